This design comes from an exercise in tuning for small area on the open sky130 flow, not from production work.
In this exercise RTL edits were held to simulation tests only and were not proved equivalent to the original.
The runs stand in the order in which they began. Some may have run side by side, so a run need not build on the results above it, and the first need not be the original design.
Not every run is shown, and edits may drop behaviour that the tests do not exercise.
In runs 6 to 10 the design's own scripts or RTL, not TritonCTS, make the clock network.
No driver is modelled on the clock port, so clock power and skew are understated where the tree is cut down; a real chip needs a root buffer or a tree.
Power is estimated from default activity; no workload was simulated.

==> design.v <==
module uart_rx#(
	parameter CLK_FRE 	= 50,
	parameter UART_RATE = 115200
	) (
	input 				clk,    
	input 				rst_n,
	output 	 			recv_en,	
	output reg 	[ 7:0] 	recv_data,	
	input 				rx_pin 
);
parameter  RATE_CNT = (CLK_FRE * 1000_000 / UART_RATE) - 1;
reg [10:0] clk_cnt;
localparam WAIT = 2'd0, START = 2'd1, RECV = 2'd2, STOP = 2'd3;
reg [1:0] state;
assign recv_en = clk_cnt == RATE_CNT * 3 / 2;
reg [ 7:0] recv_data_r;
reg [ 2:0] recv_cnt;
always@(posedge clk)
	if(!rst_n)begin
		state 		<= WAIT;
		clk_cnt 	<= 0;
		recv_data 	<= 0;
	end
	else
	case(state)
		WAIT:
			if(!rx_pin)begin 
				recv_cnt <= 'd0;
				state <= START;
			end
		START:begin 
			if(clk_cnt == RATE_CNT / 2)begin 
				clk_cnt <= 0;
				state <= RECV;
			end
			else
				clk_cnt <= clk_cnt + 1;
		end
		RECV:begin 
			if(clk_cnt == RATE_CNT)begin 
				clk_cnt <= 0;
				recv_data_r[recv_cnt] <= rx_pin;
				recv_cnt <= recv_cnt + 1;
				state <= (recv_cnt == 7 )?STOP : RECV ;
			end
			else
				clk_cnt <= clk_cnt + 1;
		end
		STOP:begin 
			recv_data <= recv_data_r;
			if(clk_cnt == RATE_CNT * 3 / 2)begin 
				clk_cnt <= 0;
				state <= WAIT;
			end
			else 
				clk_cnt <= clk_cnt + 1;
		end
	endcase
endmodule
module uart_tx#(
	parameter CLK_FRE 	= 50,
	parameter UART_RATE = 115200
	) (
	input 				clk,    
	input 				rst_n,
	input 				send_en ,	
	output 	 			send_busy ,	
	input 		[ 7:0] 	send_data ,	
	output reg 			tx_pin
);
parameter  RATE_CNT = (CLK_FRE * 1000_000 / UART_RATE) - 1;
reg [10:0] clk_cnt;
localparam WAIT = 2'd0, START = 2'd1, SEND = 2'd2, STOP = 2'd3;
reg [1:0] state;
assign send_busy = state != WAIT;
reg [ 7:0] send_data_r;
reg [ 2:0] send_cnt;
always@(posedge clk)
	if(!rst_n)begin
		state 	<= WAIT;
		clk_cnt <= 0;
		tx_pin 	<= 1;
	end
	else
	case(state)
		WAIT:
			if(send_en)begin 
				send_data_r <= send_data;
				send_cnt <= 'd0;
				state <= START;
			end
		START:begin 
			tx_pin <= 0;
			if(clk_cnt == RATE_CNT)begin 
				clk_cnt <= 0;
				state <= SEND;
			end
			else
				clk_cnt <= clk_cnt + 1;
		end
		SEND:begin 
			tx_pin <= send_data_r[send_cnt];
			if(clk_cnt == RATE_CNT)begin 
				clk_cnt <= 0;
				send_cnt <= send_cnt + 1;
				state <= (send_cnt == 7 )?STOP : SEND ;
			end
			else
				clk_cnt <= clk_cnt + 1;
		end
		STOP:begin 
			tx_pin <= 1;
			if(clk_cnt == RATE_CNT)begin 
				clk_cnt <= 0;
				state <= WAIT;
			end
			else
				clk_cnt <= clk_cnt + 1;
		end
	endcase
endmodule
module uart_top (
	input 		clk,    
	input 		rst_n,
	input 		uart_rx,
	output		uart_tx
);
parameter CLK_FRE 		= 50;
parameter UART_RATE 	= 115200;
localparam SEND = 2'd0, WAIT = 2'd1;
reg [1:0] state;
reg  [31:0] wait_cnt;
reg  [ 7:0] send_cnt;
reg  [ 7:0] send_data;
reg  	    send_en;
wire [ 7:0] recv_data;
wire 		recv_en;
wire 		send_busy;
parameter 	ENG_NUM  = 9; 
parameter 	CHE_NUM  = 2; 
parameter 	DATA_NUM = CHE_NUM * 3 + ENG_NUM;  
wire [ DATA_NUM * 8 - 1:0] char_data = {8'hE4,8'hBD,8'hA0,8'hE5,8'hA5,8'hBD,"  World","\r\n"};
wire [ 7:0] char_byte = (send_cnt < DATA_NUM) ? char_data[ (DATA_NUM - 1 - send_cnt) * 8 +: 8] : 8'h00;
always@(posedge clk)
	if(!rst_n)begin
		state 		<= SEND;
		wait_cnt 	<= 0;
		send_cnt 	<= 0;
		send_en 	<= 'b0;
	end
	else
	case(state)
		SEND:begin  
			if(send_cnt == DATA_NUM + 1)begin 
				send_en 	<= 'b0;
				send_cnt 	<=  0;
				state 		<= WAIT;
			end
			else if(!send_busy)begin
				send_en 	<= 'b1;
				send_data 	<= char_byte;
				send_cnt 	<= send_cnt + 1;
			end
		end
		WAIT: 
			if(wait_cnt == CLK_FRE * 1000_000)begin 
				wait_cnt <= 0;
				state <= SEND;
			end
			else begin
				send_en <= recv_en;
				send_data <= recv_data;
				wait_cnt <= wait_cnt + 1;
			end
	endcase
uart_tx #(
	.CLK_FRE 	(CLK_FRE 	),
	.UART_RATE 	(UART_RATE 	)
	)uart_tx_m0(
	.clk 		(clk 		),
	.rst_n 		(rst_n 		),
	.send_en 	(send_en 	),
	.send_busy 	(send_busy 	),
	.send_data 	(send_data 	),
	.tx_pin 	(uart_tx 	)
	);
uart_rx #(
	.CLK_FRE 	(CLK_FRE 	),
	.UART_RATE 	(UART_RATE 	)
	)uart_rx_m0(
	.clk 		(clk 		),
	.rst_n 		(rst_n 		),
	.recv_en 	(recv_en 	),
	.recv_data 	(recv_data 	),
	.rx_pin 	(uart_rx 	)
	);
endmodule
==> run.sh <==
#!/bin/bash
# synth_recipe.tcl (not shown) runs the flow's synth.tcl, then flattens the netlist and writes it again
# the make line also repeats each setting of config.mk as NAME=value (left out here)
make -C /OpenROAD-flow-scripts/flow DESIGN_CONFIG=/design/flow/config.mk WORK_HOME=/design/flow/orfs CLKGATE_MAP_FILE= SYNTH_SCRIPT=/design/flow/synth_recipe.tcl finish
==> config.mk <==
export PLATFORM = sky130hd
export DESIGN_NAME = uart_top
export DESIGN_NICKNAME = uart_top
export VERILOG_FILES = /design/flow/design.v
export SDC_FILE = /design/flow/constraint.sdc
export NUM_CORES = 4
export LEC_CHECK = 0
export CAP_MARGIN = 20
export CORE_MARGIN = 2
export CORE_UTILIZATION = 40
export SLEW_MARGIN = 20
==> constraint.sdc <==
create_clock -name core_clock -period 20.0 [get_ports {clk}]
set_input_delay 4.0000 -clock core_clock [delete_from_list [all_inputs] [get_ports {clk}]]
set_output_delay 4.0000 -clock core_clock [all_outputs]
set_load 0.01 [all_outputs]
==> results of run 1 <==
[worst register-to-register path: stages, from the launching register on]
cell and delay [ns]:
dfxtp_1 0.33, inv_1 0.08, ha_1 0.15, nor4b_1 0.29, nand4_1 0.25, o31ai_1 0.67
a21oi_1 0.39
[sequential cells by signal, summed over array words and instances, names as in the netlist]
register                flops
wait_cnt                   32
uart_rx_m0.clk_cnt         11
uart_tx_m0.clk_cnt         11
send_cnt                    8
send_data                   8
uart_rx_m0.recv_data        8
uart_rx_m0.recv_data_r      8
uart_tx_m0.send_data_r      8
uart_rx_m0.recv_cnt         3
uart_tx_m0.send_cnt         3
uart_rx_m0.state            2
uart_tx_m0.state            2
send_en                     1
state                       1
uart_tx_m0.tx_pin           1
[area by class of cell]
type / count / area share [%]
clock inverter: 7 / 1.01
timing repair buffer: 4 / 0.648
sequential: 107 / 42.1
tap: 176 / 3.80
multi-input combinational: 395 / 46.9
inverter: 25 / 1.62
clock buffer: 9 / 3.89
[Yosys cell counts, types with 2 or more instances]
cell,instances,share of area [%]
nor4_2,2,0.47
clkbuf_1,10,0.70
or3_2,2,0.28
buf_2,5,0.47
o21ai_1,2,0.19
ha_1,27,6.3
o32ai_1,2,0.33
mux2i_1,11,2.1
a32o_1,3,0.56
nor4b_1,5,0.82
o41ai_1,2,0.33
nor2b_1,5,0.59
nor2_1,85,6.0
nand4b_1,2,0.33
nor2_2,2,0.23
xnor2_1,30,4.9
nand4_1,13,1.5
inv_1,25,1.8
o31ai_1,3,0.42
nand3b_1,5,0.70
a21oi_1,12,1.1
and2_1,4,0.47
a211oi_1,3,0.42
and4_1,3,0.49
nor3_1,14,1.3
a22o_1,3,0.49
nor4_1,8,0.94
mux2_2,6,1.3
and3_1,6,0.70
maj3_1,2,0.37
nand2_1,38,2.7
or3_1,2,0.23
o21ai_0,12,1.1
nand2b_1,3,0.35
mux4_2,2,0.84
dfxtp_1,77,29
nand3_1,23,2.2
nor4_4,2,0.80
xor2_1,25,4.1
o311a_1,2,0.37
edfxtp_1,30,17
[worst max path at each step]
stage                              end
after floorplan           send_data[0]
after global placement    send_data[0]
after detailed placement  send_data[4]
after CTS                 send_data[2]
after global routing      send_data[3]
final                     send_data[1]
[power groups by stage]
| stage | clock network [W] | logic, W | registers [W] |
|---|---|---|---|
| 2_1_floorplan | 0 | 0.000129 | 0.000279 |
| 3_3_place_gp | 0 | 0.000152 | 0.000286 |
| 4_1_cts | 0.000174 | 0.000156 | 0.000282 |
| 6_report | 0.000168 | 0.000155 | 0.000282 |
| 3_5_place_dp | 0 | 0.000155 | 0.000287 |
| 5_1_grt | 0.000183 | 0.000177 | 0.000286 |
[cell usage in the layout (no fill, tap or decap), types with 12 or more instances in the layout]
cell type | synthesis | final
xor2_1 | 25 | 25
nor2_1 | 85 | 85
ha_1 | 27 | 27
a21oi_1 | 12 | 12
nand2_1 | 38 | 38
xnor2_1 | 30 | 30
nor3_1 | 14 | 14
dfxtp_1 | 77 | 77
nand3_1 | 23 | 23
edfxtp_1 | 30 | 30
nand4_1 | 13 | 13
inv_1 | 25 | 25
[per-stage QoR]
| stage | utilization, % | total power [W] |
|---|---|---|
| floorplan | - | 0.000408 |
| global placement | 42.0 | 0.000438 |
| detailed placement | 42.0 | 0.000442 |
| CTS | 44.1 | 0.000612 |
| global route | 44.1 | 0.000646 |
| finish | 44.1 | 0.000604 |
[metal layers]
metal	GRT usage [%]	share of wire [%]	vias up
met3	4.18	2.7	9
met1	17.7	50	1734
met4	3.90	1.1	0
met5	0	0	-
met2	22.8	46	22
li1	-	-	1907
[cells by family (layout without fill, tap and decap cells)]
family / after synthesis / count (layout)
AOI/OAI and AO/OA: 54 / 54
DFF: 107 / 107
xor gates and xnor gates: 55 / 55
adders and majority gates: 29 / 29
muxes: 19 / 19
and+or+nand+nor: 238 / 238
buffers and inverters: 43 / 45
==> impl_metrics.yaml, run 1 <==
status:
  outcome: "complete, no violations"
critical_path:
  cp_slowest_cell: "clkdlybuf4s50_1"
  reg2reg_from: "wait_cnt[1]"
  worst_setup_path_start_kind: "primary input"
  crit_family: "compound AO/OA/AOI/OAI gates"
  crit_start: "rst_n"
  max_stage_delay_ns: 0.90
  required_ns: 19.99
  end_kind: "register"
  worstSetupPathType: "primary input to register"
  reg2reg_to: "send_data[1]"
  worst-path-stages: 3
  path_buf_inv: 1
  critPathArrivalTime_ns: 5.93
  critical_path.cell_chain: "clkdlybuf4s50_1 > o21ai_0 > a21oi_1"
  reg2reg_setup_slack_ns: 17.51
  cp_max_fo: 16
  r2r_cells: 6
clock_tree:
  cts_buffers: 9
  clock-sinks: 107
  clk_pin_slew_ns: 0.07
  clock_path_buffers: 2
  htree_levels: 3
  cts_tree: "done"
  cts_root_buf: "clkbuf_16"
  cts_hold_buf: 0
  post_cts_buffers: 0
  cts_resized: 0
  clk_latency_ns: 0.35
hold_path:
  hold_path_depth: 0
  hp-class: "register to register"
  min_to: "uart_tx_m0.send_data_r[1]"
  min_from: "send_data[1]"
floorplanning:
  core_area_mm2: 0.0131
  start_util_pct: 40.7
  dieArea_mm2: 0.0143
  io_pins: 4
  chipWidth_um: 120
  die_h_um: 120
  rows: 42
logic_synthesis:
  synth_compound_area_share_pct: 7.28
  synth_warnings: 3
  synth_seq_cells: 107
  async_flop_share_pct: 0
  synth_top_family_by_area: "simple AND/OR/NAND/NOR gates"
  syn-num-nets: 575
  syn_avg_cell_area_um2: 9.81
  synth_cells: 545
  synth_xor_area_share_pct: 9.01
  synth_simple_gate_area_share_pct: 23.5
  synth_fa_ha_area_share_pct: 6.69
  muxShareOfSynthArea_pct: 4.17
  synth_ff_type: "dfxtp_1"
  seq_area_frac_synth_pct: 45.7
  ys_types: 68
  synth_edf_count: 30
  synthesis.area_mm2: 0.00535
final_layout:
  nNetsFinal: 572
  antenna_cells: 0
  area_growth_pct: 8.42
  seq_area_mm2: 0.00244
  layout-drive-gt1-share_pct: 7.68
  fillers: 1277
  final_design_area_no_fill_mm2: 0.00580
  multi_input_area_mm2: 0.00272
  fin_cells: 723
detailed_routing:
  drt-initial-drc-count: 175
  viasPerCell: 5.08
  drt-total-wl_mm: 9.23
  wl_per_cell_um: 12.8
  vias: 3672
  antenna_left: 0
  drc: 0
  first_pass_iters: 4
place:
  placed_cell_area_mm2: 0.00551
  dp.cells: 707
  place_ws_ns: 13.69
  hpwl_mm: 6.64
  gp_congestion: 0.796
  io_buffers: 3
timing:
  tightest_slew_ns: 0.754
  period_share_pct: 29.7
  rsz0062_at_grt: "no"
  fmax_ghz: 0.168
  relSlewSlack_pct: 49.4
  fin_setup_tns_ns: 0
  fin_worst_skew_ns: 0.00782
  setup_viol: 0
  setup_ws_ns: 14.06
  hold_slack_ns: 0.422
  slew_violations: 0
  period_needed_ns: 5.94
  hold_viol: 0
global_route:
  grt_pass1_wl_mm: 16.2
  grt_pass1_vias: 3500
  grt_max_degree: 32
  antenna_found_initial: 0
  grt.overflow.total: 0
  grtUsageTotal_pct: 13.8
job:
  drv_cap: 0
power_and_ir_drop:
  p_leak_nw: 2.01
  p_sw_share_pct: 31.1
  switchingPower_w: 0.000188
  peakVddDrop_uv: 68.3
  p_int_w: 0.000416
  pwr-share-clk_pct: 27.8
  pwr_density_cell_mw_per_mm2: 104
  pwr-share-seq_pct: 46.6
  p_comb_share_pct: 25.6
==> inputs of run 2 (changes only) <==
==> design.v (replaced) <==
module uart_rx (
	input 				clk,
	input 				rst_n,
	input 				hold,
	output 	 			recv_en,
	output reg 	[ 7:0] 	data_r,
	input 				rx_pin
);
localparam [8:0] T = 9'hb6, XS = 9'h4d, XP2 = 9'h9b;
localparam [3:0] PW = 4'd2, PS = 4'd7, PP1 = 4'd0, PP2 = 4'd1;
reg [8:0] rt;
reg [3:0] rp;
wire is_w = rp == PW;
wire hit  = rt == T;
assign recv_en = hit && rp == PP2;
always @(posedge clk) begin
	if (is_w)
		rt <= XS;
	else if (hit)
		rt <= (rp == PP1) ? XP2 : 9'd0;
	else
		rt <= {rt[7:0], ~(rt[8] ^ rt[4])};
	if (hit && rp[3] && !hold)
		data_r <= {rx_pin, data_r[7:1]};
	if (!rst_n)
		rp <= PW;
	else if (is_w) begin
		if (!rx_pin)
			rp <= PS;
	end else if (hit)
		rp <= rp + 4'd1;
end
endmodule
module uart_tx (
	input 				clk,
	input 				rst_n,
	input 				send_en,
	output 	 			send_busy,
	input 		[ 7:0] 	send_data,
	output reg 			tx_pin
);
localparam [8:0] T = 9'hb6;
localparam [3:0] PW = 4'd1, PS = 4'd7;
reg [8:0] tt;
reg [3:0] ph;
reg [7:0] data_r;
wire is_w = ph == PW;
wire hit  = tt == T;
assign send_busy = !is_w;
always @(posedge clk) begin
	tt <= (is_w || hit) ? 9'd0 : {tt[7:0], ~(tt[8] ^ tt[4])};
	if (is_w && send_en)
		data_r <= send_data;
	if (!rst_n) begin
		ph 		<= PW;
		tx_pin 	<= 1'b1;
	end else begin
		if (is_w) begin
			if (send_en)
				ph <= PS;
		end else if (hit)
			ph <= ph + 4'd1;
		tx_pin <= ph[3] ? data_r[ph[2:0]] : !ph[2];
	end
end
endmodule
module uart_top (
	input 		clk,
	input 		rst_n,
	input 		uart_rx,
	output		uart_tx
);
localparam [25:0] WEND = 26'h32fa021;
reg  [ 4:0] cnt;
reg  [25:0] wcnt;
reg  	    send_en;
wire [ 7:0] recv_data;
wire 		recv_en;
wire 		send_busy;
wire in_wait = cnt == 5'd17;
wire wend    = wcnt == WEND;
reg  [ 7:0] char_byte;
always @(*)
	case (cnt)
		5'd1:    char_byte = 8'hE4;
		5'd2:    char_byte = 8'hBD;
		5'd3:    char_byte = 8'hA0;
		5'd4:    char_byte = 8'hE5;
		5'd5:    char_byte = 8'hA5;
		5'd6:    char_byte = 8'hBD;
		5'd7:    char_byte = " ";
		5'd8:    char_byte = " ";
		5'd9:    char_byte = "W";
		5'd10:   char_byte = "o";
		5'd11:   char_byte = "r";
		5'd12:   char_byte = "l";
		5'd13:   char_byte = "d";
		5'd14:   char_byte = "\r";
		5'd15:   char_byte = "\n";
		default: char_byte = recv_data;
	endcase
always @(posedge clk) begin
	wcnt <= (in_wait && !wend) ? {wcnt[24:0], ~(wcnt[25] ^ wcnt[5] ^ wcnt[1] ^ wcnt[0])} : 26'd0;
	if (!rst_n) begin
		cnt 	<= 5'd0;
		send_en <= 1'b0;
	end else if (in_wait) begin
		if (wend)
			cnt <= 5'd0;
		else
			send_en <= recv_en;
	end else if (cnt == 5'd16) begin
		cnt 	<= 5'd17;
		send_en <= 1'b0;
	end else if (!send_busy) begin
		cnt 	<= cnt + 5'd1;
		send_en <= 1'b1;
	end
end
uart_tx uart_tx_m0 (
	.clk 		(clk 		),
	.rst_n 		(rst_n 		),
	.send_en 	(send_en 	),
	.send_busy 	(send_busy 	),
	.send_data 	(char_byte 	),
	.tx_pin 	(uart_tx 	)
);
uart_rx uart_rx_m0 (
	.clk 		(clk 		),
	.rst_n 		(rst_n 		),
	.hold 		(cnt == 5'd0),
	.recv_en 	(recv_en 	),
	.data_r 	(recv_data 	),
	.rx_pin 	(uart_rx 	)
);
endmodule
==> run 2 against run 1 <==
  * Register-to-register slack barely moved
  * Critical path type is now register to output port
  * Via count down 44%
  * Still clean
  * Synthesized cell count decreased by 48%
  * Cell count fell by 46%
  * Combinational power shrank 45%
  * Hold slack improved by 0.023 ns
  * Critical path depth down 2
  * Synthesized area down 41%
  * First-iteration DRC count shrank 62%
  * Routed wire length is 40% lower
  * Power is 38% lower
==> impl_metrics.yaml, run 2 <==
status:
  outcome: "complete, no violations"
critical_path:
  critical_path.cell_chain: "clkdlybuf4s50_1"
  worst_setup_path_start_kind: "register"
  critPathArrivalTime_ns: 1.17
  end_kind: "output port"
  crit_end: "uart_tx"
  r2r_cells: 6
  reg2reg_to: "uart_tx_m0.data_r[3]"
  crit_family: "buffers and inverters"
  max_stage_delay_ns: 0.52
  cp_slowest_cell: "clkdlybuf4s50_1"
  crit_start: "uart_tx_m0.tx_pin"
  cp_max_fo: 1
  required_ns: 16.00
  worstSetupPathType: "register to output port"
  reg2reg_setup_slack_ns: 17.52
  path_buf_inv: 1
  reg2reg_from: "cnt[0]"
  worst-path-stages: 1
logic_synthesis:
  async_flop_share_pct: 0
  synth_seq_cells: 75
  syn-num-nets: 299
  synth_cells: 285
  seq_area_frac_synth_pct: 52.3
  synth_top_area_share_pct: 37.2
  synth_ff_type: "dfxtp_1"
  synthTopCellsByCount: "dfxtp_1 (59), and2_1 (39), edfxtp_1 (16), and3_1 (12), nand2_1 (12)"
  synthesis.area_mm2: 0.00317
  ys_types: 61
  synth_warnings: 3
  synth_area_leader_cell: "dfxtp_1"
  syn_avg_cell_area_um2: 11.1
  synth_edf_count: 16
  synth_area_leaders: "dfxtp_1 (37%), edfxtp_1 (15%), and2_1 (7.7%), ha_1 (4.3%), and3_1 (2.4%)"
  synth.most_common_cell: "dfxtp_1"
timing:
  period_needed_ns: 5.17
  relSlewSlack_pct: 45.7
  fin_setup_tns_ns: 0
  rsz0062_at_grt: "no"
  fmax_ghz: 0.193
  hold_slack_ns: 0.445
  setup_viol: 0
  period_share_pct: 25.9
  slew_violations: 0
  fin_worst_skew_ns: 0.00545
  tightest_slew_ns: 0.814
  hold_viol: 0
clock_tree:
  clk_pin_slew_ns: 0.07
  post_cts_buffers: 0
  clock-sinks: 75
  htree_levels: 3
  cts_root_buf: "clkbuf_8"
  cts_buffers: 9
  cts_resized: 0
  cts_tree: "done"
  clk_latency_ns: 0.34
  cts_hold_buf: 0
  clock_path_buffers: 2
detailed_routing:
  vias: 2051
  first_pass_iters: 4
  drt-initial-drc-count: 67
  drc: 0
  drt-total-wl_mm: 5.51
  wl_per_cell_um: 14.0
  viasPerCell: 5.22
  antenna_left: 0
floorplanning:
  die_h_um: 93.1
  dieArea_mm2: 0.00866
  rows: 32
  start_util_pct: 41.1
  core_area_mm2: 0.00773
  chipWidth_um: 93.1
  io_pins: 4
global_route:
  grt_max_degree: 28
  grt_pass1_vias: 1991
  grt.overflow.total: 0
  grtUsageTotal_pct: 13.8
  grt_pass1_wl_mm: 9.47
  antenna_found_initial: 0
power_and_ir_drop:
  p_leak_nw: 1.34
  fin_total_pwr_w: 0.000377
  pwr_density_cell_mw_per_mm2: 109
  peakVddDrop_uv: 48.5
final_layout:
  largest-register: "wcnt"
  final_common_cell: "dfxtp_1"
  area_growth_pct: 8.79
  nNetsFinal: 300
  largest_reg_flops: 26
  multi_input_area_mm2: 0.00142
  antenna_cells: 0
  top_regs: "wcnt (26), uart_rx_m0.rt (9), uart_tx_m0.tt (9)"
  final_cell_mix: "dfxtp_1 (59), and2_1 (39), edfxtp_1 (16), and3_1 (12), nand2_1 (12)"
  fillers: 717
  final_design_area_no_fill_mm2: 0.00345
  seq_area_mm2: 0.00166
  layout-drive-gt1-share_pct: 11.3
hold_path:
  hp-class: "register to register"
place:
  hpwl_mm: 3.78
  io_buffers: 3
  placed_cell_area_mm2: 0.00327
  gp_congestion: 0.810
job:
  drv_cap: 0
[run 2: cell count changes after synthesis, sizes merged, moves of 18 or more]
cell	delta
nand2	-26
nor2	-81
and2	+35
xnor2	-25
xor2	-20
dfxtp	-18
[run 2: worst min path at each step]
stage                      from          endpoint  slack [ns]  depth (start not counted)
6_report       uart_tx_m0.tt[1]  uart_tx_m0.tt[2]        0.45                          1
5_1_grt                wcnt[15]          wcnt[16]        0.47                          1
3_5_place_dp   uart_tx_m0.tt[1]  uart_tx_m0.tt[2]        0.43                          1
3_3_place_gp           wcnt[20]          wcnt[21]        0.43                          1
2_1_floorplan  uart_rx_m0.rt[1]  uart_rx_m0.rt[2]        0.42                          2
4_1_cts        uart_tx_m0.tt[1]  uart_tx_m0.tt[2]        0.45                          1
[run 2: kinds of logic after synthesis]
| logic type | share of synthesized area [%] |
|---|---|
| DFF | 52.3 |
| and+or+nand+nor | 23.4 |
| buffers and inverters | 3.07 |
| muxes | 3.19 |
| xor gates and xnor gates | 2.76 |
| adders and majority gates | 4.34 |
| AOI/OAI and AO/OA | 10.9 |
[run 2: cell type report]
cell class,count,area share [%]
multi-input cells,187,41.0
well taps,102,3.70
clock buffers,12,4.49
flip-flops and latches,75,48.1
clock inverters,4,0.688
repair buffers,3,0.870
inverters,10,1.16
[run 2: metrics by stage]
stage / worst slack, ns / std cells / util (%)
floorplan: 15.24 / 285 / -
global placement: 14.67 / 377 / 42.4
detailed placement: 14.68 / 377 / 42.4
CTS: 14.81 / 393 / 44.7
global route: 14.77 / 393 / 44.7
finish: 14.83 / 393 / 44.7
[run 2: per-layer routing]
metal / vias up / global-route usage [%] / wire [um]
li1: 1033 / - / -
met3: 9 / 5.32 / 196
met5: - / 0 / 0
met4: 0 / 3.68 / 77
met2: 32 / 21.5 / 2460
met1: 977 / 18.1 / 2770
[run 2: where the power goes]
part           switching (W)  leakage [nW]  internal (W)
logic              0.0000449         0.624     0.0000412
clock network      0.0000533        0.0927     0.0000515
registers          0.0000113         0.627      0.000174
total               0.000109          1.34      0.000267
[run 2: worst reg2reg max path, stage by stage, from the launching register on]
cell and delay, ns:
dfxtp_1 0.42, inv_1 0.11, ha_1 0.31, mux2_1 0.33, a31o_2 0.27, a311oi_4 0.45, mux2_4 0.34
==> inputs of run 3 (changes only) <==
--- a/design.v
+++ b/design.v
@@ -8,16 +8,13 @@
 );
-localparam [8:0] T = 9'hb6, XS = 9'h4d, XP2 = 9'h9b;
-localparam [3:0] PW = 4'd2, PS = 4'd7, PP1 = 4'd0, PP2 = 4'd1;
+localparam [8:0] T = 9'd42, XS = 9'd250, T2 = 9'd190;
+localparam [3:0] PW = 4'd2, PS = 4'd7, PP2 = 4'd1;
 reg [8:0] rt;
 reg [3:0] rp;
-wire is_w = rp == PW;
-wire hit  = rt == T;
-assign recv_en = hit && rp == PP2;
+wire is_w  = rp == PW;
+wire is_p2 = rp == PP2;
+wire hit   = rt == T;
+wire hit2  = rt == T2;
+assign recv_en = is_p2 && hit2;
 always @(posedge clk) begin
-	if (is_w)
-		rt <= XS;
-	else if (hit)
-		rt <= (rp == PP1) ? XP2 : 9'd0;
-	else
-		rt <= {rt[7:0], ~(rt[8] ^ rt[4])};
+	rt <= is_w ? XS : {rt[7:0], rt[8] ^ rt[4] ^ hit};
 	if (hit && rp[3] && !hold)
@@ -29,3 +26,3 @@
 			rp <= PS;
-	end else if (hit)
+	end else if (is_p2 ? hit2 : hit)
 		rp <= rp + 4'd1;
@@ -41,3 +38,3 @@
 );
-localparam [8:0] T = 9'hb6;
+localparam [8:0] T = 9'd42, S0 = 9'd85;
 localparam [3:0] PW = 4'd1, PS = 4'd7;
@@ -50,3 +47,3 @@
 always @(posedge clk) begin
-	tt <= (is_w || hit) ? 9'd0 : {tt[7:0], ~(tt[8] ^ tt[4])};
+	tt <= is_w ? S0 : {tt[7:0], tt[8] ^ tt[4] ^ hit};
 	if (is_w && send_en)
@@ -79,3 +76,3 @@
 wire 		send_busy;
-wire in_wait = cnt == 5'd17;
+wire in_wait = cnt[4] && cnt[0];	 
 wire wend    = wcnt == WEND;
@@ -83,22 +80,23 @@
 always @(*)
-	case (cnt)
-		5'd1:    char_byte = 8'hE4;
-		5'd2:    char_byte = 8'hBD;
-		5'd3:    char_byte = 8'hA0;
-		5'd4:    char_byte = 8'hE5;
-		5'd5:    char_byte = 8'hA5;
-		5'd6:    char_byte = 8'hBD;
-		5'd7:    char_byte = " ";
-		5'd8:    char_byte = " ";
-		5'd9:    char_byte = "W";
-		5'd10:   char_byte = "o";
-		5'd11:   char_byte = "r";
-		5'd12:   char_byte = "l";
-		5'd13:   char_byte = "d";
-		5'd14:   char_byte = "\r";
-		5'd15:   char_byte = "\n";
+	case (cnt[3:0])
+		4'd1:    char_byte = 8'hE4;
+		4'd2:    char_byte = 8'hBD;
+		4'd3:    char_byte = 8'hA0;
+		4'd4:    char_byte = 8'hE5;
+		4'd5:    char_byte = 8'hA5;
+		4'd6:    char_byte = 8'hBD;
+		4'd7:    char_byte = " ";
+		4'd8:    char_byte = " ";
+		4'd9:    char_byte = "W";
+		4'd10:   char_byte = "o";
+		4'd11:   char_byte = "r";
+		4'd12:   char_byte = "l";
+		4'd13:   char_byte = "d";
+		4'd14:   char_byte = "\r";
+		4'd15:   char_byte = "\n";
 		default: char_byte = recv_data;
 	endcase
+wire [ 7:0] send_data = cnt[4] ? recv_data : char_byte;
 always @(posedge clk) begin
-	wcnt <= (in_wait && !wend) ? {wcnt[24:0], ~(wcnt[25] ^ wcnt[5] ^ wcnt[1] ^ wcnt[0])} : 26'd0;
+	wcnt <= {wcnt[24:0], in_wait && !(wcnt[25] ^ wcnt[5] ^ wcnt[1] ^ wcnt[0])};
 	if (!rst_n) begin
@@ -111,3 +109,3 @@
 			send_en <= recv_en;
-	end else if (cnt == 5'd16) begin
+	end else if (cnt[4]) begin	 
 		cnt 	<= 5'd17;
@@ -124,3 +122,3 @@
 	.send_busy 	(send_busy 	),
-	.send_data 	(char_byte 	),
+	.send_data 	(send_data 	),
 	.tx_pin 	(uart_tx 	)
==> run 3 against run 2 <==
  * Clock skew up 0.0029 ns
  * Utilization increased by 0.23 points
  * Still clean on timing, DRC and antenna
  * Clock power barely moved
==> impl_metrics.yaml, run 3 <==
status:
  outcome: "complete, no violations"
final_layout:
  multi_input_area_mm2: 0.00116
  final_common_cell: "dfxtp_1"
  antenna_cells: 0
  nNetsFinal: 280
  final_design_area_no_fill_mm2: 0.00322
  layout-drive-gt1-share_pct: 13.2
  largest_reg_flops: 26
  top_regs: "wcnt (26), uart_rx_m0.rt (9), uart_tx_m0.tt (9)"
  final_cell_mix: "dfxtp_1 (59), nor2_1 (21), edfxtp_1 (16), nand2_1 (15), inv_1 (13)"
  largest-register: "wcnt"
  fillers: 683
  area_growth_pct: 9.99
  seq_area_mm2: 0.00166
logic_synthesis:
  async_flop_share_pct: 0
  synthesis.area_mm2: 0.00293
  synth_ff_type: "dfxtp_1"
  synth_area_leader_cell: "dfxtp_1"
  ys_types: 58
  synth.most_common_cell: "dfxtp_1"
  syn_avg_cell_area_um2: 11.1
  seq_area_frac_synth_pct: 56.7
  syn-num-nets: 277
  synth_cells: 264
  synth_area_leaders: "dfxtp_1 (40%), edfxtp_1 (16%), ha_1 (4.3%), nor2_1 (2.7%), or2_2 (2.1%)"
  synth_warnings: 3
  synth_seq_cells: 75
  synthTopCellsByCount: "dfxtp_1 (59), nor2_1 (21), edfxtp_1 (16), nand2_1 (15), inv_1 (13)"
  synth_edf_count: 16
  synth_top_area_share_pct: 40.3
clock_tree:
  clock_path_buffers: 2
  htree_levels: 3
  cts_resized: 0
  clock-sinks: 75
  cts_root_buf: "clkbuf_8"
  cts_buffers: 9
  cts_hold_buf: 0
  clk_pin_slew_ns: 0.08
  clk_latency_ns: 0.34
  post_cts_buffers: 0
  cts_tree: "done"
floorplanning:
  die_h_um: 89.6
  core_area_mm2: 0.00718
  chipWidth_um: 89.6
  io_pins: 4
  start_util_pct: 40.8
  rows: 31
  dieArea_mm2: 0.00803
global_route:
  grtUsageTotal_pct: 13.7
  grt_pass1_wl_mm: 8.26
  grt_max_degree: 20
  antenna_found_initial: 0
  grt.overflow.total: 0
  grt_pass1_vias: 1746
detailed_routing:
  drt-initial-drc-count: 109
  drt-total-wl_mm: 4.72
  met2_wirelength_mm: 2.11
  top_layer_used: "met4"
  drc: 0
  vias: 1866
  wl_met3_um: 162
  viasPerCell: 5.03
  first_pass_iters: 4
  wl_per_cell_um: 12.7
  wl_met1_mm: 2.36
  antenna_left: 0
place:
  io_buffers: 3
  place_ws_ns: 14.60
  placed_cell_area_mm2: 0.00304
  gp_congestion: 0.785
  hpwl_mm: 3.20
critical_path:
  worstSetupPathType: "register to output port"
  max_stage_delay_ns: 0.53
  cp_slowest_cell: "clkdlybuf4s50_1"
  reg2reg_setup_slack_ns: 17.27
  crit_family: "buffers and inverters"
  crit_start: "uart_tx_m0.tx_pin"
  end_kind: "output port"
  reg2reg_from: "cnt[0]"
  path_buf_inv: 1
  required_ns: 16.00
  critPathArrivalTime_ns: 1.19
  critical_path.cell_chain: "clkdlybuf4s50_1"
  worst_setup_path_start_kind: "register"
  cp_max_fo: 1
timing:
  tightest_slew_ns: 0.923
  hold_viol: 0
  period_share_pct: 26.0
  relSlewSlack_pct: 38.1
  setup_viol: 0
  fin_setup_tns_ns: 0
  setup_ws_ns: 14.81
  period_needed_ns: 5.19
  fmax_ghz: 0.193
  rsz0062_at_grt: "no"
  fin_worst_skew_ns: 0.00834
  slew_violations: 0
power_and_ir_drop:
  pwr-share-clk_pct: 30.9
  p_comb_share_pct: 16.0
  peakVddDrop_uv: 54.2
  p_leak_nw: 1.18
  p_int_w: 0.000253
  switchingPower_w: 0.0000969
  p_sw_share_pct: 27.7
  pwr_density_cell_mw_per_mm2: 109
  pwr-share-seq_pct: 53.1
hold_path:
  min_from: "wcnt[20]"
  hp-class: "register to register"
job:
  drv_cap: 0
## run 3: worst paths after layout
path,cells past startpoint,end
hold / removal,0,wcnt[21]
hold reg to reg,0,wcnt[21]
setup reg to reg,7,uart_tx_m0.data_r[6]
setup / recovery,1,uart_tx
## run 3: routing by layer
layer / global-route usage, % / up-vias
li1: - / 941
met1: 18.1 / 891
met2: 19.5 / 27
met3: 4.48 / 7
met4: 8.01 / 0
met5: 0 / -
## run 3: power by group through the flow
| stage | clock network, W | logic (W) | registers, W |
|---|---|---|---|
| CTS | 0.000112 | 0.0000567 | 0.000186 |
| global placement | 0 | 0.0000563 | 0.000189 |
| finish | 0.000108 | 0.0000560 | 0.000186 |
| detailed placement | 0 | 0.0000563 | 0.000189 |
| global route | 0.000119 | 0.0000643 | 0.000189 |
| floorplan | 0 | 0.0000471 | 0.000185 |
## run 3: kinds of logic (layout without fill, tap and decap cells)
group           after synthesis  in the layout  synth area share, %
buf+inv                      25             33                 3.59
compound gates               48             48                 10.9
fa+ha+maj                    10             10                 4.27
xor+xnor                      5              5                 1.49
flops                        75             75                 56.7
simple gates                 94             94                 19.8
mux                           7              7                 3.29
## run 3: per-stage QoR
stage	util (%)	instances	hold WS (ns)	total power, W
after global placement	42.3	355	0.326	0.000245
final	44.9	371	0.351	0.000350
after detailed placement	42.3	355	0.334	0.000246
after global routing	44.9	371	0.358	0.000372
after floorplan	-	264	0.322	0.000232
after CTS	44.9	371	0.352	0.000355
## run 3: cell type report
class / instances / area share, %
clock buffer: 12 / 4.85
timing repair buffer: 4 / 1.16
clock inverter: 4 / 0.970
sequential: 75 / 51.6
inverter: 13 / 1.51
tap: 99 / 3.84
multi-input combinational: 164 / 36.1
==> inputs of run 4 (changes only) <==
--- a/config.mk
+++ b/config.mk
@@ -9,3 +9,8 @@
 export CORE_MARGIN = 2
-export CORE_UTILIZATION = 40
+export CORE_UTILIZATION = 75
+export CTS_BUF_LIST = sky130_fd_sc_hd__clkbuf_4
+export CTS_CLUSTER_DIAMETER = 100
+export CTS_CLUSTER_SIZE = 40
+export HOLD_SLACK_MARGIN = 0
+export PLACE_DENSITY = 0.85
 export SLEW_MARGIN = 20
==> run 4 against run 3 <==
  * Die area down 45%
  * Non-clock buffer count stayed put
  * Via count increased by 0.80%
  * Utilization grew 39 points
  * Synthesized cell count stayed put
  * Combinational power is 1% higher
  * Critical path depth stayed put
  * Flip-flop and latch count stayed put
  * Routed wire length rose by 5.8%
  * Sequential share of layout area grew 2.0 points
  * Power is 4.9% lower
  * Critical path type unchanged
==> impl_metrics.yaml, run 4 <==
critical_path:
  critPathArrivalTime_ns: 1.24
  crit_family: "buffers and inverters"
  cp_slowest_cell: "clkdlybuf4s50_1"
  max_stage_delay_ns: 0.52
  end_kind: "output port"
  cp_max_fo: 1
  required_ns: 16.00
  worstSetupPathType: "register to output port"
  path_buf_inv: 1
  critical_path.cell_chain: "clkdlybuf4s50_1"
  worst_setup_path_start_kind: "register"
clock_tree:
  clock_path_buffers: 2
  cts_tree: "done"
  cts_buffers: 9
  clk_pin_slew_ns: 0.12
  post_cts_buffers: 0
  cts_hold_buf: 0
  clock-sinks: 75
  cts_root_buf: "clkbuf_4"
  htree_levels: 3
  clk_latency_ns: 0.39
  cts_resized: 0
hold_path:
  hp-class: "register to register"
floorplanning:
  start_util_pct: 78.9
  dieArea_mm2: 0.00442
  rows: 22
  chipWidth_um: 66.5
  core_area_mm2: 0.00372
  die_h_um: 66.5
  io_pins: 4
detailed_routing:
  first_pass_iters: 4
  drt-total-wl_mm: 5.00
  antenna_left: 0
  viasPerCell: 5.88
  drc: 0
  drt-initial-drc-count: 125
  wl_per_cell_um: 15.6
  vias: 1881
timing:
  period_needed_ns: 5.24
  hold_viol: 0
  setup_viol: 0
  fmax_ghz: 0.191
  tightest_slew_ns: 0.945
  slew_violations: 0
  period_share_pct: 26.2
  fin_worst_skew_ns: 0.0107
  relSlewSlack_pct: 36.7
  hold_slack_ns: 0.350
  rsz0062_at_grt: "no"
  fin_setup_tns_ns: 0
status:
  outcome: "complete, no violations"
logic_synthesis:
  synth_area_leader_cell: "dfxtp_1"
  synth_area_leaders: "dfxtp_1 (40%), edfxtp_1 (16%), ha_1 (4.3%), nor2_1 (2.7%), or2_2 (2.1%)"
  seq_area_frac_synth_pct: 56.7
  synth.most_common_cell: "dfxtp_1"
  syn_avg_cell_area_um2: 11.1
  syn-num-nets: 277
  synth_edf_count: 16
  synth_warnings: 3
  synth_ff_type: "dfxtp_1"
  synth_cells: 264
  synthTopCellsByCount: "dfxtp_1 (59), nor2_1 (21), edfxtp_1 (16), nand2_1 (15), inv_1 (13)"
  ys_types: 58
  synth_seq_cells: 75
  async_flop_share_pct: 0
  synthesis.area_mm2: 0.00293
  synth_top_area_share_pct: 40.3
global_route:
  grt.overflow.total: 0
  top_usage_layer: "met2"
  grt_max_degree: 20
  use_met1_pct: 33.8
  grt_pass1_vias: 1835
  use_met2_pct: 43.6
  antenna_found_initial: 0
  grt_pass1_wl_mm: 8.51
  grt.met3_usage_pct: 6.08
  grtUsageTotal_pct: 26.2
final_layout:
  antenna_cells: 0
  final_common_cell: "dfxtp_1"
  area_growth_pct: 5.98
  final_cell_mix: "dfxtp_1 (59), nor2_1 (21), edfxtp_1 (16), nand2_1 (15), inv_1 (13)"
  top_regs: "wcnt (26), uart_rx_m0.rt (9), uart_tx_m0.tt (9)"
  nNetsFinal: 280
  largest_reg_flops: 26
  fin_cells: 320
  layout-drive-gt1-share_pct: 13.6
  seq_area_mm2: 0.00166
  multi_input_area_mm2: 0.00116
  largest-register: "wcnt"
  fillers: 207
place:
  gp_congestion: 0.804
  io_buffers: 3
  hpwl_mm: 3.47
  dp.cells: 304
power_and_ir_drop:
  p_leak_nw: 1.17
  peakVddDrop_uv: 79.7
  pwr_density_cell_mw_per_mm2: 107
  fin_total_pwr_w: 0.000333
job:
  drv_cap: 0
-- run 4: cell counts after synthesis --
Identical to the previous run, type by type.
-- run 4: final timing paths --
check,from,end,slack [ns],cells after the start
hold / removal,wcnt[15],wcnt[16],0.35,0
hold reg to reg,wcnt[15],wcnt[16],0.35,0
setup / recovery,uart_tx_m0.tx_pin,uart_tx,14.76,1
setup reg to reg,cnt[0],uart_tx_m0.data_r[6],17.35,7
-- run 4: worst reg2reg max path, stage by stage (launching register included) --
cell and delay, ns:
dfxtp_1 0.42, inv_1 0.19, ha_1 0.33, o31a_1 0.17
o221ai_1 0.16, a31oi_1 0.82, o311ai_0 0.27, o21ai_1 0.13
-- run 4: final cells by class --
| cell class | count | share of cell area (%) |
|---|---|---|
| Multi-Input combinational cell | 164 | 37.5 |
| Inverter | 13 | 1.57 |
| Timing Repair Buffer | 4 | 1.21 |
| Tap cell | 48 | 1.93 |
| Clock inverter | 5 | 1.65 |
| Clock buffer | 11 | 2.66 |
| Sequential cell | 75 | 53.5 |
-- run 4: metal layers --
metal  part of all wire, %  wire length [um]
met1                    45              2270
met2                    50              2520
met3                   3.5               174
met4                  0.68                34
met5                     0                 0
-- run 4: power by group --
| group | total [W] | switching, W | internal, W |
|---|---|---|---|
| Sequential | 0.000187 | 0.0000133 | 0.000174 |
| Clock | 0.0000894 | 0.0000487 | 0.0000406 |
| Combinational | 0.0000568 | 0.0000306 | 0.0000262 |
-- run 4: cells by family after synthesis --
| logic type | after synthesis | synth area share, % |
|---|---|---|
| AND/OR/NAND/NOR | 94 | 19.8 |
| flip-flops | 75 | 56.7 |
| AO/OA/AOI/OAI | 48 | 10.9 |
| buffers and inverters | 25 | 3.59 |
| adder cells (fa/ha/maj) | 10 | 4.27 |
| multiplexers | 7 | 3.29 |
| XOR/XNOR | 5 | 1.49 |
-- run 4: metrics by stage --
stage	setup slack (ns)	util, %	cell area [um2]
after global routing	14.70	83.6	3110
after global placement	14.60	80.0	2970
after detailed placement	14.58	80.0	2970
after CTS	14.73	83.6	3110
final	14.76	83.6	3110
after floorplan	15.39	-	2930
==> inputs of run 5 (changes only) <==
--- a/design.v
+++ b/design.v
@@ -20,3 +20,3 @@
 	if (hit && rp[3] && !hold)
-		data_r <= {rx_pin, data_r[7:1]};
+		data_r[rp[2:0]] <= rx_pin;
 	if (!rst_n)
@@ -35,3 +35,5 @@
 	output 	 			send_busy,
-	input 		[ 7:0] 	send_data,
+	input 				send_rom,
+	input 		[ 4:0] 	gcnt,
+	input 		[ 7:0] 	rx_buf,
 	output reg 			tx_pin
@@ -42,6 +44,27 @@
 reg [3:0] ph;
-reg [7:0] data_r;
-wire is_w = ph == PW;
-wire hit  = tt == T;
+reg       rom_r;
+wire is_w  = ph == PW;
+wire hit   = tt == T;
+wire first = tt == S0;
 assign send_busy = !is_w;
+reg [7:0] gbyte;
+always @(*)
+	case (gcnt[3:0])
+		4'd2:    gbyte = 8'hE4;
+		4'd3:    gbyte = 8'hBD;
+		4'd4:    gbyte = 8'hA0;
+		4'd5:    gbyte = 8'hE5;
+		4'd6:    gbyte = 8'hA5;
+		4'd7:    gbyte = 8'hBD;
+		4'd8:    gbyte = " ";
+		4'd9:    gbyte = " ";
+		4'd10:   gbyte = "W";
+		4'd11:   gbyte = "o";
+		4'd12:   gbyte = "r";
+		4'd13:   gbyte = "l";
+		4'd14:   gbyte = "d";
+		4'd15:   gbyte = "\r";
+		default: gbyte = gcnt[4] ? "\n" : rx_buf;
+	endcase
+wire [7:0] byte_now = rom_r ? gbyte : rx_buf;
 always @(posedge clk) begin
@@ -49,3 +72,3 @@
 	if (is_w && send_en)
-		data_r <= send_data;
+		rom_r <= send_rom;
 	if (!rst_n) begin
@@ -59,3 +82,4 @@
 			ph <= ph + 4'd1;
-		tx_pin <= ph[3] ? data_r[ph[2:0]] : !ph[2];
+		if (first)
+			tx_pin <= ph[3] ? byte_now[ph[2:0]] : !ph[2];
 	end
@@ -78,23 +102,2 @@
 wire wend    = wcnt == WEND;
-reg  [ 7:0] char_byte;
-always @(*)
-	case (cnt[3:0])
-		4'd1:    char_byte = 8'hE4;
-		4'd2:    char_byte = 8'hBD;
-		4'd3:    char_byte = 8'hA0;
-		4'd4:    char_byte = 8'hE5;
-		4'd5:    char_byte = 8'hA5;
-		4'd6:    char_byte = 8'hBD;
-		4'd7:    char_byte = " ";
-		4'd8:    char_byte = " ";
-		4'd9:    char_byte = "W";
-		4'd10:   char_byte = "o";
-		4'd11:   char_byte = "r";
-		4'd12:   char_byte = "l";
-		4'd13:   char_byte = "d";
-		4'd14:   char_byte = "\r";
-		4'd15:   char_byte = "\n";
-		default: char_byte = recv_data;
-	endcase
-wire [ 7:0] send_data = cnt[4] ? recv_data : char_byte;
 always @(posedge clk) begin
@@ -122,3 +125,5 @@
 	.send_busy 	(send_busy 	),
-	.send_data 	(send_data 	),
+	.send_rom 	(cnt[3:0] != 4'd0 && !cnt[4]),
+	.gcnt 		(cnt 		),
+	.rx_buf 	(recv_data 	),
 	.tx_pin 	(uart_tx 	)
@@ -128,3 +133,3 @@
 	.rst_n 		(rst_n 		),
-	.hold 		(cnt == 5'd0),
+	.hold 		(cnt[4:1] == 4'd0),
 	.recv_en 	(recv_en 	),
==> flow/run.sh (new file) <==
#!/bin/bash
# Own flow: the standard layout (standard.sh), with the synthesis's ABC
# mapping done by flow/area.abc (an area-oriented mapping) instead of ORFS's
# speed script. Registers, their names and cell types are those of the
# standard synthesis (dfflibmap runs before ABC and is unchanged).
set -euo pipefail
HERE=$(pwd)
cat > "$HERE/own_synth.tcl" <<EOT
proc synth {args} { yosys synth -nofsm -noshare {*}\$args }
proc abc {args} {
  set i [lsearch -exact \$args -script]
  if {\$i >= 0} { lset args [expr {\$i + 1}] {$HERE/flow/area.abc} }
  yosys abc {*}\$args
}
source \$::env(SCRIPTS_DIR)/synth.tcl
# left out here: clear keep_hierarchy, flatten, clean up
yosys rename -hide {w:*\$func\$*}
write_verilog -noattr -nohex -nodec \$::env(RESULTS_DIR)/1_2_yosys.v
EOT
bash standard.sh SYNTH_SCRIPT="$HERE/own_synth.tcl" ADDER_MAP_FILE= finish > "$HERE/standard.log" 2>&1
==> flow/area.abc (new file) <==
strash
dch
amap
==> standard.sh (new file) <==
#!/bin/bash
# synth_recipe.tcl (not shown) runs the flow's synth.tcl, then flattens the netlist and writes it again
# the make line also repeats each setting of config.mk as NAME=value (left out here)
make -C /OpenROAD-flow-scripts/flow DESIGN_CONFIG=/design/flow/config.mk WORK_HOME=/design/flow/orfs CLKGATE_MAP_FILE= SYNTH_SCRIPT=/design/flow/synth_recipe.tcl "${@:-finish}"
removed: run.sh
==> run 5 against run 4 <==
  * Synthesized area is 13% lower
  * Via count rose by 9.7%
  * Cell area shrank 9.8%
  * Count of clock-buffer cells in the layout decreased by 2
  * Global-route usage grew 3.6 points
  * Clock skew rose by 0.0073 ns
  * Sequential power down 5%
  * Critical path depth did not move
==> impl_metrics.yaml, run 5 <==
logic_synthesis:
  async_flop_share_pct: 0
  synth_cells: 296
  synthTopCellsByCount: "nor2_1 (69), dfxtp_1 (59), clkinv_1 (45), nand2_1 (24), a21oi_1 (17)"
  synth_area_leader_cell: "dfxtp_1"
  ys_types: 34
  synth_ff_type: "dfxtp_1"
  syn_avg_cell_area_um2: 8.59
  synth_seq_cells: 68
  synth_top_area_share_pct: 46.5
  synthesis.area_mm2: 0.00254
  syn-num-nets: 299
  synth.most_common_cell: "nor2_1"
  synth_edf_count: 9
  synth_warnings: 3
  synth_area_leaders: "dfxtp_1 (46%), edfxtp_1 (11%), nor2_1 (10%), clkinv_1 (6.6%), nand2_1 (3.5%)"
  seq_area_frac_synth_pct: 57.1
timing:
  period_needed_ns: 5.29
  relSlewSlack_pct: 57.2
  slew_violations: 0
  fmax_ghz: 0.189
  fin_worst_skew_ns: 0.0179
  hold_viol: 0
  setup_viol: 0
  fin_setup_tns_ns: 0
  tightest_slew_ns: 0.639
  period_share_pct: 26.5
  setup_ws_ns: 14.71
  rsz0062_at_grt: "no"
final_layout:
  largest-register: "wcnt"
  layout-drive-gt1-share_pct: 5.71
  nNetsFinal: 314
  fillers: 193
  multi_input_area_um2: 933
  largest_reg_flops: 26
  seq_area_mm2: 0.00145
  final_cell_mix: "nor2_1 (69), dfxtp_1 (59), clkinv_1 (45), nand2_1 (24), a21oi_1 (17)"
  antenna_cells: 0
  final_common_cell: "nor2_1"
  area_growth_pct: 10.2
  final_design_area_no_fill_mm2: 0.00280
  top_regs: "wcnt (26), uart_rx_m0.rt (9), uart_tx_m0.tt (9)"
critical_path:
  max_stage_delay_ns: 0.53
  reg2reg_setup_slack_ns: 17.51
  critical_path.cell_chain: "clkdlybuf4s50_1"
  worst_setup_path_start_kind: "register"
  path_buf_inv: 1
  end_kind: "output port"
  cp_slowest_cell: "clkdlybuf4s50_1"
  cp_max_fo: 2
  critPathArrivalTime_ns: 1.29
  required_ns: 16.00
  crit_family: "buffers and inverters"
  worstSetupPathType: "register to output port"
clock_tree:
  cts_tree: "done"
  cts_root_buf: "clkbuf_4"
  cts_hold_buf: 0
  cts_buffers: 9
  htree_levels: 3
  clock-sinks: 68
  clk_latency_ns: 0.42
  clock_path_buffers: 2
  cts_resized: 0
  post_cts_buffers: 0
  clk_pin_slew_ns: 0.12
hold_path:
  hp-class: "register to register"
place:
  placed_cell_area_mm2: 0.00264
  io_buffers: 3
  place_ws_ns: 14.51
  gp_congestion: 0.912
  hpwl_mm: 3.38
detailed_routing:
  viasPerCell: 5.72
  first_pass_iters: 6
  drt-initial-drc-count: 186
  wl_per_cell_um: 13.5
  vias: 2064
  drt-total-wl_mm: 4.86
  drc: 0
  antenna_left: 0
power_and_ir_drop:
  p_int_w: 0.000250
  pwr_density_cell_mw_per_mm2: 135
  pwr-share-seq_pct: 47.0
  pwr-share-clk_pct: 25.9
  p_leak_nw: 1.01
  switchingPower_w: 0.000129
  p_sw_share_pct: 34.2
  p_comb_share_pct: 27.0
  peakVddDrop_uv: 99.0
global_route:
  grt_pass1_wl_mm: 8.98
  antenna_found_initial: 0
  grtUsageTotal_pct: 29.8
  grt_pass1_vias: 2083
  grt.overflow.total: 0
  grt_max_degree: 18
floorplanning:
  dieArea_mm2: 0.00387
  die_h_um: 62.2
  core_area_mm2: 0.00328
  rows: 21
  chipWidth_um: 62.2
  io_pins: 4
  start_util_pct: 77.4
job:
  drv_cap: 0
status:
  outcome: "complete, no violations"
-- run 5: cell count changes in the layout (fill, tap and decap cells not counted), sizes merged, moves of 4 or more --
cell / delta
nor2: +48
ha: -10
nor2b: -9
nand2: +9
clkinv: +44
mux2i: -4
a21oi: +6
inv: -12
nor3b: -5
edfxtp: -7
-- run 5: cell type report --
type / count / area share, %
tap: 46 / 2.05
sequential: 68 / 51.8
inverter: 45 / 6.03
clock inverter: 6 / 3.08
timing repair buffer: 4 / 1.34
multi-input combinational: 183 / 33.3
clock buffer: 9 / 2.41
-- run 5: power groups by stage --
stage / combinational [W] / clock [W] / sequential, W
6_report: 0.000102 / 0.0000983 / 0.000178
5_1_grt: 0.000120 / 0.000105 / 0.000181
4_1_cts: 0.000102 / 0.000100 / 0.000178
3_5_place_dp: 0.000101 / 0 / 0.000181
3_3_place_gp: 0.0000984 / 0 / 0.000181
2_1_floorplan: 0.0000772 / 0 / 0.000177
-- run 5: path summary, 6_finish.rpt --
check | start | cells past startpoint | to
max reg2reg | cnt[2] | 15 | uart_tx_m0.tx_pin
min reg2reg | wcnt[10] | 0 | wcnt[11]
min | wcnt[10] | 0 | wcnt[11]
max | uart_tx_m0.tx_pin | 1 | uart_tx
-- run 5: through the flow --
stage / total power (W) / std cells / util, % / hold slack (ns)
final: 0.000379 / 361 / 85.3 / 0.338
after detailed placement: 0.000281 / 346 / 80.5 / 0.334
after floorplan: 0.000254 / 296 / - / 0.322
after global placement: 0.000279 / 346 / 80.5 / 0.332
after global routing: 0.000406 / 361 / 85.3 / 0.333
after CTS: 0.000380 / 361 / 85.2 / 0.342
-- run 5: cells by family after synthesis --
| group | synth area share [%] |
|---|---|
| AO/OA/AOI/OAI | 14.6 |
| buffers and inverters | 6.64 |
| flip-flops | 57.1 |
| AND/OR/NAND/NOR | 21.7 |
-- run 5: routing by layer --
metal / up-vias / part of all wire [%] / track usage, %
met1: 939 / 43 / 35.6
li1: 1047 / - / -
met2: 68 / 49 / 48.4
met4: 0 / 2.0 / 15.8
met5: - / 0 / 0
met3: 10 / 6.1 / 9.24
==> inputs of run 6 (changes only) <==
--- a/design.v
+++ b/design.v
@@ -35,4 +35,4 @@
 	output 	 			send_busy,
-	input 				send_rom,
-	input 		[ 4:0] 	gcnt,
+	input 				rom,
+	input 		[ 7:0] 	gbyte,
 	input 		[ 7:0] 	rx_buf,
@@ -44,3 +44,2 @@
 reg [3:0] ph;
-reg       rom_r;
 wire is_w  = ph == PW;
@@ -49,26 +48,5 @@
 assign send_busy = !is_w;
-reg [7:0] gbyte;
-always @(*)
-	case (gcnt[3:0])
-		4'd2:    gbyte = 8'hE4;
-		4'd3:    gbyte = 8'hBD;
-		4'd4:    gbyte = 8'hA0;
-		4'd5:    gbyte = 8'hE5;
-		4'd6:    gbyte = 8'hA5;
-		4'd7:    gbyte = 8'hBD;
-		4'd8:    gbyte = " ";
-		4'd9:    gbyte = " ";
-		4'd10:   gbyte = "W";
-		4'd11:   gbyte = "o";
-		4'd12:   gbyte = "r";
-		4'd13:   gbyte = "l";
-		4'd14:   gbyte = "d";
-		4'd15:   gbyte = "\r";
-		default: gbyte = gcnt[4] ? "\n" : rx_buf;
-	endcase
-wire [7:0] byte_now = rom_r ? gbyte : rx_buf;
+wire [7:0] byte_now = rom ? gbyte : rx_buf;
 always @(posedge clk) begin
 	tt <= is_w ? S0 : {tt[7:0], tt[8] ^ tt[4] ^ hit};
-	if (is_w && send_en)
-		rom_r <= send_rom;
 	if (!rst_n) begin
@@ -94,3 +72,5 @@
 localparam [25:0] WEND = 26'h32fa021;
-reg  [ 4:0] cnt;
+localparam [3:0] CA = 4'd15, CB = 4'd14, CI13 = 4'd7;
+reg 		m;
+reg  [ 3:0] c;
 reg  [25:0] wcnt;
@@ -100,4 +80,48 @@
 wire 		send_busy;
-wire in_wait = cnt[4] && cnt[0];	 
+wire ab      = c == CA || c == CB;
+wire is_e    = m && c[0];
+wire is_w    = m && !c[1];
+wire in_wait = m && !is_e;
 wire wend    = wcnt == WEND;
+wire step    = is_e || (!send_busy && !is_w);
+wire rom     = m ^ !ab;
+reg fb;
+always @(*)
+	case (c)
+		4'd0:	fb = 1'b1;
+		4'd1:	fb = 1'b1;
+		4'd2:	fb = 1'b1;
+		4'd3:	fb = 1'b1;
+		4'd4:	fb = 1'b0;
+		4'd5:	fb = 1'b1;
+		4'd6:	fb = 1'b1;
+		4'd7:	fb = 1'b1;
+		4'd8:	fb = 1'b0;
+		4'd9:	fb = 1'b0;
+		4'd10:	fb = 1'b0;
+		4'd11:	fb = 1'b0;
+		4'd12:	fb = 1'b1;
+		4'd13:	fb = 1'b0;
+		4'd14:	fb = 1'b0;
+		4'd15:	fb = 1'b0;
+	endcase
+reg  [ 7:0] gbyte;
+always @(*)
+	case (c)
+		4'd12:	gbyte = 8'hE4;
+		4'd9:	gbyte = 8'hBD;
+		4'd2:	gbyte = 8'hA0;
+		4'd5:	gbyte = 8'hE5;
+		4'd11:	gbyte = 8'hA5;
+		4'd6:	gbyte = 8'hBD;
+		4'd13:	gbyte = " ";
+		4'd10:	gbyte = " ";
+		4'd4:	gbyte = "W";
+		4'd8:	gbyte = "o";
+		4'd0:	gbyte = "r";
+		4'd1:	gbyte = "l";
+		4'd3:	gbyte = "d";
+		4'd7:	gbyte = "\r";
+		default:	gbyte = "\n";
+	endcase
 always @(posedge clk) begin
@@ -105,15 +129,21 @@
 	if (!rst_n) begin
-		cnt 	<= 5'd0;
+		m 		<= 1'b0;
+		c 		<= CA;
 		send_en <= 1'b0;
-	end else if (in_wait) begin
-		if (wend)
-			cnt <= 5'd0;
-		else
-			send_en <= recv_en;
-	end else if (cnt[4]) begin	 
-		cnt 	<= 5'd17;
-		send_en <= 1'b0;
-	end else if (!send_busy) begin
-		cnt 	<= cnt + 5'd1;
-		send_en <= 1'b1;
+	end else begin
+		if (is_w && wend) begin
+			m 	<= 1'b0;
+			c 	<= CA;
+		end else if (step) begin
+			c 	<= {c[2:0], fb};
+			if (!m && c == CI13)
+				m <= 1'b1;
+		end
+		if (in_wait) begin
+			if (!wend)
+				send_en <= recv_en;
+		end else if (is_e)
+			send_en <= 1'b0;
+		else if (!send_busy)
+			send_en <= 1'b1;
 	end
@@ -125,4 +155,4 @@
 	.send_busy 	(send_busy 	),
-	.send_rom 	(cnt[3:0] != 4'd0 && !cnt[4]),
-	.gcnt 		(cnt 		),
+	.rom 		(rom 		),
+	.gbyte 		(gbyte 		),
 	.rx_buf 	(recv_data 	),
@@ -133,3 +163,3 @@
 	.rst_n 		(rst_n 		),
-	.hold 		(cnt[4:1] == 4'd0),
+	.hold 		(!m && ab 	),
 	.recv_en 	(recv_en 	),
==> flow/run.sh (replaced) <==
#!/bin/bash
# Own flow: the standard layout (standard.sh) with these changes.
#  1. Synthesis: ABC maps the logic with flow/area.abc (area-oriented) in
#     place of ORFS's speed script, and ORFS's adder mapping is off. The
#     registers, their names and cell types are the standard synthesis's
#     (dfflibmap runs before ABC and is unchanged).
#  2. Clock tree: flow/cts1.tcl in place of ORFS's CTS step: the clock port
#     drives four clock buffers, each driving the registers near it.
set -euo pipefail
HERE=$(pwd)
RES="$HERE/orfs/results/sky130hd/uart_top/base"
cat > "$HERE/own_synth.tcl" <<EOT
proc synth {args} { yosys synth -nofsm -noshare {*}\$args }
proc abc {args} {
  set i [lsearch -exact \$args -script]
  if {\$i >= 0} { lset args [expr {\$i + 1}] {$HERE/flow/area.abc} }
  yosys abc {*}\$args
}
source \$::env(SCRIPTS_DIR)/synth.tcl
# left out here: clear keep_hierarchy, flatten, clean up
yosys rename -hide {w:*\$func\$*}
write_verilog -noattr -nohex -nodec \$::env(RESULTS_DIR)/1_2_yosys.v
EOT
ARGS=(SYNTH_SCRIPT="$HERE/own_synth.tcl" ADDER_MAP_FILE= BUFFER_PORTS_ARGS="-buffer_cell sky130_fd_sc_hd__buf_1")
bash standard.sh "${ARGS[@]}" place > "$HERE/orfs_to_place.log" 2>&1
RES="$RES" CTS_GROUPS=4 CTS_BUF=sky130_fd_sc_hd__clkbuf_8 \
  openroad -no_init -exit "$HERE/flow/cts1.tcl" > "$HERE/cts1.log" 2>&1
cp "$RES/4_1_cts.odb" "$RES/4_cts.odb"
bash standard.sh "${ARGS[@]}" finish > "$HERE/orfs_finish.log" 2>&1
test -s "$HERE/out/final.def"
==> flow/area.abc (replaced) <==
strash
&get -n
&deepsyn -T 60
&put
dch -f
amap
==> flow/cts1.tcl (new file) <==
# Clock tree of one level: the clock port drives CTS_GROUPS clock buffers
# (CTS_BUF), each placed at the centre of a group of nearby registers and
# driving their clock pins. The groups come from splitting the registers at
# the median of the wider side of their bounding box, again and again.
# Replaces ORFS's 4_1_cts step: reads 3_place.odb/.sdc, writes 4_1_cts.odb
# and 4_cts.sdc.
set res $::env(RES)
set plat $::env(FLOW_HOME)/platforms/sky130hd
read_liberty $plat/lib/sky130_fd_sc_hd__tt_025C_1v80.lib
read_db $res/3_place.odb
read_sdc $res/3_place.sdc
source $plat/setRC.tcl

set block [ord::get_db_block]
set clk [$block findNet clk]
$clk setSigType CLOCK

proc centre {it} {
  set b [[$it getInst] getBBox]
  return [list [expr {([$b xMin] + [$b xMax]) / 2}] [expr {([$b yMin] + [$b yMax]) / 2}]]
}
proc split_group {g} {
  set xs {}; set ys {}
  foreach it $g { lassign [centre $it] x y; lappend xs $x; lappend ys $y }
  set dx [expr {[tcl::mathfunc::max {*}$xs] - [tcl::mathfunc::min {*}$xs]}]
  set dy [expr {[tcl::mathfunc::max {*}$ys] - [tcl::mathfunc::min {*}$ys]}]
  set k [expr {$dx >= $dy ? 0 : 1}]
  set keyed {}
  foreach it $g { lappend keyed [list [lindex [centre $it] $k] $it] }
  set sorted {}
  foreach p [lsort -integer -index 0 $keyed] { lappend sorted [lindex $p 1] }
  set h [expr {[llength $sorted] / 2}]
  return [list [lrange $sorted 0 [expr {$h - 1}]] [lrange $sorted $h end]]
}

set groups [list [$clk getITerms]]
while {[llength $groups] < $::env(CTS_GROUPS)} {
  # split the largest group
  set big 0
  for {set i 1} {$i < [llength $groups]} {incr i} {
    if {[llength [lindex $groups $i]] > [llength [lindex $groups $big]]} { set big $i }
  }
  set halves [split_group [lindex $groups $big]]
  set groups [lreplace $groups $big $big {*}$halves]
}

set master [[ord::get_db] findMaster $::env(CTS_BUF)]
set i 0
foreach g $groups {
  set sx 0; set sy 0
  foreach it $g { lassign [centre $it] x y; incr sx $x; incr sy $y }
  set n [llength $g]
  set buf [odb::dbInst_create $block $master clkbuf_0_$i]
  set net [odb::dbNet_create $block clknet_0_$i]
  $net setSigType CLOCK
  foreach it $g { $it disconnect; $it connect $net }
  [$buf findITerm A] connect $clk
  [$buf findITerm X] connect $net
  $buf setLocation [expr {$sx / $n}] [expr {$sy / $n}]
  $buf setPlacementStatus PLACED
  puts "clock buffer $i ($::env(CTS_BUF)) drives $n registers"
  incr i
}

detailed_placement
check_placement -verbose
set_propagated_clock [all_clocks]
estimate_parasitics -placement
report_clock_skew
repair_timing -hold -hold_margin 0 -verbose
detailed_placement
check_placement -verbose
report_worst_slack -min
report_worst_slack -max
write_db $res/4_1_cts.odb
write_sdc -no_timestamp $res/4_cts.sdc
==> config.mk (replaced) <==
export PLATFORM = sky130hd
export DESIGN_NAME = uart_top
export DESIGN_NICKNAME = uart_top
export VERILOG_FILES = /design/flow/design.v
export SDC_FILE = /design/flow/constraint.sdc
export NUM_CORES = 4
export LEC_CHECK = 0
export CAP_MARGIN = 0
export CORE_AREA = 2.3 2.72 57.5 59.84
export DIE_AREA = 0 0 59.8 62.56
export GPL_TIMING_DRIVEN = 0
export HOLD_SLACK_MARGIN = 0
export PLACE_DENSITY = 0.88
export SLEW_MARGIN = 0
==> run 6 against run 5 <==
  * Routed wire length decreased by 6.8%
  * Flip-flop and latch count decreased by 1
  * First-iteration DRC count down 4.8%
  * Power fell by 35%
  * Maximum frequency is 7.3% higher
  * Die area fell by 3.4%
  * Sequential share of layout area rose by 4.8 points
  * Synthesized area decreased by 5.6%
==> impl_metrics.yaml, run 6 <==
detailed_routing:
  viasPerCell: 6.08
  vias: 1862
  first_pass_iters: 4
  drc: 0
  drt-total-wl_mm: 4.53
  drt-initial-drc-count: 177
  antenna_left: 0
  wl_per_cell_um: 14.8
critical_path:
  crit_start: "rst_n"
  max_stage_delay_ns: 0.33
  cp_slowest_cell: "or2_0"
  worstSetupPathType: "primary input to register"
  required_ns: 20.06
  end_kind: "register"
  critical_path.cell_chain: "buf_1 > o31ai_1 > or2_0 > o22a_1"
  reg2reg_from: "wcnt[10]"
  worst-path-stages: 4
  reg2reg_setup_slack_ns: 17.43
  cp_max_fo: 7
  path_buf_inv: 1
  reg2reg_to: "c[2]"
  critPathArrivalTime_ns: 4.99
  worst_setup_path_start_kind: "primary input"
  crit_family: "compound AO/OA/AOI/OAI gates"
  r2r_cells: 6
  crit_end: "c[2]"
floorplanning:
  dieArea_mm2: 0.00374
  die_h_um: 62.6
  start_util_pct: 76.2
  rows: 21
  io_pins: 4
  core_area_mm2: 0.00315
  chipWidth_um: 59.8
power_and_ir_drop:
  switchingPower_w: 0.0000656
  pwr-share-clk_pct: 20.5
  pwr_density_cell_mw_per_mm2: 98.0
  p_int_w: 0.000180
  p_comb_share_pct: 15.9
  p_sw_share_pct: 26.7
  pwr-share-seq_pct: 63.6
  p_leak_nw: 0.875
  peakVddDrop_uv: 101
logic_synthesis:
  synth_seq_cells: 67
  synth_top_area_share_pct: 49.2
  syn-num-nets: 268
  synth.most_common_cell: "dfxtp_1"
  synthTopCellsByCount: "dfxtp_1 (59), nor2_1 (52), clkinv_1 (32), nor3_1 (19)"
  async_flop_share_pct: 0
  synth_cells: 265
  synth_edf_count: 8
  synth_area_leaders: "dfxtp_1 (49%), edfxtp_1 (10%), nor2_1 (8.1%), clkinv_1 (5.0%), nor3_1 (4.0%)"
  synth_ff_type: "dfxtp_1"
  ys_types: 32
  seq_area_frac_synth_pct: 59.2
  syn_avg_cell_area_um2: 9.06
  synth_area_leader_cell: "dfxtp_1"
  synth_warnings: 3
  synthesis.area_mm2: 0.00240
final_layout:
  final_cell_mix: "dfxtp_1 (59), nor2_1 (52), clkinv_1 (32), nor3_1 (19)"
  top_regs: "wcnt (26), uart_rx_m0.rt (9), uart_tx_m0.tt (9)"
  fin_cells: 306
  largest-register: "wcnt"
  fin_util_pct: 79.6
  final_common_cell: "dfxtp_1"
  largest_reg_flops: 26
  layout-drive-gt1-share_pct: 1.47
  antenna_cells: 0
  nNetsFinal: 277
  fillers: 220
  area_growth_pct: 4.53
global_route:
  grt_pass1_wl_mm: 7.87
  grtUsageTotal_pct: 26.5
  grt_max_degree: 18
  grt_pass1_vias: 1731
  antenna_found_initial: 0
  grt.overflow.total: 0
timing:
  period_share_pct: 24.7
  setup_viol: 0
  fin_worst_skew_ns: 0.0236
  rsz0062_at_grt: "no"
  relSlewSlack_pct: 32.0
  fmax_ghz: 0.203
  period_needed_ns: 4.93
  fin_setup_tns_ns: 0
  tightest_slew_ns: 1.01
  slew_violations: 0
  hold_viol: 0
hold_path:
  hp-class: "register to register"
  min_from: "wcnt[4]"
  hold_path_depth: 0
clock_tree:
  clk_pin_slew_ns: 0.10
  clk_latency_ns: 0.17
place:
  gp_congestion: 0.948
  dp.cells: 302
  io_buffers: 3
  hpwl_mm: 3.27
status:
  outcome: "complete, no violations"
job:
  drv_cap: 0
[run 6: changes by cell type in the layout (fill, tap and decap cells not counted), sizes merged, moves of 4 or more]
cell	before	now
a211oi	6	2
a21oi	17	12
clkbuf	9	4
clkinv	46	32
nand2	24	12
nand3	3	8
nor2	69	52
nor3	8	19
[run 6: power groups by stage]
stage / logic [W] / clock network [W] / registers, W
after floorplan: 0.0000297 / 0 / 0.000157
after global placement: 0.0000368 / 0 / 0.000159
after detailed placement: 0.0000379 / 0 / 0.000160
after global routing: 0.0000449 / 0.0000556 / 0.000158
final: 0.0000390 / 0.0000505 / 0.000156
[run 6: cell type report]
cell class	count	area (um2)	share of cell area, %
tap	34	42.5	1.69
timing repair buffer	3	11.3	0.449
buffer	4	55.1	2.19
sequential	67	1420	56.6
inverter	32	120	4.79
multi-input combinational	166	860	34.2
[run 6: cells by family (layout without fill, tap and decap cells)]
family          after synthesis  in the layout  share of synthesized area, %
simple gates                120            120                          23.8
flops                        67             67                          59.2
compound gates               46             46                          12.0
buf+inv                      32             39                          5.00
[run 6: through the flow]
stage               setup WS [ns]  hold slack [ns]  instance area [um2]  power, W
finish                      15.07            0.343                 2510  0.000246
floorplan                   15.35            0.322                 2400  0.000187
global placement            14.95            0.327                 2450  0.000196
global route                15.01            0.359                 2510  0.000259
detailed placement          14.88            0.338                 2450  0.000197
[run 6: layer usage]
metal / up-vias / GRT usage (%) / routed length (um)
met1: 853 / 36.7 / 1960
met5: - / 0 / 0
li1: 940 / - / -
met2: 60 / 44.7 / 2200
met3: 9 / 2.48 / 279
met4: 0 / 5.83 / 93
[run 6: worst min-delay path by stage]
stage	slack, ns	end
6_report	0.34	wcnt[5]
5_1_grt	0.36	wcnt[22]
3_5_place_dp	0.34	wcnt[5]
3_3_place_gp	0.33	wcnt[9]
2_1_floorplan	0.32	wcnt[12]
[run 6: worst reg2reg max path, stage by stage, from the launching register on]
cell	delay, ns
dfxtp_1	0.31
or4_1	0.52
or4_1	0.46
or4_1	0.44
o31ai_1	0.33
or2_0	0.31
o22a_1	0.17
==> inputs of run 7 (changes only) <==
--- a/design.v
+++ b/design.v
@@ -10,4 +10,7 @@
 localparam [3:0] PW = 4'd2, PS = 4'd7, PP2 = 4'd1;
-reg [8:0] rt;
+reg [8:0] rq;		 
+localparam [8:0] POL = 9'b010101010;
+wire [8:0] rt = rq ^ POL;
 reg [3:0] rp;
+integer i;
 wire is_w  = rp == PW;
@@ -18,5 +21,6 @@
 always @(posedge clk) begin
-	rt <= is_w ? XS : {rt[7:0], rt[8] ^ rt[4] ^ hit};
-	if (hit && rp[3] && !hold)
-		data_r[rp[2:0]] <= rx_pin;
+	rq <= POL ^ (is_w ? XS : {rt[7:0], rt[8] ^ rt[4] ^ hit});
+	for (i = 0; i < 8; i = i + 1)
+		if (hit && rp == 4'd8 + i && !hold)
+			data_r[i] <= rx_pin;
 	if (!rst_n)
@@ -42,3 +46,5 @@
 localparam [3:0] PW = 4'd1, PS = 4'd7;
-reg [8:0] tt;
+reg [8:0] tq;		 
+localparam [8:0] POL = 9'b101010101;
+wire [8:0] tt = tq ^ POL;
 reg [3:0] ph;
@@ -50,3 +56,3 @@
 always @(posedge clk) begin
-	tt <= is_w ? S0 : {tt[7:0], tt[8] ^ tt[4] ^ hit};
+	tq <= POL ^ (is_w ? S0 : {tt[7:0], tt[8] ^ tt[4] ^ hit});
 	if (!rst_n) begin
==> run 7 against run 6 <==
  * Still clean
  * Critical path depth rose by 3
  * Combinational power increased by 110%
  * Power is 31% higher
  * Maximum frequency down 4.4%
  * Largest cell class unchanged
==> impl_metrics.yaml, run 7 <==
logic_synthesis:
  synth_area_leaders: "dfxtp_1 (51%), edfxtp_1 (10%), nor2_1 (8.3%), nor3_1 (3.2%), clkinv_1 (3.1%)"
  syn_avg_cell_area_um2: 9.54
  muxShareOfSynthArea_pct: 0
  synth_area_leader_cell: "dfxtp_1"
  synth.most_common_cell: "dfxtp_1"
  synth_cells: 243
  seq_area_frac_synth_pct: 61.3
  synth_simple_gate_area_share_pct: 23.0
  synthTopCellsByCount: "dfxtp_1 (59), nor2_1 (51), clkinv_1 (19), nand2_1 (18), nor3_1 (15)"
  synthesis.area_mm2: 0.00232
  synth_edf_count: 8
  synth_compound_area_share_pct: 12.6
  synth_fa_ha_area_share_pct: 0
  synth_warnings: 3
  syn-num-nets: 246
  async_flop_share_pct: 0
  synth_seq_cells: 67
  synth_xor_area_share_pct: 0
  synth_top_area_share_pct: 50.9
  synth_ff_type: "dfxtp_1"
  ys_types: 33
  synth_top_family_by_area: "simple AND/OR/NAND/NOR gates"
final_layout:
  multi_input_area_um2: 831
  area_growth_pct: 4.91
  antenna_cells: 0
  layout-drive-gt1-share_pct: 2.00
  seq_area_mm2: 0.00142
  top_regs: "wcnt (26), uart_rx_m0.rq (9), uart_tx_m0.tq (9)"
  final_cell_mix: "dfxtp_1 (59), nor2_1 (51), clkinv_1 (19), nand2_1 (18), nor3_1 (14)"
  final_common_cell: "dfxtp_1"
  fillers: 220
  fin_cells: 284
  nNetsFinal: 255
  largest_reg_flops: 26
  largest-register: "wcnt"
critical_path:
  required_ns: 20.07
  cp_common_cell: "nor2_1"
  r2r_cells: 8
  worst_setup_path_start_kind: "primary input"
  critPathArrivalTime_ns: 5.23
  critical_path.cell_chain: "buf_1 > nor2_1 > a311oi_1 > nor2_1 > nand2_1 > nor2_1 > a211oi_1"
  end_kind: "register"
  reg2reg_from: "uart_tx_m0.ph[0]"
  reg2reg_setup_slack_ns: 17.06
  worstSetupPathType: "primary input to register"
  crit_start: "uart_rx"
  max_stage_delay_ns: 0.30
  cp_max_fo: 9
  cp_slowest_cell: "a311oi_1"
  reg2reg_to: "c[0]"
floorplanning:
  dieArea_mm2: 0.00374
  io_pins: 4
  die_h_um: 62.6
  start_util_pct: 73.5
  rows: 21
  core_area_mm2: 0.00315
  chipWidth_um: 59.8
timing:
  period_needed_ns: 5.16
  fin_setup_tns_ns: 0
  slew_violations: 0
  hold_slack_ns: 0.349
  rsz0062_at_grt: "no"
  relSlewSlack_pct: 40.2
  period_share_pct: 25.8
  setup_viol: 0
  fmax_ghz: 0.194
  tightest_slew_ns: 0.892
  fin_worst_skew_ns: 0.0167
  hold_viol: 0
global_route:
  grt.met3_usage_pct: 1.66
  grt_pass1_vias: 1568
  grt_pass1_wl_mm: 6.88
  use_met2_pct: 37.9
  antenna_found_initial: 0
  top_usage_layer: "met2"
  grtUsageTotal_pct: 22.6
  grt.overflow.total: 0
  grt_max_degree: 18
  use_met1_pct: 33.0
detailed_routing:
  drt-total-wl_mm: 4.01
  drt-initial-drc-count: 142
  first_pass_iters: 4
  antenna_left: 0
  drc: 0
  viasPerCell: 6.00
  vias: 1705
  wl_per_cell_um: 14.1
place:
  io_buffers: 3
  hpwl_mm: 2.94
  gp_congestion: 0.861
  dp.cells: 280
power_and_ir_drop:
  fin_total_pwr_w: 0.000322
  peakVddDrop_uv: 82.6
  p_leak_nw: 0.842
  pwr_density_cell_mw_per_mm2: 132
status:
  outcome: "complete, no violations"
clock_tree:
  clk_pin_slew_ns: 0.09
  clk_latency_ns: 0.16
hold_path:
  min_to: "wcnt[22]"
  min_from: "wcnt[21]"
  hold_path_depth: 0
  hp-class: "register to register"
job:
  drv_cap: 0
-- run 7: cell count changes after synthesis, sizes merged, moves of 3 or more --
| cell | before | now |
|---|---|---|
| nand3 | 8 | 4 |
| a211oi | 2 | 5 |
| nand2 | 12 | 18 |
| nor3b | 1 | 4 |
| o22ai | 4 | 1 |
| clkinv | 32 | 19 |
| nand4 | 4 | 1 |
| nor3 | 19 | 15 |
| or2 | 9 | 3 |
| nor2b | 3 | 0 |
-- run 7: cell families after synthesis --
logic type,after synthesis
buf+inv,19
flops,67
simple gates,113
compound gates,44
-- run 7: worst max path at each step --
| stage | slack (ns) | to | cells after the start |
|---|---|---|---|
| after floorplan | 15.13 | uart_rx_m0.rp[2] | 8 |
| after global placement | 14.71 | uart_rx_m0.rp[3] | 7 |
| after detailed placement | 14.67 | uart_rx_m0.rp[2] | 9 |
| after global routing | 14.63 | uart_rx_m0.rp[3] | 7 |
| final | 14.84 | uart_rx_m0.rp[3] | 7 |
-- run 7: layer usage --
metal | routed length (um) | vias to the layer above
met5 | 0 | -
met4 | 48 | 0
met3 | 163 | 6
met2 | 1930 | 34
met1 | 1860 | 787
li1 | - | 878
-- run 7: through the flow --
stage | util (%) | cell area [um2] | setup WS, ns
3_3_place_gp | 75.2 | 2370 | 14.71
6_report | 77.1 | 2430 | 14.84
5_1_grt | 77.1 | 2430 | 14.63
3_5_place_dp | 75.2 | 2370 | 14.67
2_1_floorplan | - | 2320 | 15.13
-- run 7: area by class of cell --
class                           count  share of cell area (%)
Inverter                           19                    2.93
Timing Repair Buffer                3                   0.463
Buffer                              4                    2.26
Multi-Input combinational cell    157                    34.2
Tap cell                           34                    1.75
Sequential cell                    67                    58.4
-- run 7: power by group --
| part | total, W | internal, W | switching (W) |
|---|---|---|---|
| clock network | 0.0000489 | 0.0000185 | 0.0000304 |
| registers | 0.000191 | 0.000166 | 0.0000249 |
| logic | 0.0000821 | 0.0000315 | 0.0000506 |
| total | 0.000322 | 0.000216 | 0.000106 |
-- run 7: worst max-delay path, delay by kind of cell --
kind                   cells  cell delay (ns)
and+or+nand+nor            4             0.42
buffers and inverters      1             0.27
AOI/OAI and AO/OA          2             0.53
==> inputs of run 8 (changes only) <==
--- a/design.v
+++ b/design.v
@@ -77,3 +77,3 @@
 );
-localparam [25:0] WEND = 26'h32fa021;
+localparam [25:0] WEND = 26'h29e558a;
 localparam [3:0] CA = 4'd15, CB = 4'd14, CI13 = 4'd7;
@@ -133,3 +133,3 @@
 always @(posedge clk) begin
-	wcnt <= {wcnt[24:0], in_wait && !(wcnt[25] ^ wcnt[5] ^ wcnt[1] ^ wcnt[0])};
+	wcnt <= {wcnt[24:0], in_wait && !(wcnt[25] ^ wcnt[4])};
 	if (!rst_n) begin
--- a/flow/run.sh
+++ b/flow/run.sh
@@ -7,3 +7,4 @@
 #  2. Clock tree: flow/cts1.tcl in place of ORFS's CTS step: the clock port
-#     drives four clock buffers, each driving the registers near it.
+#     drives one inverter, which drives two inverters, each driving the
+#     registers in its half of the layout (two inversions: no polarity change).
 set -euo pipefail
@@ -25,3 +26,3 @@
 bash standard.sh "${ARGS[@]}" place > "$HERE/orfs_to_place.log" 2>&1
-RES="$RES" CTS_GROUPS=4 CTS_BUF=sky130_fd_sc_hd__clkbuf_8 \
+RES="$RES" CTS_GROUPS=2 CTS_BUF=sky130_fd_sc_hd__inv_12 CTS_ROOT=sky130_fd_sc_hd__inv_2 \
   openroad -no_init -exit "$HERE/flow/cts1.tcl" > "$HERE/cts1.log" 2>&1
--- a/flow/cts1.tcl
+++ b/flow/cts1.tcl
@@ -1,4 +1,4 @@
-# Clock tree of one level: the clock port drives CTS_GROUPS clock buffers
-# (CTS_BUF), each placed at the centre of a group of nearby registers and
-# driving their clock pins. The groups come from splitting the registers at
+# Clock tree: the clock port drives CTS_GROUPS clock cells (CTS_BUF), or one
+# CTS_ROOT cell that drives them; each CTS_BUF cell is placed at the centre
+# of a group of nearby registers and drives their clock pins. The groups come from splitting the registers at
 # the median of the wider side of their bounding box, again and again.
@@ -46,2 +46,31 @@
 
+proc out_pin {inst} {
+  foreach it [$inst getITerms] {
+    if {[$it isOutputSignal]} { return $it }
+  }
+  error "no output on [$inst getName]"
+}
+proc in_pin {inst} {
+  foreach it [$inst getITerms] {
+    if {[$it isInputSignal]} { return $it }
+  }
+  error "no input on [$inst getName]"
+}
+
+# With CTS_ROOT set, the clock port drives one CTS_ROOT cell at the centre of
+# all registers, which drives the group cells; two inverting cells in a row
+# (CTS_ROOT and CTS_BUF both inverters) keep the clock's polarity.
+set feed $clk
+if {[info exists ::env(CTS_ROOT)] && $::env(CTS_ROOT) ne ""} {
+  set sx 0; set sy 0; set n 0
+  foreach g $groups { foreach it $g { lassign [centre $it] x y; incr sx $x; incr sy $y; incr n } }
+  set root [odb::dbInst_create $block [[ord::get_db] findMaster $::env(CTS_ROOT)] clkroot_0]
+  set feed [odb::dbNet_create $block clknet_root]
+  $feed setSigType CLOCK
+  [in_pin $root] connect $clk
+  [out_pin $root] connect $feed
+  $root setLocation [expr {$sx / $n}] [expr {$sy / $n}]
+  $root setPlacementStatus PLACED
+}
+
 set master [[ord::get_db] findMaster $::env(CTS_BUF)]
@@ -56,4 +85,4 @@
   foreach it $g { $it disconnect; $it connect $net }
-  [$buf findITerm A] connect $clk
-  [$buf findITerm X] connect $net
+  [in_pin $buf] connect $feed
+  [out_pin $buf] connect $net
   $buf setLocation [expr {$sx / $n}] [expr {$sy / $n}]
==> run 8 against run 7 <==
  * Maximum frequency up 2.4%
  * Routed wire length up 3.3%
  * Flip-flop and latch count unchanged
  * Clock skew down 0.0047 ns
  * Hold slack better by 0.0052 ns
  * Critical endpoint is now c[1]
  * Power down 3.5%
  * Register-to-register slack better by 0.39 ns
  * Combinational power down 0.5%
  * Clock power down 4.9%
  * Sequential share of layout area up 0.70 points
  * Die area unchanged
==> impl_metrics.yaml, run 8 <==
critical_path:
  r2r_cells: 9
  max_stage_delay_ns: 0.42
  crit_family: "compound AO/OA/AOI/OAI gates"
  cp_slowest_cell: "a31oi_1"
  required_ns: 20.10
  critical_path.cell_chain: "buf_1 > clkinv_1 > a31oi_1 > o221ai_1"
  cp_max_fo: 6
  reg2reg_from: "uart_tx_m0.ph[1]"
  worst-path-stages: 4
  crit_start: "rst_n"
  critPathArrivalTime_ns: 5.14
  worstSetupPathType: "primary input to register"
  path_buf_inv: 2
  end_kind: "register"
  worst_setup_path_start_kind: "primary input"
timing:
  hold_viol: 0
  fin_setup_tns_ns: 0
  slew_violations: 0
  relSlewSlack_pct: 39.4
  hold_slack_ns: 0.354
  period_share_pct: 25.2
  tightest_slew_ns: 0.904
  fmax_ghz: 0.198
  period_needed_ns: 5.04
  setup_ws_ns: 14.96
  setup_viol: 0
  fin_worst_skew_ns: 0.0121
  rsz0062_at_grt: "no"
logic_synthesis:
  synth_seq_cells: 67
  synth_edf_count: 8
  synth_cells: 250
  synth_area_leader_cell: "dfxtp_1"
  synthTopCellsByCount: "dfxtp_1 (59), nor2_1 (57), clkinv_1 (28), nor3_1 (17), nand2_1 (16)"
  async_flop_share_pct: 0
  synthesis.area_mm2: 0.00231
  seq_area_frac_synth_pct: 61.6
  synth.most_common_cell: "dfxtp_1"
  syn_avg_cell_area_um2: 9.23
  synth_warnings: 3
  ys_types: 26
  synth_ff_type: "dfxtp_1"
  synth_area_leaders: "dfxtp_1 (51%), edfxtp_1 (10%), nor2_1 (9.3%), clkinv_1 (4.6%), nor3_1 (3.7%)"
  syn-num-nets: 253
  synth_top_area_share_pct: 51.2
global_route:
  grt.overflow.total: 0
  grt_pass1_vias: 1706
  grt_pass1_wl_mm: 7.12
  grtUsageTotal_pct: 23.6
  grt_max_degree: 35
  antenna_found_initial: 0
detailed_routing:
  drc: 0
  antenna_left: 0
  drt-initial-drc-count: 88
  first_pass_iters: 4
  vias: 1749
  wl_per_cell_um: 14.3
  viasPerCell: 6.03
  drt-total-wl_mm: 4.14
hold_path:
  hp-class: "register to register"
  hold_path_depth: 0
  min_from: "wcnt[22]"
power_and_ir_drop:
  p_sw_share_pct: 37.2
  p_leak_nw: 0.873
  switchingPower_w: 0.000115
  pwr-share-seq_pct: 58.7
  p_int_w: 0.000195
  peakVddDrop_uv: 66.2
  pwr-share-clk_pct: 15.0
  p_comb_share_pct: 26.3
  pwr_density_cell_mw_per_mm2: 129
clock_tree:
  clk_latency_ns: 0.25
  clk_pin_slew_ns: 0.12
final_layout:
  layout-drive-gt1-share_pct: 1.56
  final_cell_mix: "dfxtp_1 (59), nor2_1 (57), clkinv_1 (28), nand2_1 (16), nor3_1 (16)"
  fillers: 228
  nNetsFinal: 261
  top_regs: "wcnt (26), uart_rx_m0.rq (9), uart_tx_m0.tq (9)"
  antenna_cells: 0
  final_design_area_no_fill_mm2: 0.00240
  largest-register: "wcnt"
  area_growth_pct: 4.12
  largest_reg_flops: 26
  final_common_cell: "dfxtp_1"
place:
  placed_cell_area_mm2: 0.00237
  gp_congestion: 0.921
  io_buffers: 3
  hpwl_mm: 3.03
  place_ws_ns: 14.72
floorplanning:
  die_h_um: 62.6
  rows: 21
  start_util_pct: 73.2
  io_pins: 4
  dieArea_mm2: 0.00374
  core_area_mm2: 0.00315
  chipWidth_um: 59.8
job:
  drv_cap: 0
status:
  outcome: "complete, no violations"
[run 8: changes by cell type in the layout (fill, tap and decap cells not counted), sizes merged, moves of 4 or more]
| cell | delta |
|---|---|
| clkinv | +9 |
| nor2 | +6 |
| a21oi | -4 |
| clkbuf | -4 |
| nand3 | +4 |
| nand4 | +4 |
| or3 | -4 |
| or4 | -4 |
[run 8: layer usage]
| metal | share of wire (%) | vias to the layer above | routed length, um | global-route usage, % |
|---|---|---|---|---|
| met1 | 44 | 803 | 1820 | 32.5 |
| met3 | 4.1 | 10 | 171 | 2.48 |
| met4 | 2.6 | 0 | 107 | 7.50 |
| met2 | 49 | 52 | 2040 | 38.5 |
| met5 | 0 | - | 0 | 0 |
| li1 | - | 884 | - | - |
[run 8: power by group through the flow]
stage,clock [W],combinational (W),sequential (W)
2_1_floorplan,0,0.0000641,0.000179
3_3_place_gp,0,0.0000776,0.000184
3_5_place_dp,0,0.0000811,0.000186
5_1_grt,0.0000515,0.0000936,0.000186
6_report,0.0000465,0.0000817,0.000183
[run 8: area by class of cell]
cell class	count	area [um2]	share of cell area, %
inverter	31	141	5.88
timing repair buffer	3	11.3	0.469
multi-input combinational	155	787	32.7
sequential	67	1420	59.1
tap	34	42.5	1.77
[run 8: cell families after synthesis]
| group | Yosys count | synth area share, % |
|---|---|---|
| buffers and inverters | 28 | 4.55 |
| AND/OR/NAND/NOR | 115 | 22.2 |
| flip-flops | 67 | 61.6 |
| AO/OA/AOI/OAI | 40 | 11.7 |
[run 8: stage by stage]
stage / total power (W) / instances / utilization (%)
after floorplan: 0.000243 / 250 / -
after global placement: 0.000262 / 287 / 74.9
after detailed placement: 0.000267 / 287 / 75.1
after global routing: 0.000331 / 290 / 76.2
final: 0.000311 / 290 / 76.2
[run 8: final timing paths]
check | to | slack, ns
setup / recovery | c[1] | 14.96
hold / removal | wcnt[23] | 0.35
setup reg to reg | c[0] | 17.45
hold reg to reg | wcnt[23] | 0.35
==> inputs of run 9 (changes only) <==
--- a/design.v
+++ b/design.v
@@ -13,3 +13,5 @@
 wire [8:0] rt = rq ^ POL;
-reg [3:0] rp;
+reg [3:0] rpq;		 
+localparam [3:0] RPOL = 4'd8;
+wire [3:0] rp = rpq ^ RPOL;
 integer i;
@@ -17,4 +19,4 @@
 wire is_p2 = rp == PP2;
-wire hit   = rt == T;
-wire hit2  = rt == T2;
+wire hit   = rt[7:0] == T[7:0];
+wire hit2  = {rt[7:5], rt[3:0]} == {T2[7:5], T2[3:0]};
 assign recv_en = is_p2 && hit2;
@@ -26,8 +28,8 @@
 	if (!rst_n)
-		rp <= PW;
+		rpq <= PW ^ RPOL;
 	else if (is_w) begin
 		if (!rx_pin)
-			rp <= PS;
+			rpq <= PS ^ RPOL;
 	end else if (is_p2 ? hit2 : hit)
-		rp <= rp + 4'd1;
+		rpq <= RPOL ^ (rp + 4'd1);
 end
@@ -49,6 +51,8 @@
 wire [8:0] tt = tq ^ POL;
-reg [3:0] ph;
+reg [3:0] pq;		 
+localparam [3:0] PPOL = 4'd8;
+wire [3:0] ph = pq ^ PPOL;
 wire is_w  = ph == PW;
-wire hit   = tt == T;
-wire first = tt == S0;
+wire hit   = tt[7:0] == T[7:0];
+wire first = {tt[8], tt[6:0]} == {S0[8], S0[6:0]};
 assign send_busy = !is_w;
@@ -58,3 +62,3 @@
 	if (!rst_n) begin
-		ph 		<= PW;
+		pq 		<= PW ^ PPOL;
 		tx_pin 	<= 1'b1;
@@ -63,5 +67,5 @@
 			if (send_en)
-				ph <= PS;
+				pq <= PS ^ PPOL;
 		end else if (hit)
-			ph <= ph + 4'd1;
+			pq <= PPOL ^ (ph + 4'd1);
 		if (first)
--- a/flow/run.sh
+++ b/flow/run.sh
@@ -2,4 +2,5 @@
 # Own flow: the standard layout (standard.sh) with these changes.
-#  1. Synthesis: ABC maps the logic with flow/area.abc (area-oriented) in
-#     place of ORFS's speed script, and ORFS's adder mapping is off. The
+#  1. Synthesis: ABC maps the logic with flow/area1..8.abc (area-oriented
+#     scripts with different seeds; the smallest result is kept) in place of
+#     ORFS's speed script, and ORFS's adder mapping is off. The
 #     registers, their names and cell types are the standard synthesis's
@@ -15,5 +16,21 @@
 proc abc {args} {
+  # Map with each of flow/area1..8.abc (the same script with different
+  # random seeds) and keep the smallest result.
   set i [lsearch -exact \$args -script]
-  if {\$i >= 0} { lset args [expr {\$i + 1}] {$HERE/flow/area.abc} }
-  yosys abc {*}\$args
+  set lib [lindex \$::env(LIB_FILES) 0]
+  yosys design -save abc_in
+  set best 1e18
+  foreach k {1 2 3 4 5 6 7 8} {
+    yosys design -load abc_in
+    lset args [expr {\$i + 1}] "$HERE/flow/area\$k.abc"
+    yosys abc {*}\$args
+    yosys tee -q -o {$HERE/abc_try.txt} stat -liberty \$lib
+    set f [open {$HERE/abc_try.txt}]
+    regexp {Chip area for [^:]*: ([0-9.]+)} [read \$f] -> area
+    close \$f
+    puts "ABC try \$k: area \$area"
+    if {\$area < \$best} { set best \$area; yosys design -save abc_best }
+  }
+  yosys design -load abc_best
+  puts "ABC kept area \$best"
 }
==> flow/area1.abc (new file) <==
strash
&get -n
&deepsyn -T 30 -S 1
&put
dch -f
amap
==> flow/area2.abc (new file) <==
strash
&get -n
&deepsyn -T 30 -S 2
&put
dch -f
amap
==> flow/area3.abc (new file) <==
strash
&get -n
&deepsyn -T 30 -S 3
&put
dch -f
amap
==> flow/area4.abc (new file) <==
strash
&get -n
&deepsyn -T 30 -S 4
&put
dch -f
amap
==> flow/area5.abc (new file) <==
strash
&get -n
&deepsyn -T 30 -S 5
&put
dch -f
amap
==> flow/area6.abc (new file) <==
strash
&get -n
&deepsyn -T 30 -S 6
&put
dch -f
amap
==> flow/area7.abc (new file) <==
strash
&get -n
&deepsyn -T 30 -S 7
&put
dch -f
amap
==> flow/area8.abc (new file) <==
strash
&get -n
&deepsyn -T 30 -S 8
&put
dch -f
amap
removed: flow/area.abc
==> run 9 against run 8 <==
  * Maximum frequency increased by 0.80%
  * Largest cell class unchanged
  * Utilization is 0.56 points lower
  * Sequential power increased by 4%
  * Register-to-register slack worse by 0.31 ns
  * Combinational power increased by 9.3%
  * Still clean on timing, DRC and antenna
  * Via count fell by 2.8%
  * Hold slack better by 0.0021 ns
  * Critical path type unchanged
  * Highest routed layer unchanged
  * Power increased by 4.7%
==> impl_metrics.yaml, run 9 <==
logic_synthesis:
  synth_cells: 241
  synth.most_common_cell: "dfxtp_1"
  synth_area_leader_cell: "dfxtp_1"
  syn-num-nets: 244
  seq_area_frac_synth_pct: 61.9
  synth_top_area_share_pct: 51.4
  synth_edf_count: 8
  synthTopCellsByCount: "dfxtp_1 (59), nor2_1 (53), clkinv_1 (25), nand2_1 (16)"
  synth_warnings: 3
  synth_ff_type: "dfxtp_1"
  synth_seq_cells: 67
  async_flop_share_pct: 0
  synth_area_leaders: "dfxtp_1 (51%), edfxtp_1 (10%), nor2_1 (8.7%), clkinv_1 (4.1%), nor3_1 (2.6%)"
  ys_types: 32
  syn_avg_cell_area_um2: 9.53
  synthesis.area_mm2: 0.00230
timing:
  fin_worst_skew_ns: 0.0104
  slew_violations: 0
  period_share_pct: 25.0
  setup_ws_ns: 15.00
  relSlewSlack_pct: 42.3
  setup_viol: 0
  fin_setup_tns_ns: 0
  rsz0062_at_grt: "no"
  period_needed_ns: 5.00
  hold_viol: 0
  tightest_slew_ns: 0.854
  fmax_ghz: 0.200
detailed_routing:
  first_pass_iters: 5
  antenna_left: 0
  wl_per_cell_um: 14.4
  vias: 1700
  drt-initial-drc-count: 125
  drc: 0
  drt-total-wl_mm: 4.04
  viasPerCell: 6.05
power_and_ir_drop:
  switchingPower_w: 0.000120
  pwr_density_cell_mw_per_mm2: 136
  p_int_w: 0.000205
  pwr-share-seq_pct: 58.4
  p_sw_share_pct: 37.0
  p_leak_nw: 0.836
  p_comb_share_pct: 27.4
  pwr-share-clk_pct: 14.1
  peakVddDrop_uv: 75.3
hold_path:
  min_from: "wcnt[3]"
  min_to: "wcnt[4]"
  hold_path_depth: 0
  hp-class: "register to register"
global_route:
  antenna_found_initial: 0
  grt_pass1_wl_mm: 7.26
  grt_pass1_vias: 1643
  grt.overflow.total: 0
  grtUsageTotal_pct: 23.9
  grt_max_degree: 35
place:
  place_ws_ns: 14.72
  placed_cell_area_mm2: 0.00235
  hpwl_mm: 2.99
  gp_congestion: 0.924
  io_buffers: 3
critical_path:
  critPathArrivalTime_ns: 5.16
  r2r_cells: 11
  required_ns: 20.16
  worstSetupPathType: "primary input to register"
  worst_setup_path_start_kind: "primary input"
  cp_slowest_cell: "nor2_1"
  cp_max_fo: 9
  reg2reg_to: "uart_tx_m0.tx_pin"
  worst-path-stages: 9
  crit_family: "simple AND/OR/NAND/NOR gates"
  path_buf_inv: 1
  reg2reg_setup_slack_ns: 17.14
  max_stage_delay_ns: 0.21
  critical_path.cell_chain: "buf_1 > nor2_1 > a31oi_1 > nor2_1 > nand2_1 > nor2_1 > a21oi_1 > nor2_1 > nor2_1"
  cp_common_cell: "nor2_1"
  reg2reg_from: "c[2]"
  end_kind: "register"
final_layout:
  largest_reg_flops: 26
  largest-register: "wcnt"
  final_design_area_no_fill_mm2: 0.00239
  final_common_cell: "dfxtp_1"
  layout-drive-gt1-share_pct: 1.21
  area_growth_pct: 3.92
  antenna_cells: 0
  top_regs: "wcnt (26), uart_rx_m0.rq (9), uart_tx_m0.tq (9)"
  final_cell_mix: "dfxtp_1 (59), nor2_1 (53), clkinv_1 (25), nand2_1 (16)"
  nNetsFinal: 252
  fillers: 228
clock_tree:
  clk_latency_ns: 0.25
  clk_pin_slew_ns: 0.12
floorplanning:
  core_area_mm2: 0.00315
  die_h_um: 62.6
  io_pins: 4
  start_util_pct: 72.8
  dieArea_mm2: 0.00374
  chipWidth_um: 59.8
  rows: 21
job:
  drv_cap: 0
status:
  outcome: "complete, no violations"
run 9: area by class of cell:
class                   count  area [um2]  area share, %
inverters                  28         130           5.45
multi-input cells         149         781           32.7
flip-flops and latches     67        1420           59.6
well taps                  34        42.5           1.78
repair buffers              3        11.3          0.472
run 9: kinds of logic after synthesis:
logic type / share of synthesized area (%)
AOI/OAI and AO/OA: 13.5
buffers and inverters: 4.09
DFF: 61.9
and+or+nand+nor: 20.5
run 9: layer usage:
metal | GRT usage [%] | wire length (um)
met5 | 0 | 0
met4 | 5.28 | 82
met3 | 1.45 | 210
met2 | 38.5 | 1870
met1 | 35.4 | 1880
run 9: worst max path at each step:
stage	from	slack (ns)	to
after floorplan	uart_rx	15.11	uart_rx_m0.rpq[2]
after global placement	uart_rx	14.75	uart_rx_m0.rpq[2]
after detailed placement	uart_rx	14.72	uart_rx_m0.rpq[2]
after global routing	uart_rx	14.80	uart_rx_m0.rpq[2]
final	uart_rx	15.00	uart_rx_m0.rpq[2]
run 9: power by group through the flow:
stage	logic, W	registers (W)	clock network [W]
after floorplan	0.0000680	0.000186	0
after global placement	0.0000837	0.000191	0
after detailed placement	0.0000872	0.000192	0
after global routing	0.000102	0.000194	0.0000506
final	0.0000893	0.000190	0.0000460
run 9: stage by stage:
step,hold slack (ns),total power (W),util (%),cells
after detailed placement,0.334,0.000280,74.5,278
after global routing,0.363,0.000346,75.7,281
final,0.356,0.000325,75.7,281
after floorplan,0.322,0.000254,-,241
after global placement,0.326,0.000275,74.5,278
==> inputs of run 10 (changes only) <==
--- a/design.v
+++ b/design.v
@@ -41,3 +41,3 @@
 	output 	 			send_busy,
-	input 				rom,
+	input 				rom,		 
 	input 		[ 7:0] 	gbyte,
@@ -51,2 +51,3 @@
 wire [8:0] tt = tq ^ POL;
+reg       rom_r;
 reg [3:0] pq;		 
@@ -58,5 +59,7 @@
 assign send_busy = !is_w;
-wire [7:0] byte_now = rom ? gbyte : rx_buf;
+wire [7:0] byte_now = rom_r ? gbyte : rx_buf;
 always @(posedge clk) begin
 	tq <= POL ^ (is_w ? S0 : {tt[7:0], tt[8] ^ tt[4] ^ hit});
+	if (is_w && send_en)
+		rom_r <= rom;
 	if (!rst_n) begin
@@ -81,3 +84,3 @@
 );
-localparam [25:0] WEND = 26'h29e558a;
+localparam [25:0] WEND = 26'h3cab141;
 localparam [3:0] CA = 4'd15, CB = 4'd14, CI13 = 4'd7;
@@ -85,3 +88,3 @@
 reg  [ 3:0] c;
-reg  [25:0] wcnt;
+reg  [21:0] wcnt;
 reg  	    send_en;
@@ -91,8 +94,5 @@
 wire ab      = c == CA || c == CB;
-wire is_e    = m && c[0];
-wire is_w    = m && !c[1];
-wire in_wait = m && !is_e;
-wire wend    = wcnt == WEND;
-wire step    = is_e || (!send_busy && !is_w);
-wire rom     = m ^ !ab;
+wire wend    = {wcnt, c} == WEND;
+wire rom     = !m && c != CA;
+wire fbw     = !(wcnt[21] ^ wcnt[0]);
 reg fb;
@@ -117,23 +117,24 @@
 	endcase
-reg  [ 7:0] gbyte;
+reg  [ 7:0] gtab;
 always @(*)
 	case (c)
-		4'd12:	gbyte = 8'hE4;
-		4'd9:	gbyte = 8'hBD;
-		4'd2:	gbyte = 8'hA0;
-		4'd5:	gbyte = 8'hE5;
-		4'd11:	gbyte = 8'hA5;
-		4'd6:	gbyte = 8'hBD;
-		4'd13:	gbyte = " ";
-		4'd10:	gbyte = " ";
-		4'd4:	gbyte = "W";
-		4'd8:	gbyte = "o";
-		4'd0:	gbyte = "r";
-		4'd1:	gbyte = "l";
-		4'd3:	gbyte = "d";
-		4'd7:	gbyte = "\r";
-		default:	gbyte = "\n";
+		4'd12:	gtab = 8'hE4;
+		4'd9:	gtab = 8'hBD;
+		4'd2:	gtab = 8'hA0;
+		4'd5:	gtab = 8'hE5;
+		4'd11:	gtab = 8'hA5;
+		4'd6:	gtab = 8'hBD;
+		4'd13:	gtab = " ";
+		4'd10:	gtab = " ";
+		4'd4:	gtab = "W";
+		4'd8:	gtab = "o";
+		4'd0:	gtab = "r";
+		4'd1:	gtab = "l";
+		4'd3:	gtab = "d";
+		4'd7:	gtab = "\r";
+		default:	gtab = {4'b0000, c[3], 3'b010};	 
 	endcase
+wire [ 7:0] gbyte = m ? "\n" : gtab;
 always @(posedge clk) begin
-	wcnt <= {wcnt[24:0], in_wait && !(wcnt[25] ^ wcnt[4])};
+	wcnt <= {wcnt[20:0], m && c[3]};
 	if (!rst_n) begin
@@ -142,18 +143,15 @@
 		send_en <= 1'b0;
-	end else begin
-		if (is_w && wend) begin
+	end else if (m) begin
+		if (wend) begin
 			m 	<= 1'b0;
 			c 	<= CA;
-		end else if (step) begin
-			c 	<= {c[2:0], fb};
-			if (!m && c == CI13)
-				m <= 1'b1;
+		end else begin
+			c 	<= {c[2:0], fbw};
+			send_en <= recv_en;
 		end
-		if (in_wait) begin
-			if (!wend)
-				send_en <= recv_en;
-		end else if (is_e)
-			send_en <= 1'b0;
-		else if (!send_busy)
-			send_en <= 1'b1;
+	end else if (!send_busy) begin
+		c 		<= {c[2:0], fb};
+		send_en <= 1'b1;
+		if (c == CI13)
+			m 	<= 1'b1;
 	end
==> run 10 against run 9 <==
  * Flip-flop and latch count is 2 lower
  * Combinational power down 37%
  * Synthesized cell count shrank 1.2%
  * Routed wire length is 2.9% lower
  * Critical path type unchanged
  * Largest cell class unchanged
==> impl_metrics.yaml, run 10 <==
power_and_ir_drop:
  p_leak_nw: 0.833
  pwr_density_cell_mw_per_mm2: 116
  peakVddDrop_uv: 53.8
critical_path:
  cp_max_fo: 10
  reg2reg_from: "uart_tx_m0.pq[0]"
  cp_slowest_cell: "buf_1"
  critPathArrivalTime_ns: 5.15
  worst_setup_path_start_kind: "primary input"
  required_ns: 20.18
  crit_family: "buffers and inverters"
  critical_path.cell_chain: "buf_1 > o221ai_1 > nor3_1 > nor2_1 > a21oi_1"
  max_stage_delay_ns: 0.40
  end_kind: "register"
  crit_start: "rst_n"
  path_buf_inv: 1
  worstSetupPathType: "primary input to register"
logic_synthesis:
  ys_types: 25
  synth_top_area_share_pct: 49.9
  synthTopCellsByCount: "dfxtp_1 (56), nor2_1 (49), clkinv_1 (23), nand2_1 (20), nor3_1 (19)"
  synth_area_leader_cell: "dfxtp_1"
  synth_cells: 238
  synth_seq_cells: 65
  syn-num-nets: 241
  synth_ff_type: "dfxtp_1"
  syn_avg_cell_area_um2: 9.45
  synth.most_common_cell: "dfxtp_1"
  synth_edf_count: 9
  synthesis.area_mm2: 0.00225
  synth_area_leaders: "dfxtp_1 (50%), edfxtp_1 (12%), nor2_1 (8.2%), nor3_1 (4.2%), clkinv_1 (3.8%)"
  seq_area_frac_synth_pct: 61.9
  synth_warnings: 3
  async_flop_share_pct: 0
clock_tree:
  clk_latency_ns: 0.25
  clk_pin_slew_ns: 0.11
final_layout:
  fillers: 230
  largest-register: "wcnt"
  nNetsFinal: 249
  area_growth_pct: 4.01
  antenna_cells: 0
  final_common_cell: "dfxtp_1"
  largest_reg_flops: 22
  layout-drive-gt1-share_pct: 1.23
  final_cell_mix: "dfxtp_1 (56), nor2_1 (49), clkinv_1 (23), nand2_1 (20), nor3_1 (19)"
  top_regs: "wcnt (22), uart_rx_m0.rq (9), uart_tx_m0.tq (9)"
hold_path:
  hp-class: "register to register"
  min_from: "wcnt[16]"
floorplanning:
  chipWidth_um: 59.8
  die_h_um: 62.6
  start_util_pct: 71.3
  core_area_mm2: 0.00315
  io_pins: 4
  rows: 21
  dieArea_mm2: 0.00374
timing:
  tightest_slew_ns: 1.14
  setup_viol: 0
  fmax_ghz: 0.201
  period_share_pct: 24.8
  fin_setup_tns_ns: 0
  period_needed_ns: 4.97
  hold_slack_ns: 0.354
  slew_violations: 0
  hold_viol: 0
  rsz0062_at_grt: "no"
  fin_worst_skew_ns: 0.00817
  relSlewSlack_pct: 23.1
detailed_routing:
  viasPerCell: 5.98
  drt-total-wl_mm: 3.92
  vias: 1662
  drt-initial-drc-count: 67
  antenna_left: 0
  wl_per_cell_um: 14.1
  drc: 0
  first_pass_iters: 4
global_route:
  grt_pass1_vias: 1552
  antenna_found_initial: 0
  grtUsageTotal_pct: 21.3
  grt_pass1_wl_mm: 6.51
  grt_max_degree: 34
  grt.overflow.total: 0
place:
  hpwl_mm: 2.90
  gp_congestion: 0.865
  io_buffers: 3
status:
  outcome: "complete, no violations"
job:
  drv_cap: 0
[run 10: changes by cell type after synthesis, sizes merged, moves of 3 or more]
cell,delta
nor3,+7
nand3,-6
nor2,-4
dfxtp,-3
nand2,+4
o221ai,-3
[run 10: cells by family (layout without fill, tap and decap cells)]
group	Yosys count	after routing	share of synthesized area, %
AND/OR/NAND/NOR	108	108	22.1
flip-flops	65	65	61.9
buffers and inverters	23	29	3.84
AO/OA/AOI/OAI	42	42	12.1
[run 10: layout make-up]
type | instances | area [um2] | area share [%]
well taps | 34 | 42.5 | 1.82
inverters | 26 | 123 | 5.24
multi-input cells | 150 | 771 | 33.0
flip-flops and latches | 65 | 1390 | 59.5
repair buffers | 3 | 11.3 | 0.482
[run 10: report_power, final]
part / switching (W) / internal [W] / total [W]
clock: 0.0000399 / 0.00000552 / 0.0000454
sequential: 0.0000163 / 0.000154 / 0.000170
combinational: 0.0000353 / 0.0000210 / 0.0000563
[run 10: worst paths after layout]
kind                                  to  slack [ns]  cells past startpoint
worst max-delay path                  fb       15.03                      5
worst min-delay path            wcnt[17]        0.35                      0
worst max register to register        fb       16.68                     11
worst min register to register  wcnt[17]        0.35                      0
[run 10: stage by stage]
stage               utilization, %  area, um2  setup slack [ns]  total power [W]  instances
finish                        74.2       2340             15.03         0.000272        278
global route                  74.2       2340             14.93         0.000288        278
floorplan                        -       2250             15.28         0.000213        238
global placement              73.0       2300             14.86         0.000226        275
detailed placement            73.0       2300             14.82         0.000228        275
[run 10: layer usage]
metal / track usage (%) / part of all wire (%)
met4: 4.44 / 2.1
met5: 0 / 0
met1: 28.4 / 44
met3: 1.86 / 3.9
met2: 37.0 / 50
[run 10: worst reg2reg max path, delay by kind of cell, from the launching register on]
kind	cells	cell delay (ns)
and+or+nand+nor	5	1.46
buffers and inverters	3	0.72
DFF	1	0.46
AOI/OAI and AO/OA	3	0.56

[re-timing with driven ports]
The results above use ideal ports. As a check the final layouts listed here were re-extracted and re-timed, cells and wires unchanged.
Step 1: set_driving_cell puts a clkbuf_16 on clk and a buf_2 on each other input, an assumption about the parent block.
Step 2 times the ports against the registers' clock, not the clock port: input delays grow and output delays shrink by t, the midpoint of the rising clock arrivals with the driver on.
a / b / c = ideal / step 1 / step 2; a / b = the first two.
| run | shift t [ns] | slack for setup (ns) | clock arrival spread, ns |
|---|---|---|---|
| run 1 | 0.383 | 14.057 / 14.074 / 13.691 | 0.009 / 0.008 |
| run 2 | 0.360 | 14.830 / 14.802 / 14.640 | 0.005 / 0.005 |
| run 3 | 0.369 | 14.807 / 14.777 / 14.592 | 0.010 / 0.010 |
| run 4 | 0.412 | 14.762 / 14.738 / 14.534 | 0.011 / 0.011 |
| run 5 | 0.434 | 14.706 / 14.684 / 14.455 | 0.018 / 0.018 |
| run 6 | 0.212 | 15.068 / 15.102 / 14.890 | 0.023 / 0.023 |
| run 7 | 0.205 | 14.839 / 14.869 / 14.664 | 0.016 / 0.017 |
| run 8 | 0.274 | 14.961 / 14.968 / 14.694 | 0.012 / 0.012 |
| run 9 | 0.276 | 15.000 / 15.011 / 14.734 | 0.011 / 0.011 |
| run 10 | 0.271 | 15.034 / 15.036 / 14.765 | 0.010 / 0.009 |
After both steps setup and hold are still met in every run listed. The setup slack of run 1, which loses most, moves by +0.017 ns with the drivers and by -0.366 ns with both steps.
